This design comes from an exercise in tuning for small area on the open sky130 flow, not from production work. Function was checked by simulation only, so behaviour that the tests miss may differ from the original. The runs stand in the order in which they began. Some may have run side by side, so a run need not build on the results above it, and the first need not be the original design. Some runs may be left out. An edit can pass the tests and still lose a function that they never use. No driver is modelled on the clock port, so clocking that relies on it looks cheaper here than on a real chip. Power is estimated from default activity; no workload was simulated.

[design.v]
module sd_adc (
    input  bit        clk,
    input  bit        rst,
    input  bit        adc_lvds_pin,
    output bit        adc_fb_pin,
    output bit [15:0] adc_output,
    output bit        adc_valid
);
    bit [7:0]  cnt;
    bit        ena, vld, fb;
    bit [16:0] cacc;
    bit [14:0] racc;
    bit [16:0] xs;
    bit [15:0] yr, zr;
    bit        y16, z16;
    bit [15:0] tr, s3, s2, hr;
    bit        cs, c2, c3, sat_hi, sat_lo;
    bit [2:0]  nb;
    bit        zo;
    wire c255 = (cnt == 8'd255);
    wire c0   = (cnt == 8'd0);
    wire a    = fb & ~(c0 & ~ena);
    wire shift_in = (cnt[7:4] == 4'd0);                  
    wire k16      = (cnt == 8'd16);
    wire wr       = (cnt >= 8'd3)  && (cnt <= 8'd18);    
    wire fix      = (cnt >= 8'd20) && (cnt <= 8'd35);    
    wire ymask    = (nb <= 3'd1);
    wire zmask    = (nb <= 3'd2);
    wire zk = zmask ? 1'b0 : (shift_in ? zr[0] : (k16 ? z16 : 1'b0));
    wire xk = xs[0];
    wire sk = xk ^ zk ^ cs;
    wire cs_n = (xk & zk) | (xk & cs) | (zk & cs);
    wire yj  = ~ymask && (cnt >= 8'd3) && (cnt <= 8'd18) && zr[13];
    wire yj2 = ~ymask && (cnt >= 8'd3) && (cnt <= 8'd16) && zr[15];
    wire t    = yj ^ yj2 ^ c2;
    wire c2_n = (yj & yj2) | (yj & c2) | (yj2 & c2);
    wire ns   = ~sk;
    wire fo   = t ^ ns ^ c3;
    wire c3_n = (t & ns) | (t & c3) | (ns & c3);
    wire tin = wr ? fo : (fix ? (sat_hi | (~sat_lo & tr[0])) : tr[0]);
    always_ff @(posedge clk) begin
        fb  <= adc_lvds_pin;
        ena <= c255;
        vld <= ena;
        cnt <= rst ? 8'd0 : cnt + 8'd1;
        if (rst) begin
            cacc <= '0;
            racc <= '0;
        end else if (c255) begin
            cacc <= {2'b00, racc} + {8'd0, a, 8'd0};
            racc <= '0;
        end else begin
            cacc <= cacc + {9'd0, a ? ~cnt : 8'd0};
            racc <= racc + {7'd0, a ? cnt + 8'd1 : 8'd0};
        end
        if (rst)       nb <= 3'd0;
        else if (c255 && nb != 3'd7) nb <= nb + 3'd1;
        zo <= (nb <= 3'd4);
        xs <= (xs >> 1) | (c255 ? cacc : 17'd0);
        yr <= {shift_in ? xs[0] : yr[0], yr[15:1]};
        zr <= {shift_in ? yr[0] : zr[0], zr[15:1]};
        cs <= c255 ? 1'b0 : cs_n;
        c2 <= (cnt == 8'd2) ? 1'b0 : c2_n;
        c3 <= (cnt == 8'd2) ? 1'b1 : c3_n;
        if (k16) begin
            y16    <= xs[0];
            z16    <= y16;
            sat_hi <= (~ymask & y16) | (xs[0] & ~zmask & z16);
        end
        if (cnt == 8'd19) begin
            sat_hi <= sat_hi | (fo & ~tr[15]);
            sat_lo <= ~sat_hi & fo & tr[15];
        end
        tr <= {tin, tr[15:1]};
        s3 <= {wr ? tr[0] : s3[0], s3[15:1]};
        s2 <= {wr ? s3[0] : s2[0], s2[15:1]};
        hr <= {wr ? s2[0] : hr[0], hr[15:1]};
    end
    assign adc_fb_pin = fb;
    assign adc_valid  = vld;
    assign adc_output = {hr[1:0], hr[15:2]} & {16{~zo}};
endmodule
[run.sh]
#!/bin/bash
# synth_recipe.tcl (not shown) runs the flow's synth.tcl, then flattens the netlist and writes it again
# the make line also repeats each setting of config.mk as NAME=value (left out here)
make -C /OpenROAD-flow-scripts/flow DESIGN_CONFIG=/design/flow/config.mk WORK_HOME=/design/flow/orfs CLKGATE_MAP_FILE= SYNTH_SCRIPT=/design/flow/synth_recipe.tcl finish
[config.mk]
export PLATFORM = sky130hd
export DESIGN_NAME = sd_adc
export DESIGN_NICKNAME = sd_adc
export VERILOG_FILES = /design/flow/design.v
export SDC_FILE = /design/flow/constraint.sdc
export NUM_CORES = 4
export LEC_CHECK = 0
export CAP_MARGIN = 20
export CORE_MARGIN = 2
export CORE_UTILIZATION = 40
export SLEW_MARGIN = 20
[constraint.sdc]
create_clock -name core_clock -period 5.0 [get_ports {clk}]
set_input_delay 1.0000 -clock core_clock [delete_from_list [all_inputs] [get_ports {clk}]]
set_output_delay 1.0000 -clock core_clock [all_outputs]
set_load 0.01 [all_outputs]
==> summary.txt, run 1 <==
* Outcome: no timing/DRC/antenna violations
* Initial antenna violation count at 0
* Synthesis-to-layout area growth at 16.2%
* WL/cell at 13.7 um
* Finished Cell Area at 6760 um^2
* Row count at 44
* Antenna-violating nets left at 0
* Final setup vio count at 0
* Largest net degree at the start of global routing at 29
* Leakage at 2.81 nW
* Post-Syn Area at 5820 um^2
* Post-DP Area at 6180 um^2
* Post-synth ARST share at 0%
* Die X-Extent at 125 um
* CP Capture Type: register
* Total Routing Usage GR at 14.5%
* Routability cong. at 0.833
* Power share of the clock group at 44.6%
* Port buffer count at 20
* Total congestion overflow at 0
* Core area at 14400 um^2
* Count leader, synth: dfxtp_1
* Cts bufs inserted at 17
* Detailed-route via count at 3812
* Total power draw at 2.86 mW
* Router iterations before antenna repair at 4
* RSZ-0062 raised after global routing: false
* Worst Path Required at 5.35 ns
* Clock Latency Late Sink at 0.42 ns
* Die Span Y at 125 um
* Vias in the first global route at 3733
* # fillers at 1306
* Net Count, Synth at 580
* Setup Buffers After CTS at 0
* Measured slew at the worst slew-check pin at 0.728 ns
* Psw at 0.696 mW
* # diodes at 0
* Max cap viols at 0
* Routed WL at 10400 um
* CP startpoint kind: register
* Switching part of the total at 24.3%
* Clock transition at path regs at 0.07 ns
* CTS sink cnt at 167
* Post-Route Setup TNS at 0 ns
* Hold_buf cts at 0
* IO Count at 21
* Synth top area cells: dfxtp_1 (56%), ha_1 (5.4%), nor2_1 (3.4%), a21o_1 (2.8%), nand2_1 (2.1%)
* Final Slew Violations at 0
* Detail Placement HPWL at 7070 um
* Crit Path Class: register to register
* Maximum clock path buffer count at 2
* Synth area leader: dfxtp_1
* Gate power share at 6.0%
* Synth Register Bits at 167
* Post-route clock period utilization at 77.8%
* Mean Syn Cell Area at 10.6 um^2
* Post-Synthesis Cells at 547
* Remaining DRCs at 0
* Number of gates resized after CTS at 0
* Initial drt markers at 161
* CP max FO at 16
* Max_slew headroom at 51.0%
* CTS tree: yes
* Ratio of cells with drive above 1 in the final layout at 7.57%
* Synth Flop Type: dfxtp_1
* Clock H-tree levels at 4
* Hold crit path type: register to register
* Worst Skew at 0.00623 ns
* Flop pwr share at 49.4%
* P per Cell Area at 423 nW/um^2
* Final Hold Fails at 0
* Sequential share of the synthesized area at 58.1%
* Initial Util at 40.5%
* Synth top area share at 56.0%
* Post-layout net count at 601
* Worst vdd ir at 0.000243 V
* Ys Warns at 1
* Vias per std cell at 4.98
* Synth cell types at 53
* Clock tree root driver cell: clkbuf_16
* Commonest cells post-synth: dfxtp_1 (163), nor2_1 (52), nand2_1 (33), ha_1 (25), a21oi_1 (23)
* Fmax at 257 MHz
* Internal power at 2.17 mW
* EDFF count, synth at 4
* Die ar. at 15500 um^2
* Crit path time final at 3.89 ns
* First-pass GRT wire length at 18100 um
* Crit path DAT at 4.24 ns
-- power by group through the flow --
stage | Combinational (mW) | Sequential [mW] | Clock, mW
floorplan | 0.143 | 1.43 | 0
global placement | 0.169 | 1.44 | 0
detailed placement | 0.172 | 1.44 | 0
CTS | 0.173 | 1.41 | 1.31
global route | 0.198 | 1.42 | 1.36
finish | 0.173 | 1.41 | 1.28
-- worst paths after layout --
kind	from	to	slack [ns]	cells past startpoint
setup reg to reg	cnt[5]$_SDFF_PP0_	cacc[14]$_SDFF_PP0_	1.11	11
hold reg to reg	s3[12]$_DFF_P_	s3[11]$_DFF_P_	0.32	0
setup / recovery	cnt[5]$_SDFF_PP0_	cacc[14]$_SDFF_PP0_	1.11	11
hold / removal	s3[12]$_DFF_P_	s3[11]$_DFF_P_	0.32	0
-- layer usage --
metal  wire [um]  share of wire (%)  vias up  GRT usage [%]
met4         148                1.4        0           5.22
met2        4750                 45       69           22.3
li1            -                  -     1946              -
met1        5100                 49     1784           18.9
met3         453                4.3       13           5.24
met5           0                  0        -              0
-- cell usage in the layout (no fill, tap or decap), types with 9 or more instances in the layout --
cell type | Yosys | routed
or3_1 | 9 | 9
nor2b_1 | 18 | 18
o21ai_0 | 17 | 17
xor2_1 | 10 | 10
a21o_1 | 22 | 22
ha_1 | 25 | 25
nand4_1 | 11 | 11
nand3_1 | 21 | 21
nand2_1 | 33 | 33
nor2_1 | 52 | 52
a21oi_1 | 23 | 23
clkbuf_16 | 0 | 17
inv_1 | 18 | 18
clkdlybuf4s50_1 | 0 | 20
dfxtp_1 | 163 | 163
xnor2_1 | 12 | 12
-- critical path, cell delays in order, from the launching register on --
cell and delay [ns]:
dfxtp_1 0.37, nor3_1 0.39, nand2b_1 0.22, o31ai_4 0.63
nor2_1 0.15, ha_1 0.25, fa_1 0.42, a21oi_1 0.21
o21ai_1 0.14, o22ai_1 0.48, mux2_2 0.40, a21oi_1 0.14
-- logic make-up after synthesis --
group	synth area share, %
AO/OA/AOI/OAI	12.4
XOR/XNOR	3.31
adder cells (fa/ha/maj)	7.09
buffers and inverters	2.90
flip-flops	58.1
multiplexers	0.967
AND/OR/NAND/NOR	15.3
-- sequential cells by signal, summed over array words and instances (netlist names), 3 cells and up --
name  count
zr       16
racc     15
cacc     17
s2       16
cnt       8
tr       16
xs       17
yr       16
s3       16
hr       16
nb        3
-- final cells by class --
cell class              count  area, um^2  area share, %
flip-flops and latches    167        3380           50.0
multi-input cells         340        2270           33.6
clock buffers              17         425           6.29
well taps                 184         230           3.40
repair buffers             23         223           3.29
clock inverters            15         160           2.37
inverters                  19        71.3           1.05
-- through the flow --
| step | hold slack [ns] | setup slack (ns) | utilization [%] | std cells |
|---|---|---|---|---|
| 2_1_floorplan | 0.310 | 1.70 | - | 547 |
| 3_3_place_gp | 0.310 | 1.34 | 43.0 | 733 |
| 3_5_place_dp | 0.312 | 1.16 | 43.0 | 733 |
| 4_1_cts | 0.324 | 1.16 | 47.1 | 765 |
| 5_1_grt | 0.329 | 0.654 | 47.1 | 765 |
| 6_report | 0.322 | 1.11 | 47.1 | 765 |
==> inputs of run 2 (changes only) <==
--- a/config.mk
+++ b/config.mk
@@ -10,2 +10,3 @@
 export CORE_UTILIZATION = 40
+export CTS_BUF_LIST = sky130_fd_sc_hd__clkbuf_2 sky130_fd_sc_hd__clkbuf_4 sky130_fd_sc_hd__clkbuf_8
 export SLEW_MARGIN = 20
==> summary.txt, run 2 <==
* CTS sink cnt at 167
* Antenna-violating nets left at 0
* Worst vdd ir at 0.000187 V
* Cts bufs inserted at 17
* Outcome: no timing/DRC/antenna violations
* Post-layout net count at 601
* First-pass GRT wire length at 17800 um
* # fillers at 1323
* Net Count, Synth at 580
* Clock H-tree levels at 4
* Initial antenna violation count at 0
* WL/cell at 13.5 um
* Ratio of cells with drive above 1 in the final layout at 7.57%
* Vias in the first global route at 3712
* Vias per std cell at 4.94
* Worst hold start: s3[12]$_DFF_P_
* Crit path DAT at 4.25 ns
* Mean Syn Cell Area at 10.6 um^2
* CTS tree: yes
* Die X-Extent at 125 um
* Synth cell types at 53
* Clock tree root driver cell: clkbuf_8
* Synth Register Bits at 167
* Reg2Reg Depth at 11
* IO Count at 21
* Setup Buffers After CTS at 0
* Most frequent cells in the layout: dfxtp_1 (163), nor2_1 (52), nand2_1 (33)
* Crit Path Class: register to register
* Remaining DRCs at 0
* Power share of the clock group at 37.1%
* CP startpoint kind: register
* Maximum clock path buffer count at 2
* Largest net degree at the start of global routing at 29
* Leakage at 2.73 nW
* Commonest cells post-synth: dfxtp_1 (163), nor2_1 (52), nand2_1 (33), ha_1 (25), a21oi_1 (23)
* Biggest registers after layout: cacc: 17 flops, xs: 17 flops
* Reg-to-reg slack, setup at 1.12 ns
* Post-Syn Area at 5820 um^2
* CP max FO at 16
* Post-Route Setup TNS at 0 ns
* Synthesis-to-layout area growth at 12.9%
* Fmax at 258 MHz
* RSZ-0062 raised after global routing: false
* Port buffer count at 20
* Psw at 0.648 mW
* Most common cell after layout, fill and taps aside: dfxtp_1
* Hold depth at 0
* Router iterations before antenna repair at 6
* Routed WL at 10300 um
* Total congestion overflow at 0
* Synth top area cells: dfxtp_1 (56%), ha_1 (5.4%), nor2_1 (3.4%), a21o_1 (2.8%), nand2_1 (2.1%)
* R2R Path Start: cnt[5]$_SDFF_PP0_
* Detail Placement HPWL at 7070 um
* Row count at 44
* Hold crit path type: register to register
* Core area at 14400 um^2
* Hold path endpoint: s3[11]$_DFF_P_
* Final Slew Violations at 0
* Ys Warns at 1
* Worst Path Required at 5.38 ns
* Switching part of the total at 25.7%
* Total Routing Usage GR at 14.3%
* CP Capture Type: register
* P per Cell Area at 384 nW/um^2
* Gate power share at 6.9%
* Measured slew at the worst slew-check pin at 0.715 ns
* Max_slew headroom at 51.9%
* Max cap viols at 0
* Clock Latency Late Sink at 0.45 ns
* Post-Synthesis Cells at 547
* Crit path time final at 3.88 ns
* EDFF count, synth at 4
* Sequential share of the synthesized area at 58.1%
* Count leader, synth: dfxtp_1
* Flop pwr share at 56.0%
* Post-route clock period utilization at 77.5%
* Synth Flop Type: dfxtp_1
* Synth area leader: dfxtp_1
* Die ar. at 15500 um^2
* Routability cong. at 0.833
* Clock transition at path regs at 0.09 ns
* Die Span Y at 125 um
* Worst Skew at 0.0105 ns
* Initial drt markers at 146
* R2r endpoint: cacc[14]$_SDFF_PP0_
* Number of gates resized after CTS at 0
* Final Hold Fails at 0
* Final setup vio count at 0
* Internal power at 1.87 mW
* # diodes at 0
* Final hold slack at 0.328 ns
* Post-synth ARST share at 0%
* Hold_buf cts at 0
* Synth top area share at 56.0%
* Initial Util at 40.5%
* Detailed-route via count at 3782
run 2: layout make-up:
cell class,instances,area (um^2),share of cell area [%]
clock buffers,17,234,3.56
multi-input cells,340,2270,34.6
well taps,184,230,3.50
flip-flops and latches,167,3380,51.5
clock inverters,15,160,2.44
inverters,19,71.3,1.09
repair buffers,23,223,3.39
run 2: worst max-delay path: stages (launching register included):
cell      delay, ns
dfxtp_1        0.38
nor3_1         0.39
nand2b_1       0.22
o31ai_4        0.62
nor2_1         0.15
ha_1           0.25
fa_1           0.42
a21oi_1        0.21
o21ai_1        0.14
o22ai_1        0.47
mux2_2         0.40
a21oi_1        0.14
run 2: kinds of logic (layout without fill, tap and decap cells):
logic type | after synthesis | in the layout | synth area share [%]
muxes | 5 | 5 | 0.967
adders and majority gates | 30 | 30 | 7.09
and+or+nand+nor | 178 | 178 | 15.3
buffers and inverters | 40 | 74 | 2.90
xor gates and xnor gates | 22 | 22 | 3.31
DFF | 167 | 167 | 58.1
AOI/OAI and AO/OA | 105 | 105 | 12.4
run 2: worst max path at each step:
stage,to,start,slack (ns)
5_1_grt,cacc[14]$_SDFF_PP0_,cnt[7]$_SDFF_PP0_,0.65
4_1_cts,cacc[14]$_SDFF_PP0_,cnt[7]$_SDFF_PP0_,1.15
6_report,cacc[14]$_SDFF_PP0_,cnt[5]$_SDFF_PP0_,1.12
3_5_place_dp,cacc[14]$_SDFF_PP0_,cnt[7]$_SDFF_PP0_,1.16
3_3_place_gp,cacc[14]$_SDFF_PP0_,cnt[5]$_SDFF_PP0_,1.34
2_1_floorplan,cacc[14]$_SDFF_PP0_,cnt[5]$_SDFF_PP0_,1.70
run 2: power by group through the flow:
stage | combinational [mW] | clock, mW | sequential [mW]
5_1_grt | 0.198 | 1.02 | 1.42
4_1_cts | 0.173 | 0.971 | 1.41
2_1_floorplan | 0.143 | 0 | 1.43
3_3_place_gp | 0.169 | 0 | 1.44
3_5_place_dp | 0.172 | 0 | 1.44
6_report | 0.173 | 0.936 | 1.41
run 2: per-stage QoR:
| step | cell area [um^2] | util [%] | setup slack, ns | std cells | power, mW |
|---|---|---|---|---|---|
| final | 6570 | 45.7 | 1.12 | 765 | 2.52 |
| after global routing | 6570 | 45.7 | 0.647 | 765 | 2.64 |
| after CTS | 6570 | 45.7 | 1.15 | 765 | 2.56 |
| after detailed placement | 6180 | 43.0 | 1.16 | 733 | 1.62 |
| after global placement | 6180 | 43.0 | 1.34 | 733 | 1.61 |
| after floorplan | 5820 | - | 1.70 | 547 | 1.57 |
run 2: routing by layer:
layer | up-vias | global-route usage, % | wire [um]
met1 | 1763 | 18.7 | 5020
li1 | 1943 | - | -
met3 | 16 | 4.85 | 444
met4 | 0 | 5.02 | 144
met5 | - | 0 | 0
met2 | 60 | 22.1 | 4730
==> inputs of run 3 (changes only) <==
==> design.v (replaced) <==
module sd_adc (
    input  bit        clk,
    input  bit        rst,
    input  bit        adc_lvds_pin,
    output bit        adc_fb_pin,
    output bit [15:0] adc_output,
    output bit        adc_valid
);
    bit [7:0]  cnt;
    bit        ena, vld, fb;
    bit [16:0] cacc;
    bit [14:0] racc;
    bit [16:0] xs;
    bit [15:0] yr, zr;
    bit        y16, z16;
    bit [15:0] tr, s3, s2, hn;
    bit        cs, c2, c3, sat_hi, sat_lo;
    bit        nb0;
    bit        zo;
    wire c255 = (cnt == 8'd255);
    wire c0   = (cnt == 8'd0);
    wire a    = fb & ~(c0 & ~ena);
    wire ar   = a & ~rst;
    wire shift_in = (cnt[7:4] == 4'd0);                  
    wire k16      = (cnt == 8'd16);
    wire wr       = (cnt >= 8'd3)  && (cnt <= 8'd18);    
    wire zk = nb0 ? 1'b0 : (shift_in ? zr[0] : (k16 ? z16 : 1'b0));
    wire xk = xs[0];
    wire sk = xk ^ zk ^ cs;
    wire cs_n = (xk & zk) | (xk & cs) | (zk & cs);
    wire yj  = ~nb0 && (cnt != 8'd19) && zr[13];
    wire yj2 = ~nb0 && (cnt <= 8'd16) && zr[15];
    wire t    = yj ^ yj2 ^ c2;
    wire c2_n = (yj & yj2) | (yj & c2) | (yj2 & c2);
    wire ns   = ~sk;
    wire fo   = t ^ ns ^ c3;
    wire c3_n = (t & ns) | (t & c3) | (ns & c3);
    wire tin = wr ? fo : (sat_hi | (~sat_lo & tr[0]));
    bit [16:0] cbase, cacc_n;
    bit [17:0] cc;
    bit [7:0]  cop, rop;
    bit [14:0] racc_n;
    bit [15:0] rc;
    always_comb begin
        cbase = (c255 | rst) ? {2'b00, racc} : cacc;
        cop   = ar ? ~cnt : 8'd0;
        cc[0] = 1'b0;
        for (int i = 0; i < 8; i++) begin
            cacc_n[i] = cbase[i] ^ cop[i] ^ cc[i];
            cc[i+1]   = (cbase[i] & cop[i]) | (cbase[i] & cc[i]) | (cop[i] & cc[i]);
        end
        cc[8] = cc[8] | (ar & c255);
        for (int i = 8; i < 17; i++) begin
            cacc_n[i] = cbase[i] ^ cc[i];
            cc[i+1]   = cbase[i] & cc[i];
        end
        rop   = a ? cnt : 8'd0;
        rc[0] = a;
        for (int i = 0; i < 8; i++) begin
            racc_n[i] = racc[i] ^ rop[i] ^ rc[i];
            rc[i+1]   = (racc[i] & rop[i]) | (racc[i] & rc[i]) | (rop[i] & rc[i]);
        end
        for (int i = 8; i < 15; i++) begin
            racc_n[i] = racc[i] ^ rc[i];
            rc[i+1]   = racc[i] & rc[i];
        end
    end
    always_ff @(posedge clk) begin
        fb  <= adc_lvds_pin;
        ena <= c255;
        vld <= ena;
        cnt <= rst ? 8'd0 : cnt + 8'd1;
        cacc <= cacc_n;
        racc <= (rst | c255) ? 15'd0 : racc_n;
        nb0 <= rst | (nb0 & ~c255);
        zo  <= nb0;
        xs <= (xs >> 1) | (c255 ? cacc : 17'd0);
        yr <= {shift_in ? xs[0] & ~nb0 : yr[0], yr[15:1]};
        zr <= {shift_in ? yr[0] & ~nb0 : zr[0], zr[15:1]};
        cs <= c255 ? 1'b0 : cs_n;
        c2 <= (cnt == 8'd2) ? 1'b0 : c2_n;
        c3 <= (cnt == 8'd2) ? 1'b1 : c3_n;
        if (k16) begin
            y16    <= xs[0] & ~nb0;
            z16    <= y16 & ~nb0;
            sat_hi <= ~nb0 & (y16 | (xs[0] & z16));
            sat_lo <= 1'b0;
        end
        if (cnt == 8'd19) begin
            sat_hi <= sat_hi | (fo & ~tr[15]);
            sat_lo <= ~sat_hi & fo & tr[15];
        end
        tr <= {tin, tr[15:1]};
        s3 <= {wr ? tr[0] & ~nb0 : s3[0], s3[15:1]};
        s2 <= {wr ? s3[0] & ~nb0 : s2[0], s2[15:1]};
        hn <= {wr ? ~(s2[0] & ~nb0) : hn[0], hn[15:1]};
    end
    assign adc_fb_pin = fb;
    assign adc_valid  = vld;
    assign adc_output = ~({hn[1:0], hn[15:2]} | {16{zo}});
endmodule
==> summary.txt, run 3 <==
* Vias in the first global route at 2805
* Most common cell on crit path: ha_4
* Maximum clock path buffer count at 2
* Hold crit path type: register to register
* Worst path cell trace: buf_6 > a41oi_4 > mux2_4 > ha_4 > inv_2 > fa_2 > fa_2 > inv_2 > fa_2 > fa_2 > fa_2 > fa_2 > fa_2 > a21o_1 > ha_2 > ha_4 > ha_4 > ha_4 > ha_4 > ha_4 > ha_4 > ha_4 > xnor2_1
* Most frequent cells in the layout: dfxtp_1 (157), nor2_1 (35), buf_4 (33)
* Post-Syn Area at 5150 um^2
* # diodes at 0
* Detail Placement HPWL at 5290 um
* Post-synth ARST share at 0%
* Post-route clock period utilization at 103%
* Sequential share of the synthesized area at 64.9%
* Synth top area share at 62.6%
* Ys Warns at 1
* Post-layout net count at 478
* Max incr delay on CP at 0.36 ns
* Worst vdd ir at 0.000178 V
* EDFF count, synth at 4
* Worst Skew at 0.00770 ns
* Initial Util at 40.8%
* Clock tree root driver cell: clkbuf_8
* Detailed-route via count at 2735
* Most common cell after layout, fill and taps aside: dfxtp_1
* Clock transition at path regs at 0.09 ns
* Met1 Routed Length at 3770 um
* Synth area leader: dfxtp_1
* Remaining DRCs at 0
* Synth Register Bits at 165
* Max_slew headroom at 68.9%
* Routed WL at 7840 um
* Outcome: finished with violations
* Fmax at 194 MHz
* Max cap viols at 0
* Synthesis-to-layout area growth at 24.0%
* RSZ-0062 raised after global routing: true
* Synth Flop Type: dfxtp_1
* Top layer in use: met4
* Vias per std cell at 4.38
* Area taken by flip-flops and latches at 3350 um^2
* Antenna-violating nets left at 0
* Layout Check Fails: negative setup slack
* Count leader, synth: dfxtp_1
* Crit path DAT at 5.50 ns
* Crit Path Class: input port to register
* Clock H-tree levels at 4
* IO Count at 21
* Multi-input logic area at 1900 um^2
* Router iterations before antenna repair at 4
* Post-DP Area at 5910 um^2
* Die Span Y at 117 um
* Cts bufs inserted at 17
* Biggest registers after layout: cacc: 17 flops, xs: 17 flops
* Final Slew Violations at 0
* Clock Latency Late Sink at 0.46 ns
* Core area at 12600 um^2
* Crit path time final at 5.14 ns
* Final setup vio count at 3
* Commonest cells post-synth: dfxtp_1 (161), nor2_1 (35), and2_1 (21), ha_1 (19), a21o_1 (18)
* Final Hold Fails at 0
* CP Capture Type: register
* WL/cell at 12.6 um
* CP max FO at 2
* CP startpoint kind: input port
* Leakage at 2.75 nW
* Worst setup margin at -0.143 ns
* Initial antenna violation count at 0
* DR WL met2 at 3530 um
* CTS tree: yes
* Mean Syn Cell Area at 13.5 um^2
* Post-Synthesis Cells at 381
* Port buffer count at 20
* CTS sink cnt at 165
* First-pass GRT wire length at 13400 um
* P per Cell Area at 392 nW/um^2
* Largest net degree at the start of global routing at 26
* Die X-Extent at 117 um
* Synth cell types at 41
* CP max stage cell: fa_2
* Net Count, Synth at 420
* Total congestion overflow at 0
* Row count at 41
* Die ar. at 13800 um^2
* Worst Path Required at 5.36 ns
* Final hold slack at 0.331 ns
* Total Routing Usage GR at 12.7%
* Routability cong. at 0.767
* Finished Cell Area at 6390 um^2
* Initial drt markers at 148
* Synth top area cells: dfxtp_1 (63%), fa_1 (6.6%), mux2_4 (4.7%), ha_1 (4.6%), a21o_1 (2.6%)
* Routed wl met3 at 374 um
* Measured slew at the worst slew-check pin at 0.466 ns
* # fillers at 1101
* Ratio of cells with drive above 1 in the final layout at 29.2%
run 3: where the power goes:
part	switching, mW	internal, mW
clock network	0.518	0.432
registers	0.0396	1.39
logic	0.0564	0.0657
total	0.615	1.89
run 3: metal layers:
metal / track usage, % / vias to the layer above
li1: - / 1359
met1: 15.9 / 1312
met2: 18.6 / 46
met3: 5.67 / 18
met4: 6.10 / 0
met5: 0 / -
run 3: path summary, 6_finish.rpt:
path	cells past startpoint	endpoint	slack [ns]	startpoint
max	23	cacc[16]$_DFF_P_	-0.14	rst
min	0	s2[0]$_DFF_P_	0.33	s2[1]$_DFF_P_
max reg2reg	23	cacc[16]$_DFF_P_	-0.09	cnt[7]$_SDFF_PP0_
min reg2reg	0	s2[0]$_DFF_P_	0.33	s2[1]$_DFF_P_
run 3: logic make-up after synthesis:
logic type	Yosys count	synth area share [%]
flops	165	64.9
simple gates	89	9.13
compound gates	32	4.91
mux	20	5.46
fa+ha+maj	36	11.2
xor+xnor	9	1.53
buf+inv	30	2.87
run 3: area by class of cell:
cell class              instances  area share [%]
well taps                     172            3.37
inverters                      15           0.881
repair buffers                 54            7.21
clock buffers                  18            3.88
clock inverters                14            2.43
multi-input cells             186            29.8
flip-flops and latches        165            52.5
run 3: through the flow:
stage	setup TNS, ns	util, %	power (mW)	instances	setup WS (ns)
after detailed placement	-4.68	46.8	1.58	587	-1.03
after global placement	-4.25	46.8	1.57	587	-0.968
after global routing	-0.786	50.6	2.62	624	-0.240
final	-0.264	50.6	2.51	624	-0.143
after floorplan	-1.71	-	1.53	381	-0.530
after CTS	-0.248	50.4	2.54	622	-0.126
run 3: repair_timing:
action                     in CTS  in global routing
gates resized for setup        12                  7
setup endpoints to repair       7                  5
pin swaps                       1                  2
hold buffers                    0                  0
buffers inserted                3                  2
run 3: worst max-delay path, delay by kind of cell:
kind / cells / cell delay, ns
fa+ha+maj: 16 / 3.49
mux: 1 / 0.34
buf+inv: 3 / 0.19
xor+xnor: 1 / 0.11
compound gates: 2 / 0.36
==> inputs of run 4 (changes only) <==
==> flow/run.sh (new file) <==
#!/bin/bash
# Own layout flow: the standard ORFS flow (standard.sh), with
#  - CTS without dummy loads and with small clock buffers,
#  - port buffers of the smallest buffer cell,
#  - power recovery (downsizing on paths with slack) after global routing.
# The full output of the flow goes to standard.log in the work folder; ORFS
# keeps each step's own log under orfs/logs.
set -euo pipefail
export CTS_ARGS='-sink_clustering_enable -repair_clock_nets -dont_use_dummy_load -buf_list "sky130_fd_sc_hd__clkbuf_2 sky130_fd_sc_hd__clkbuf_4 sky130_fd_sc_hd__clkbuf_8"'
export BUFFER_PORTS_ARGS='-buffer_cell sky130_fd_sc_hd__buf_1'
export RECOVER_POWER=100
bash standard.sh > standard.log 2>&1
==> standard.sh (new file) <==
#!/bin/bash
# synth_recipe.tcl (not shown) runs the flow's synth.tcl, then flattens the netlist and writes it again
# the make line also repeats each setting of config.mk as NAME=value (left out here)
make -C /OpenROAD-flow-scripts/flow DESIGN_CONFIG=/design/flow/config.mk WORK_HOME=/design/flow/orfs CLKGATE_MAP_FILE= SYNTH_SCRIPT=/design/flow/synth_recipe.tcl "${@:-finish}"
removed: run.sh
==> summary.txt, run 4 <==
* Outcome: finished with violations
* Layout Check Fails: negative setup slack
* Max_slew headroom at 68.5%
* Initial antenna violation count at 0
* Synth top area share at 62.6%
* Detailed-route via count at 2691
* RSZ-0062 raised after global routing: true
* Routability cong. at 0.817
* IO Count at 21
* Initial drt markers at 89
* Measured slew at the worst slew-check pin at 0.472 ns
* CP max FO at 2
* Router iterations before antenna repair at 4
* Area taken by flip-flops and latches at 3350 um^2
* Total Routing Usage GR at 11.9%
* Crit path DAT at 5.51 ns
* Final Hold Fails at 0
* CP delay by family, top: adder cells
* R2R Path Start: cnt[1]$_SDFF_PP0_
* Cts bufs inserted at 17
* Final hold slack at 0.309 ns
* Synth top area cells: dfxtp_1 (63%), fa_1 (6.6%), mux2_4 (4.7%), ha_1 (4.6%), a21o_1 (2.6%)
* Synth Flop Type: dfxtp_1
* Commonest cells post-synth: dfxtp_1 (161), nor2_1 (35), and2_1 (21), ha_1 (19), a21o_1 (18)
* EDFF count, synth at 4
* Max incr delay on CP at 0.35 ns
* Most common cell after layout, fill and taps aside: dfxtp_1
* Die X-Extent at 117 um
* Port buffer count at 20
* Crit Path Class: input port to register
* Biggest registers after layout: cacc: 17 flops, xs: 17 flops
* # diodes at 0
* CTS sink cnt at 165
* Worst setup margin at -0.197 ns
* Hold_buf cts at 0
* Sequential share of the synthesized area at 64.9%
* Vias in the first global route at 2737
* Antenna-violating nets left at 0
* Clock H-tree levels at 4
* Die Span Y at 117 um
* Clock tree root driver cell: clkbuf_8
* Total power draw at 2.22 mW
* Detail Placement HPWL at 5200 um
* CP max stage cell: fa_2
* Row count at 41
* Post-Route Setup TNS at -0.445 ns
* CP startpoint kind: input port
* Crit path time final at 5.20 ns
* Final setup vio count at 4
* WL/cell at 12.4 um
* Synth Register Bits at 165
* Net Count, Synth at 420
* Routed WL at 7510 um
* Post-layout net count at 474
* # fillers at 1154
* Number of standard cells in the final layout excluding fillers at 605
* Post-Synthesis Cells at 381
* Vias per std cell at 4.45
* Clock Latency Late Sink at 0.43 ns
* Initial Util at 40.8%
* P per Cell Area at 366 nW/um^2
* Synth cell types at 41
* Die ar. at 13800 um^2
* Post-Syn Area at 5150 um^2
* Count leader, synth: dfxtp_1
* Total congestion overflow at 0
* Max cap viols at 0
* Critical Path Source: rst
* First-pass GRT wire length at 12900 um
* Largest net degree at the start of global routing at 26
* Mean Syn Cell Area at 13.5 um^2
* Hold crit path type: register to register
* Worst vdd ir at 0.000161 V
* Multi-input logic area at 1900 um^2
* Ratio of cells with drive above 1 in the final layout at 25.4%
* Clock transition at path regs at 0.09 ns
* Most frequent cells in the layout: dfxtp_1 (158), nor2_1 (34), buf_4 (28)
* Worst path cell trace: buf_8 > a41oi_4 > mux2_4 > ha_4 > inv_2 > fa_2 > fa_2 > inv_2 > fa_2 > fa_2 > fa_2 > fa_2 > fa_2 > a21o_1 > ha_2 > ha_4 > ha_4 > ha_4 > ha_4 > ha_4 > ha_4 > ha_4 > xnor2_2
* Synthesis-to-layout area growth at 17.8%
* Most common cell on crit path: ha_4
* Ys Warns at 1
* Post-route clock period utilization at 104%
* CP Capture Type: register
* Synth area leader: dfxtp_1
* Worst hold start: yr[5]$_DFF_P_
* Remaining DRCs at 0
* Fmax at 192 MHz
* CTS tree: yes
* Worst Skew at 0.0266 ns
* Post-synth ARST share at 0%
* Core area at 12600 um^2
* DP Cell Count at 585
* Maximum clock path buffer count at 2
* Critical path buffer and inverter count at 3
* Final Slew Violations at 0
* Worst Path Required at 5.32 ns
* Leakage at 2.61 nW
## run 4: cell count changes in the layout (fill, tap and decap cells not counted), moves of 3 or more
cell,change
buf_4,-5
inv_6,-8
inv_8,-3
clkdlybuf4s50_1,-19
buf_1,+19
## run 4: path summary, 6_finish.rpt
path	to	slack (ns)	cells past startpoint
max reg2reg	cacc[16]$_DFF_P_	-0.12	23
max	cacc[16]$_DFF_P_	-0.20	23
min reg2reg	yr[4]$_DFF_P_	0.31	0
min	yr[4]$_DFF_P_	0.31	0
## run 4: repair_timing
item | 4_1_cts | 5_1_grt
endpoints found under the setup margin | 4 | 5
resized for setup | 9 | 5
pin swaps | 2 | 2
buffers inserted | 2 | 1
## run 4: kinds of logic after synthesis
logic type | count (synthesis) | synth area share [%]
compound gates | 32 | 4.91
flops | 165 | 64.9
fa+ha+maj | 36 | 11.2
simple gates | 89 | 9.13
mux | 20 | 5.46
xor+xnor | 9 | 1.53
buf+inv | 30 | 2.87
## run 4: layer usage
layer	part of all wire, %	global-route usage [%]	routed length [um]
met2	47	18.6	3520
met1	47	14.9	3510
met4	2.0	4.82	148
met3	4.3	4.55	324
met5	0	0	0
## run 4: layout make-up
type | count | area share, %
timing repair buffer | 50 | 5.13
multi-input combinational | 186 | 31.3
inverter | 15 | 0.928
clock buffer | 17 | 3.86
tap | 172 | 3.55
sequential | 165 | 55.2
## run 4: report_power, final
part / switching [mW] / internal, mW
logic: 0.0547 / 0.0602
clock network: 0.372 / 0.299
registers: 0.0378 / 1.40
total: 0.464 / 1.75
## run 4: per-stage QoR
step / instance area [um^2] / util, % / setup WS, ns
floorplan: 5370 / - / -0.530
global placement: 5770 / 45.7 / -0.600
detailed placement: 5770 / 45.7 / -0.665
CTS: 6050 / 47.9 / -0.164
global route: 6070 / 48.1 / -0.309
finish: 6070 / 48.1 / -0.197
==> inputs of run 5 (changes only) <==
--- a/design.v
+++ b/design.v
@@ -12,2 +12,3 @@
     bit [14:0] racc;
+    bit        c4, rc4;
     bit [16:0] xs;
@@ -21,4 +22,4 @@
     wire c0   = (cnt == 8'd0);
-    wire a    = fb & ~(c0 & ~ena);
-    wire ar   = a & ~rst;
+    wire first = c0 & ~ena;
+    wire a    = fb & ~first;
     wire shift_in = (cnt[7:4] == 4'd0);                  
@@ -38,30 +39,26 @@
     wire tin = wr ? fo : (sat_hi | (~sat_lo & tr[0]));
-    bit [16:0] cbase, cacc_n;
-    bit [17:0] cc;
+    bit [3:0]  cl, rl, cm, rm;
+    bit        cl_c, rl_c, cm_c, rm_c;
+    bit [16:0] cacc_n;
+    bit [15:0] racc_n;
     bit [7:0]  cop, rop;
-    bit [14:0] racc_n;
-    bit [15:0] rc;
+    function automatic bit [4:0] add4(input bit [3:0] x, input bit [3:0] y, input bit ci);
+        bit [4:0] c;
+        bit [3:0] r;
+        c[0] = ci;
+        for (int i = 0; i < 4; i++) begin
+            r[i]   = x[i] ^ y[i] ^ c[i];
+            c[i+1] = (x[i] & y[i]) | (x[i] & c[i]) | (y[i] & c[i]);
+        end
+        add4 = {c[4], r};
+    endfunction
     always_comb begin
-        cbase = (c255 | rst) ? {2'b00, racc} : cacc;
-        cop   = ar ? ~cnt : 8'd0;
-        cc[0] = 1'b0;
-        for (int i = 0; i < 8; i++) begin
-            cacc_n[i] = cbase[i] ^ cop[i] ^ cc[i];
-            cc[i+1]   = (cbase[i] & cop[i]) | (cbase[i] & cc[i]) | (cop[i] & cc[i]);
-        end
-        cc[8] = cc[8] | (ar & c255);
-        for (int i = 8; i < 17; i++) begin
-            cacc_n[i] = cbase[i] ^ cc[i];
-            cc[i+1]   = cbase[i] & cc[i];
-        end
-        rop   = a ? cnt : 8'd0;
-        rc[0] = a;
-        for (int i = 0; i < 8; i++) begin
-            racc_n[i] = racc[i] ^ rop[i] ^ rc[i];
-            rc[i+1]   = (racc[i] & rop[i]) | (racc[i] & rc[i]) | (rop[i] & rc[i]);
-        end
-        for (int i = 8; i < 15; i++) begin
-            racc_n[i] = racc[i] ^ rc[i];
-            rc[i+1]   = racc[i] & rc[i];
-        end
+        cop = a ? ~cnt : 8'd0;
+        rop = a ? cnt : 8'd0;
+        {cl_c, cl} = add4(cacc[3:0], cop[3:0], 1'b0);
+        {cm_c, cm} = add4(cacc[7:4], cop[7:4], c4);
+        cacc_n = {cacc[16:8] + {8'd0, cm_c}, cm, cl};
+        {rl_c, rl} = add4(racc[3:0], rop[3:0], a);
+        {rm_c, rm} = add4(racc[7:4], rop[7:4], rc4);
+        racc_n = {{1'b0, racc[14:8]} + {7'd0, rm_c}, rm, rl};
     end
@@ -72,7 +69,14 @@
         cnt <= rst ? 8'd0 : cnt + 8'd1;
-        cacc <= cacc_n;
-        racc <= (rst | c255) ? 15'd0 : racc_n;
+        if (c255 | first) begin
+            cacc <= {1'b0, racc_n};
+            c4   <= rl_c;
+        end else begin
+            cacc <= cacc_n;
+            c4   <= cl_c;
+        end
+        racc <= (rst | c255) ? 15'd0 : racc_n[14:0];
+        rc4  <= ~(rst | c255) & rl_c;
         nb0 <= rst | (nb0 & ~c255);
         zo  <= nb0;
-        xs <= (xs >> 1) | (c255 ? cacc : 17'd0);
+        xs <= (xs >> 1) | (c255 ? cacc_n : 17'd0);
         yr <= {shift_in ? xs[0] & ~nb0 : yr[0], yr[15:1]};
==> run.sh (new file) <==
#!/bin/bash
# synth_recipe.tcl (not shown) runs the flow's synth.tcl, then flattens the netlist and writes it again
# the make line also repeats each setting of config.mk as NAME=value (left out here)
make -C /OpenROAD-flow-scripts/flow DESIGN_CONFIG=/design/flow/config.mk WORK_HOME=/design/flow/orfs CLKGATE_MAP_FILE= SYNTH_SCRIPT=/design/flow/synth_recipe.tcl finish
removed: flow/run.sh
removed: standard.sh
==> summary.txt, run 5 <==
* Clock transition at path regs at 0.09 ns
* Commonest cells post-synth: dfxtp_1 (163), nor2_1 (48), inv_1 (28), fa_1 (17)
* Fmax at 269 MHz
* Reg2Reg Depth at 13
* # diodes at 0
* Final Slew Violations at 0
* Remaining DRCs at 0
* Biggest registers after layout: cacc: 17 flops, xs: 17 flops
* Vias in the first global route at 2794
* Sequential share of the synthesized area at 64.4%
* Synth Flop Type: dfxtp_1
* CP startpoint kind: register
* Maximum clock path buffer count at 2
* Die ar. at 14100 um^2
* EDFF count, synth at 4
* Crit path time final at 3.72 ns
* Number of gates resized after CTS at 0
* Worst vdd ir at 0.000268 V
* Final Hold Fails at 0
* Hold path endpoint: yr[7]$_DFF_P_
* Crit Path Class: register to register
* Synth area leader: dfxtp_1
* IO Count at 21
* Core area at 12700 um^2
* Finished Cell Area at 6020 um^2
* First-pass GRT wire length at 13700 um
* Final core utilization at 47.3%
* Ratio of cells with drive above 1 in the final layout at 12.6%
* Ys Warns at 1
* Detailed-route via count at 2768
* Post-Synthesis Cells at 414
* Post-DP Area at 5590 um^2
* Max_slew headroom at 60.7%
* Worst Path Required at 5.32 ns
* CTS tree: yes
* Post-Syn Area at 5260 um^2
* Total Routing Usage GR at 12.5%
* Hold crit path type: register to register
* Max cap viols at 0
* Synthesis-to-layout area growth at 14.6%
* Synth Register Bits at 167
* Final setup vio count at 0
* Initial antenna violation count at 0
* Critical Path Source: cnt[0]$_SDFF_PP0_
* CP delay by family, top: adder cells
* Die X-Extent at 119 um
* RSZ-0062 raised after global routing: false
* Critical path buffer and inverter count at 2
* Synth top area cells: dfxtp_1 (62%), fa_1 (6.5%), nor2_1 (3.4%), mux2i_1 (2.5%), edfxtp_1 (2.3%)
* Detail Placement HPWL at 5330 um
* Post-route clock period utilization at 74.4%
* P per Cell Area at 441 nW/um^2
* Row count at 41
* Most common cell after layout, fill and taps aside: dfxtp_1
* Post-layout net count at 470
* Vias per std cell at 4.42
* Routed WL at 7850 um
* Leakage at 2.49 nW
* Worst setup margin at 1.28 ns
* Crit path DAT at 4.04 ns
* Initial drt markers at 136
* Worst slack, placed at 1.26 ns
* CP Capture Type: register
* Worst hold start: yr[8]$_DFF_P_
* Post-Route Setup TNS at 0 ns
* Cts bufs inserted at 17
* Clock tree root driver cell: clkbuf_8
* Worst Skew at 0.0110 ns
* Router iterations before antenna repair at 4
* Mean Syn Cell Area at 12.7 um^2
* Hold_buf cts at 0
* CP max stage cell: dfxtp_1
* Routability cong. at 0.785
* Reg-to-reg slack, setup at 1.28 ns
* Worst path cell trace: inv_1 > ha_1 > a41o_1 > or2_2 > fa_1 > fa_1 > fa_1 > inv_1 > ha_1 > ha_1 > nand3_1 > xor2_1 > mux2i_1
* Number of standard cells in the final layout excluding fillers at 626
* Measured slew at the worst slew-check pin at 0.588 ns
* Setup Buffers After CTS at 0
* Total congestion overflow at 0
* Total power draw at 2.66 mW
* Hold depth at 0
* Antenna-violating nets left at 0
* Max incr delay on CP at 0.47 ns
* R2r endpoint: cacc[12]$_DFF_P_
* Initial Util at 41.3%
* Most frequent cells in the layout: dfxtp_1 (163), nor2_1 (48), inv_1 (28)
* Outcome: no timing/DRC/antenna violations
* WL/cell at 12.5 um
* Port buffer count at 20
* Clock H-tree levels at 4
* Synth top area share at 62.1%
* CP max FO at 11
* Largest net degree at the start of global routing at 19
* Count leader, synth: dfxtp_1
* CTS sink cnt at 167
* Post-synth ARST share at 0%
* Clock Latency Late Sink at 0.44 ns
* Net Count, Synth at 443
* Die Span Y at 119 um
* Final hold slack at 0.328 ns
* Synth cell types at 48
* R2R Path Start: cnt[0]$_SDFF_PP0_
* DP Cell Count at 594
run 5: changes by cell type after synthesis, moves of 10 or more:
cell,delta
ha_1,-10
and2_1,-11
o21bai_1,+10
mux2i_1,+10
a21o_1,-12
mux2_4,-13
inv_1,+13
nor2_1,+13
run 5: layout make-up:
cell class	count	area [um^2]
clock inverters	14	190
inverters	29	109
flip-flops and latches	167	3380
multi-input cells	206	1680
well taps	172	215
clock buffers	18	248
repair buffers	20	200
fillers	1186	6700
run 5: power by group:
group	total (mW)	leakage [nW]	switching (mW)	internal, mW
Combinational	0.184	0.915	0.0973	0.0863
Clock	1.01	0.215	0.493	0.521
Sequential	1.46	1.36	0.0387	1.42
run 5: layer usage:
metal	vias up	global-route usage (%)	part of all wire, %
li1	1386	-	-
met1	1331	16.5	49
met2	44	18.7	46
met3	7	4.49	3.8
met4	0	5.21	1.1
met5	-	0	0
run 5: worst max path at each step:
| stage | end | slack (ns) | cells after the start |
|---|---|---|---|
| global route | xs[16]$_SDFF_PN0_ | 1.03 | 13 |
| finish | cacc[12]$_DFF_P_ | 1.28 | 13 |
| CTS | xs[16]$_SDFF_PN0_ | 1.28 | 13 |
| detailed placement | cacc[12]$_DFF_P_ | 1.26 | 13 |
| global placement | cacc[12]$_DFF_P_ | 1.40 | 13 |
| floorplan | cacc[12]$_DFF_P_ | 1.56 | 14 |
run 5: kinds of logic (layout without fill, tap and decap cells):
logic type	Yosys count	after routing	share of synthesized area [%]
flip-flops	167	167	64.4
AND/OR/NAND/NOR	109	109	11.5
buffers and inverters	41	81	3.69
AO/OA/AOI/OAI	30	30	4.07
adder cells (fa/ha/maj)	26	26	8.62
multiplexers	22	22	4.62
XOR/XNOR	19	19	3.17
==> inputs of run 6 (changes only) <==
==> flow/run.sh (new file) <==
#!/bin/bash
# Own layout flow: the standard ORFS flow (standard.sh), with
#  - CTS without dummy loads and with small clock buffers,
#  - port buffers of the smallest buffer cell,
#  - power recovery (downsizing on paths with slack) after global routing.
# The full output of the flow goes to standard.log in the work folder; ORFS
# keeps each step's own log under orfs/logs.
set -euo pipefail
export CTS_ARGS='-sink_clustering_enable -repair_clock_nets -dont_use_dummy_load -buf_list "sky130_fd_sc_hd__clkbuf_2 sky130_fd_sc_hd__clkbuf_4 sky130_fd_sc_hd__clkbuf_8"'
export BUFFER_PORTS_ARGS='-buffer_cell sky130_fd_sc_hd__buf_1'
export RECOVER_POWER=100
bash standard.sh > standard.log 2>&1
==> standard.sh (new file) <==
#!/bin/bash
# synth_recipe.tcl (not shown) runs the flow's synth.tcl, then flattens the netlist and writes it again
# the make line also repeats each setting of config.mk as NAME=value (left out here)
make -C /OpenROAD-flow-scripts/flow DESIGN_CONFIG=/design/flow/config.mk WORK_HOME=/design/flow/orfs CLKGATE_MAP_FILE= SYNTH_SCRIPT=/design/flow/synth_recipe.tcl "${@:-finish}"
removed: run.sh
==> summary.txt, run 6 <==
* Outcome: no timing/DRC/antenna violations
* Most common cell after layout, fill and taps aside: dfxtp_1
* Post-Route Setup TNS at 0 ns
* Commonest cells post-synth: dfxtp_1 (163), nor2_1 (48), inv_1 (28), fa_1 (17)
* Post-synth ARST share at 0%
* CP max FO at 11
* Hold crit path type: register to register
* Number of gates resized after CTS at 0
* # diodes at 0
* Max_slew headroom at 26.9%
* CP max stage cell: nor4_1
* Biggest registers after layout: cacc: 17 flops, xs: 17 flops
* EDFF count, synth at 4
* Multi-input logic area at 1630 um^2
* Crit path DAT at 4.21 ns
* Final core utilization at 44.4%
* Vias per std cell at 4.38
* Final Slew Violations at 0
* Max cap viols at 0
* Maximum clock path buffer count at 2
* Clock tree root driver cell: clkbuf_8
* Final hold slack at 0.310 ns
* Most common cell on crit path: fa_1
* Synth cell types at 48
* CP delay by family, top: adder cells
* Total power draw at 2.32 mW
* Total Routing Usage GR at 12.5%
* Ratio of cells with drive above 1 in the final layout at 7.29%
* Antenna-violating nets left at 0
* Sequential share of the synthesized area at 64.4%
* Synth Flop Type: dfxtp_1
* Most frequent cells in the layout: dfxtp_1 (163), nor2_1 (48), inv_1 (28)
* Post-layout net count at 470
* Row count at 41
* DP Cell Count at 594
* Clock H-tree levels at 4
* WL/cell at 12.6 um
* Net Count, Synth at 443
* Core area at 12700 um^2
* Routability cong. at 0.777
* Hold_buf cts at 0
* Worst slack, placed at 1.26 ns
* Die Span Y at 119 um
* Area taken by flip-flops and latches at 3380 um^2
* Remaining DRCs at 0
* Largest net degree at the start of global routing at 19
* Post-route clock period utilization at 77.7%
* Clock Latency Late Sink at 0.44 ns
* Router iterations before antenna repair at 4
* Final Hold Fails at 0
* P per Cell Area at 411 nW/um^2
* Mean Syn Cell Area at 12.7 um^2
* Synth top area cells: dfxtp_1 (62%), fa_1 (6.5%), nor2_1 (3.4%), mux2i_1 (2.5%), edfxtp_1 (2.3%)
* Synth Register Bits at 167
* Routed WL at 7700 um
* CP Capture Type: register
* Max incr delay on CP at 0.94 ns
* Post-Syn Area at 5260 um^2
* First-pass GRT wire length at 13500 um
* Worst Path Required at 5.32 ns
* Crit Path Class: register to register
* CP startpoint kind: register
* Number of standard cells in the final layout excluding fillers at 611
* Post-DP Area at 5460 um^2
* CTS sink cnt at 167
* Ys Warns at 1
* Post-Synthesis Cells at 414
* Synthesis-to-layout area growth at 7.43%
* Clock transition at path regs at 0.09 ns
* Detailed-route via count at 2679
* Worst vdd ir at 0.000184 V
* Worst setup margin at 1.11 ns
* Worst Skew at 0.0312 ns
* # fillers at 1232
* Setup Buffers After CTS at 0
* Finished Cell Area at 5650 um^2
* Die ar. at 14100 um^2
* Measured slew at the worst slew-check pin at 1.09 ns
* Initial antenna violation count at 0
* Fmax at 257 MHz
* Die X-Extent at 119 um
* Crit path time final at 3.89 ns
* Total congestion overflow at 0
* Detail Placement HPWL at 5300 um
* RSZ-0062 raised after global routing: false
* IO Count at 21
* Worst path cell trace: nor4_1 > a41o_1 > nor2_1 > ha_1 > o21bai_1 > fa_1 > fa_1 > fa_1 > mux2_2
* Count leader, synth: dfxtp_1
* Cts bufs inserted at 17
* Leakage at 2.33 nW
* Initial drt markers at 142
* Final setup vio count at 0
* Critical path buffer and inverter count at 0
* Vias in the first global route at 2769
* Synth area leader: dfxtp_1
* CTS tree: yes
* Synth top area share at 62.1%
* Port buffer count at 20
* Initial Util at 41.3%
-- run 6: changes by cell type in the layout (fill, tap and decap cells not counted), moves of 3 or more --
cell | before | now
buf_1 | 0 | 19
mux2_1 | 0 | 3
inv_6 | 3 | 0
clkdlybuf4s50_1 | 20 | 0
clkinv_4 | 3 | 0
bufinv_16 | 3 | 0
-- run 6: logic make-up (layout without fill, tap and decap cells) --
family	count (synthesis)	after routing	synth area share, %
buffers and inverters	41	66	3.69
DFF	167	167	64.4
xor gates and xnor gates	19	19	3.17
AOI/OAI and AO/OA	30	30	4.07
and+or+nand+nor	109	109	11.5
muxes	22	22	4.62
adders and majority gates	26	26	8.62
-- run 6: final cells by class --
cell class,instances,share of cell area (%)
clock buffer,17,4.14
inverter,29,1.93
multi-input combinational,206,28.9
sequential,167,59.9
tap,172,3.81
timing repair buffer,20,1.33
-- run 6: metal layers --
layer	track usage (%)	share of wire (%)	vias to the layer above
li1	-	-	1373
met3	4.73	3.8	12
met1	16.4	51	1252
met5	0	0	-
met4	5.13	1.4	0
met2	18.5	44	42
-- run 6: power breakdown --
part / switching [mW] / internal, mW
sequential: 0.0377 / 1.42
combinational: 0.0962 / 0.0822
clock: 0.383 / 0.300
total: 0.517 / 1.80
-- run 6: worst paths after layout --
path | depth (start not counted) | slack, ns | startpoint | to
worst max-delay path | 9 | 1.11 | cnt[5]$_SDFF_PP0_ | cacc[3]$_DFF_P_
worst min register to register | 0 | 0.31 | zr[7]$_DFF_P_ | zr[6]$_DFF_P_
worst max register to register | 9 | 1.11 | cnt[5]$_SDFF_PP0_ | cacc[3]$_DFF_P_
worst min-delay path | 0 | 0.31 | zr[7]$_DFF_P_ | zr[6]$_DFF_P_
==> inputs of run 7 (changes only) <==
--- a/design.v
+++ b/design.v
@@ -54,2 +54,13 @@
     endfunction
+    function automatic bit [9:0] inc9(input bit [8:0] x, input bit ci);
+        bit [9:0] c;
+        bit [8:0] r;
+        c[0] = ci;
+        for (int i = 0; i < 9; i++) begin
+            r[i]   = x[i] ^ c[i];
+            c[i+1] = x[i] & c[i];
+        end
+        inc9 = {c[9], r};
+    endfunction
+    bit [9:0] ci9, ri9;
     always_comb begin
@@ -59,6 +70,8 @@
         {cm_c, cm} = add4(cacc[7:4], cop[7:4], c4);
-        cacc_n = {cacc[16:8] + {8'd0, cm_c}, cm, cl};
+        ci9 = inc9(cacc[16:8], cm_c);
+        cacc_n = {ci9[8:0], cm, cl};
         {rl_c, rl} = add4(racc[3:0], rop[3:0], a);
         {rm_c, rm} = add4(racc[7:4], rop[7:4], rc4);
-        racc_n = {{1'b0, racc[14:8]} + {7'd0, rm_c}, rm, rl};
+        ri9 = inc9({2'b00, racc[14:8]}, rm_c);
+        racc_n = {ri9[7:0], rm, rl};
     end
==> summary.txt, run 7 <==
* Outcome: no timing/DRC/antenna violations
* Synth top area share at 62.7%
* Post-Syn Area at 5210 um^2
* Total power draw at 2.32 mW
* Count leader, synth: dfxtp_1
* Post-Route Setup TNS at 0 ns
* IO Count at 21
* First-pass GRT wire length at 13500 um
* Synth Area in Compound Gates at 4.81%
* WL/cell at 12.7 um
* Post-route clock period utilization at 83.5%
* Routed WL at 7560 um
* Post-Synthesis Cells at 396
* CP startpoint kind: register
* Largest net degree at the start of global routing at 21
* CP max stage cell: dfxtp_1
* Routed wl met3 at 281 um
* Detail Placement HPWL at 5000 um
* Total Routing Usage GR at 12.4%
* Remaining DRCs at 0
* Row count at 41
* Crit path time final at 4.17 ns
* Synth Register Bits at 167
* Mean Syn Cell Area at 13.2 um^2
* Top layer in use: met4
* Most frequent cells in the layout: dfxtp_1 (163), nor2_1 (34), inv_1 (28)
* Die Span Y at 118 um
* Synth cell types at 45
* EDFF count, synth at 4
* # diodes at 0
* DR WL met2 at 3450 um
* Final setup vio count at 0
* Switching part of the total at 22.3%
* P per Cell Area at 413 nW/um^2
* Maximum clock path buffer count at 2
* Gate power share at 7.3%
* Initial drt markers at 162
* Finished Cell Area at 5620 um^2
* CTS tree: yes
* Clock H-tree levels at 4
* Vias in the first global route at 2778
* Crit path DAT at 4.49 ns
* Final Hold Fails at 0
* Crit Path Class: register to register
* Internal power at 1.80 mW
* Post-layout net count at 465
* CP Capture Type: register
* Core area at 12700 um^2
* Synth Flop Type: dfxtp_1
* Clock tree root driver cell: clkbuf_8
* Fmax at 240 MHz
* # fillers at 1208
* Clock Latency Late Sink at 0.43 ns
* Xor/xnor share of the synthesized area at 1.01%
* Final Slew Violations at 0
* Max_slew headroom at 31.7%
* Leakage at 2.43 nW
* Clock transition at path regs at 0.08 ns
* Die ar. at 13900 um^2
* Most common cell after layout, fill and taps aside: dfxtp_1
* Antenna-violating nets left at 0
* Setup Buffers After CTS at 0
* Routability cong. at 0.780
* CTS sink cnt at 167
* Synth top area cells: dfxtp_1 (63%), fa_1 (6.5%), ha_1 (4.8%), nor2_1 (2.5%), edfxtp_1 (2.3%)
* Max incr delay on CP at 0.52 ns
* Worst vdd ir at 0.000222 V
* Most common cell on crit path: ha_1
* Biggest registers after layout: cacc: 17 flops, xs: 17 flops
* Flop pwr share at 63.0%
* Power share of the clock group at 29.7%
* Post-synth ARST share at 0%
* Hold crit path type: register to register
* Cts bufs inserted at 17
* Initial Util at 41.1%
* Total congestion overflow at 0
* Synth area leader: dfxtp_1
* Area share of fa/ha/maj cells after synthesis at 11.3%
* Worst Skew at 0.0258 ns
* RSZ-0062 raised after global routing: false
* Port buffer count at 20
* Critical path buffer and inverter count at 1
* Area taken by flip-flops and latches at 3380 um^2
* Post-synthesis mux area share at 4.32%
* Synthesis-to-layout area growth at 7.88%
* Post-DP Area at 5430 um^2
* Die X-Extent at 118 um
* Vias per std cell at 4.51
* Met1 Routed Length at 3710 um
* Commonest cells post-synth: dfxtp_1 (163), nor2_1 (34), inv_1 (27), ha_1 (20), fa_1 (17)
* CP delay by family, top: adder cells
* Hold_buf cts at 0
* Net Count, Synth at 436
* Initial antenna violation count at 0
* Router iterations before antenna repair at 4
* Multi-input logic area at 1610 um^2
* Ratio of cells with drive above 1 in the final layout at 8.04%
* Combinational family with the most area after synthesis: adder cells
* Detailed-route via count at 2684
* Worst path cell trace: nor2_1 > a41o_1 > or2_2 > fa_1 > fa_1 > fa_1 > inv_1 > ha_1 > ha_1 > ha_1 > ha_1 > ha_1 > ha_1 > ha_1 > ha_1 > mux2_2
* Number of gates resized after CTS at 0
* Simple-gate share of the synthesized area at 10.2%
* Max cap viols at 0
* CP max FO at 11
* Worst Path Required at 5.32 ns
* Ys Warns at 1
* Measured slew at the worst slew-check pin at 1.01 ns
* Sequential share of the synthesized area at 65.0%
* Psw at 0.518 mW
==> run 7: cell type report <==
type                            instances  share of cell area (%)
Tap cell                              172                    3.83
Sequential cell                       167                    60.2
Timing Repair Buffer                   20                    1.34
Multi-Input combinational cell        191                    28.6
Clock buffer                           17                    4.16
Inverter                               28                    1.87
==> run 7: power by group through the flow <==
stage	sequential, mW	combinational, mW	clock, mW
final	1.46	0.168	0.688
after global routing	1.47	0.196	0.770
after CTS	1.46	0.174	0.711
after detailed placement	1.49	0.172	0
after global placement	1.49	0.169	0
after floorplan	1.48	0.138	0
==> run 7: kinds of logic (layout without fill, tap and decap cells) <==
family          count (synthesis)  in the layout
flops                         167            167
simple gates                   93             93
buf+inv                        38             65
fa+ha+maj                      37             37
compound gates                 35             35
mux                            20             20
xor+xnor                        6              6
==> run 7: worst register-to-register path, delay by kind of cell (launching register included) <==
kind / cells / cell delay, ns
AOI/OAI and AO/OA: 1 / 0.38
adders and majority gates: 11 / 2.36
buffers and inverters: 1 / 0.06
DFF: 1 / 0.52
muxes: 1 / 0.26
and+or+nand+nor: 2 / 0.50
==> run 7: final timing paths <==
path | startpoint | end | slack, ns | cells past startpoint
max | cnt[2]$_SDFF_PP0_ | cacc[15]$_DFF_P_ | 0.83 | 16
min reg2reg | s2[5]$_DFF_P_ | s2[4]$_DFF_P_ | 0.31 | 0
max reg2reg | cnt[2]$_SDFF_PP0_ | cacc[15]$_DFF_P_ | 0.83 | 16
min | s2[5]$_DFF_P_ | s2[4]$_DFF_P_ | 0.31 | 0
==> run 7: per-stage QoR <==
step                worst slack, ns  std cells  hold WS [ns]  utilization, %
finish                        0.825        595         0.305            44.3
global route                  0.567        595         0.323            44.3
CTS                           0.720        595         0.310            44.7
detailed placement            0.709        578         0.312            42.8
global placement              0.797        578         0.312            42.8
floorplan                     0.912        396         0.310               -
==> run 7: metal layers <==
metal	vias to the layer above	track usage [%]
li1	1339	-
met1	1295	16.1
met2	41	18.7
met3	9	4.26
met4	0	5.50
met5	-	0
==> inputs of run 8 (changes only) <==
==> flow/run.sh (replaced) <==
#!/bin/bash
# Own layout flow: the standard ORFS flow (standard.sh), with
#  - CTS without dummy loads, with buf_6 as the clock buffer (same drive
#    as clkbuf_8 at less area),
#  - port buffers of the smallest buffer cell,
#  - power recovery (downsizing on paths with slack) after global routing.
# The full output of the flow goes to standard.log in the work folder; ORFS
# keeps each step's own log under orfs/logs.
set -euo pipefail
export CTS_ARGS='-sink_clustering_enable -repair_clock_nets -dont_use_dummy_load -buf_list sky130_fd_sc_hd__buf_6'
export BUFFER_PORTS_ARGS='-buffer_cell sky130_fd_sc_hd__buf_1'
export RECOVER_POWER=100
bash standard.sh > standard.log 2>&1
--- a/config.mk
+++ b/config.mk
@@ -10,3 +10,2 @@
 export CORE_UTILIZATION = 40
-export CTS_BUF_LIST = sky130_fd_sc_hd__clkbuf_2 sky130_fd_sc_hd__clkbuf_4 sky130_fd_sc_hd__clkbuf_8
 export SLEW_MARGIN = 20
==> summary.txt, run 8 <==
* Worst vdd ir at 0.000215 V
* Die ar. at 13900 um^2
* Biggest registers after layout: cacc: 17 flops, xs: 17 flops
* Port buffer count at 20
* Synth top area cells: dfxtp_1 (63%), fa_1 (6.5%), ha_1 (4.8%), nor2_1 (2.5%), edfxtp_1 (2.3%)
* Synth Flop Type: dfxtp_1
* Routability cong. at 0.780
* Post-Syn Area at 5210 um^2
* CP max stage cell: dfxtp_1
* Post-layout net count at 465
* Clock tree root driver cell: buf_6
* Core area at 12700 um^2
* IO Count at 21
* Worst Skew at 0.0268 ns
* Hold crit path type: register to register
* # diodes at 0
* Total congestion overflow at 0
* Synthesis-to-layout area growth at 7.06%
* CTS sink cnt at 167
* Most frequent cells in the layout: dfxtp_1 (163), nor2_1 (34), inv_1 (28)
* Clock transition at path regs at 0.09 ns
* Final Hold Fails at 0
* Detailed-route via count at 2654
* Post-route clock period utilization at 83.5%
* CTS tree: yes
* CP Capture Type: register
* CP max FO at 11
* Synth area leader: dfxtp_1
* Synth cell types at 45
* Initial drt markers at 125
* Max cap viols at 0
* WL/cell at 12.7 um
* Mean Syn Cell Area at 13.2 um^2
* Maximum clock path buffer count at 2
* Number of gates resized after CTS at 0
* P per Cell Area at 409 nW/um^2
* Router iterations before antenna repair at 4
* Cts bufs inserted at 17
* Die X-Extent at 118 um
* Net Count, Synth at 436
* Setup Buffers After CTS at 0
* Max incr delay on CP at 0.51 ns
* Remaining DRCs at 0
* CP delay by family, top: adder cells
* Ys Warns at 1
* Antenna-violating nets left at 0
* Post-Synthesis Cells at 396
* Largest net degree at the start of global routing at 21
* DR WL met2 at 3480 um
* Critical path buffer and inverter count at 1
* Synth top area share at 62.7%
* RSZ-0062 raised after global routing: false
* Final setup vio count at 0
* Crit path time final at 4.17 ns
* Vias per std cell at 4.46
* CP startpoint kind: register
* Most common cell on crit path: ha_1
* Leakage at 2.41 nW
* Vias in the first global route at 2773
* Final hold slack at 0.303 ns
* Initial Util at 41.1%
* Count leader, synth: dfxtp_1
* Clock H-tree levels at 4
* Hold_buf cts at 0
* Most common cell after layout, fill and taps aside: dfxtp_1
* Commonest cells post-synth: dfxtp_1 (163), nor2_1 (34), inv_1 (27), ha_1 (20), fa_1 (17)
* Post-synth ARST share at 0%
* First-pass GRT wire length at 13500 um
* Synth Register Bits at 167
* Initial antenna violation count at 0
* Worst path cell trace: nor2_1 > a41o_1 > or2_2 > fa_1 > fa_1 > fa_1 > inv_1 > ha_1 > ha_1 > ha_1 > ha_1 > ha_1 > ha_1 > ha_1 > ha_1 > mux2_2
* Post-Route Setup TNS at 0 ns
* Die Span Y at 118 um
* Total Routing Usage GR at 12.3%
* Row count at 41
* # fillers at 1217
* Crit path DAT at 4.46 ns
* Sequential share of the synthesized area at 65.0%
* Worst Path Required at 5.28 ns
* Routed WL at 7540 um
* Routed wl met3 at 294 um
* Clock Latency Late Sink at 0.41 ns
* Max_slew headroom at 31.5%
* Ratio of cells with drive above 1 in the final layout at 8.04%
* Met1 Routed Length at 3690 um
* Top layer in use: met4
* Measured slew at the worst slew-check pin at 1.01 ns
* Crit Path Class: register to register
* Outcome: no timing/DRC/antenna violations
* Final Slew Violations at 0
* Fmax at 240 MHz
* Detail Placement HPWL at 5000 um
* EDFF count, synth at 4
[run 8: cell count changes in the layout (fill, tap and decap cells not counted)]
cell	delta
clkbuf_8	-17
buf_6	+17
[run 8: cell families after synthesis]
| family | after synthesis | synth area share (%) |
|---|---|---|
| buf+inv | 38 | 3.36 |
| mux | 20 | 4.32 |
| compound gates | 35 | 4.81 |
| flops | 167 | 65.0 |
| simple gates | 93 | 10.2 |
| xor+xnor | 6 | 1.01 |
| fa+ha+maj | 37 | 11.3 |
[run 8: through the flow]
step	util [%]	area (um^2)	setup slack (ns)	instances	total power [mW]
after floorplan	-	5210	0.912	396	1.62
after global placement	42.8	5430	0.797	578	1.66
after detailed placement	42.8	5430	0.709	578	1.66
after CTS	44.3	5620	0.724	595	2.31
after global routing	44.0	5580	0.552	595	2.41
final	44.0	5580	0.825	595	2.28
[run 8: where the power goes]
| group | switching (mW) | internal, mW | total [mW] |
|---|---|---|---|
| Clock | 0.389 | 0.258 | 0.647 |
| Sequential | 0.0376 | 1.43 | 1.46 |
| Combinational | 0.0914 | 0.0767 | 0.168 |
[run 8: cell type report]
type | count | area (um^2) | area share (%)
sequential | 167 | 3380 | 60.7
timing repair buffer | 20 | 75.1 | 1.35
multi-input combinational | 191 | 1610 | 28.8
clock buffer | 17 | 191 | 3.43
tap | 172 | 215 | 3.86
inverter | 28 | 105 | 1.89
[run 8: path summary, 6_finish.rpt]
kind	cells after the start	to	slack (ns)	start
max reg2reg	16	cacc[15]$_DFF_P_	0.83	cnt[3]$_SDFF_PP0_
min	0	s2[4]$_DFF_P_	0.30	s2[5]$_DFF_P_
min reg2reg	0	s2[4]$_DFF_P_	0.30	s2[5]$_DFF_P_
max	16	cacc[15]$_DFF_P_	0.83	cnt[3]$_SDFF_PP0_
[run 8: metal layers]
metal	vias to the layer above	track usage, %
li1	1339	-
met1	1267	16.3
met2	42	18.6
met3	6	4.26
met4	0	4.59
met5	-	0
==> inputs of run 9 (changes only) <==
--- a/flow/run.sh
+++ b/flow/run.sh
@@ -9,3 +9,3 @@
 set -euo pipefail
-export CTS_ARGS='-sink_clustering_enable -repair_clock_nets -dont_use_dummy_load -buf_list sky130_fd_sc_hd__buf_6'
+export CTS_ARGS='-sink_clustering_enable -repair_clock_nets -dont_use_dummy_load -buf_list sky130_fd_sc_hd__buf_4'
 export BUFFER_PORTS_ARGS='-buffer_cell sky130_fd_sc_hd__buf_1'
==> summary.txt, run 9 <==
* Maximum clock path buffer count at 2
* Crit Path Class: register to register
* Vias in the first global route at 2756
* Synth cell types at 45
* CP Capture Type: register
* Leakage at 2.39 nW
* Crit path DAT at 4.50 ns
* Count leader, synth: dfxtp_1
* First-pass GRT wire length at 13500 um
* Switching part of the total at 22.9%
* Routed WL at 7530 um
* Worst vdd ir at 0.000194 V
* Hold_buf cts at 0
* Final Hold Fails at 0
* Synth Flop Type: dfxtp_1
* Antenna-violating nets left at 0
* Final core utilization at 43.5%
* Die Span Y at 118 um
* Worst Skew at 0.0353 ns
* CTS sink cnt at 167
* Crit path time final at 4.18 ns
* Initial Util at 41.1%
* Hold crit path type: register to register
* Commonest cells post-synth: dfxtp_1 (163), nor2_1 (34), inv_1 (27), ha_1 (20), fa_1 (17)
* Detail Placement HPWL at 5000 um
* Clock transition at path regs at 0.12 ns
* Synth area leader: dfxtp_1
* Clock tree root driver cell: buf_4
* Die X-Extent at 118 um
* Worst setup margin at 0.819 ns
* Ratio of cells with drive above 1 in the final layout at 8.04%
* Most common cell after layout, fill and taps aside: dfxtp_1
* Port buffer count at 20
* # fillers at 1225
* Mean Syn Cell Area at 13.2 um^2
* Xor/xnor share of the synthesized area at 1.01%
* Number of gates resized after CTS at 0
* Reg-to-reg slack, setup at 0.82 ns
* CP startpoint kind: register
* Remaining DRCs at 0
* Detailed-route via count at 2645
* Internal power at 1.67 mW
* Flop pwr share at 67.4%
* Post-synth ARST share at 0%
* Max_slew headroom at 31.6%
* Post-Syn Area at 5210 um^2
* Synth top area share at 62.7%
* Post-Synthesis Cells at 396
* Total power draw at 2.17 mW
* Final setup vio count at 0
* Fmax at 239 MHz
* Worst Path Required at 5.32 ns
* Simple-gate share of the synthesized area at 10.2%
* Total congestion overflow at 0
* Most frequent cells in the layout: dfxtp_1 (163), nor2_1 (34), inv_1 (28)
* R2r endpoint: cacc[15]$_DFF_P_
* Worst slack, placed at 0.709 ns
* Synth top area cells: dfxtp_1 (63%), fa_1 (6.5%), ha_1 (4.8%), nor2_1 (2.5%), edfxtp_1 (2.3%)
* Finished Cell Area at 5510 um^2
* End point of the critical path: cacc[15]$_DFF_P_
* Outcome: no timing/DRC/antenna violations
* Post-DP Area at 5430 um^2
* Die ar. at 13900 um^2
* Post-synthesis mux area share at 4.32%
* Cts bufs inserted at 17
* Initial antenna violation count at 0
* Reg2Reg Depth at 16
* Initial drt markers at 143
* Clock Latency Late Sink at 0.45 ns
* # diodes at 0
* Sequential share of the synthesized area at 65.0%
* Critical Path Source: cnt[3]$_SDFF_PP0_
* Routability cong. at 0.780
* IO Count at 21
* Combinational family with the most area after synthesis: adder cells
* EDFF count, synth at 4
* Net Count, Synth at 436
* Post-Route Setup TNS at 0 ns
* Synth Register Bits at 167
* Synthesis-to-layout area growth at 5.84%
* P per Cell Area at 393 nW/um^2
* RSZ-0062 raised after global routing: false
* Biggest registers after layout: cacc: 17 flops, xs: 17 flops
* Post-route clock period utilization at 83.6%
* Final Slew Violations at 0
* R2R Path Start: cnt[3]$_SDFF_PP0_
* Measured slew at the worst slew-check pin at 1.01 ns
* WL/cell at 12.7 um
* Area share of fa/ha/maj cells after synthesis at 11.3%
* Post-layout net count at 465
* Setup Buffers After CTS at 0
* Clock H-tree levels at 4
* Psw at 0.495 mW
* Largest net degree at the start of global routing at 21
* CP max FO at 11
* Total Routing Usage GR at 12.2%
* CTS tree: yes
* Row count at 41
* Gate power share at 7.8%
* Core area at 12700 um^2
* Vias per std cell at 4.45
* Power share of the clock group at 24.8%
* Ys Warns at 1
* Router iterations before antenna repair at 4
* Synth Area in Compound Gates at 4.81%
* Max cap viols at 0
==> run 9: worst min path at each step <==
stage              startpoint  slack, ns        endpoint  depth (start not counted)
2_1_floorplan   s2[1]$_DFF_P_       0.31   s2[0]$_DFF_P_                          0
3_3_place_gp    s2[6]$_DFF_P_       0.31   s2[5]$_DFF_P_                          0
3_5_place_dp   yr[13]$_DFF_P_       0.31  yr[12]$_DFF_P_                          0
4_1_cts         s2[5]$_DFF_P_       0.31   s2[4]$_DFF_P_                          0
5_1_grt         s2[5]$_DFF_P_       0.31   s2[4]$_DFF_P_                          0
6_report        s2[5]$_DFF_P_       0.30   s2[4]$_DFF_P_                          0
==> run 9: cells by family after synthesis <==
family                   count (synthesis)
flip-flops                             167
AO/OA/AOI/OAI                           35
buffers and inverters                   38
multiplexers                            20
adder cells (fa/ha/maj)                 37
AND/OR/NAND/NOR                         93
XOR/XNOR                                 6
==> run 9: per-stage QoR <==
stage,cells,hold WS (ns)
finish,595,0.299
global route,595,0.314
CTS,595,0.306
detailed placement,578,0.312
global placement,578,0.312
floorplan,396,0.310
==> run 9: final cells by class <==
class | count | area, um^2 | area share, %
Multi-Input combinational cell | 191 | 1610 | 29.1
Sequential cell | 167 | 3380 | 61.4
Inverter | 28 | 105 | 1.91
Tap cell | 172 | 215 | 3.90
Timing Repair Buffer | 20 | 75.1 | 1.36
Clock buffer | 17 | 128 | 2.32
==> run 9: power groups by stage <==
stage               Combinational, mW  Clock (mW)  Sequential [mW]
floorplan                       0.138           0             1.48
global placement                0.169           0             1.49
detailed placement              0.172           0             1.49
CTS                             0.175       0.563             1.46
global route                    0.196       0.621             1.47
finish                          0.168       0.538             1.46
==> run 9: worst max-delay path, stage by stage (launching register included) <==
cell	delay, ns
dfxtp_1	0.51
nor2_1	0.18
a41o_1	0.39
or2_2	0.33
fa_1	0.41
fa_1	0.38
fa_1	0.36
inv_1	0.06
ha_1	0.14
ha_1	0.14
ha_1	0.13
ha_1	0.13
ha_1	0.14
ha_1	0.14
ha_1	0.14
ha_1	0.23
mux2_2	0.26
==> run 9: routing by layer <==
metal | share of wire, % | GRT usage [%] | up-vias
met2 | 46 | 18.6 | 41
met5 | 0 | 0 | -
met3 | 3.5 | 4.26 | 5
met1 | 50 | 16.3 | 1264
met4 | 1.0 | 3.92 | 0
li1 | - | - | 1335
==> inputs of run 10 (changes only) <==
--- a/flow/run.sh
+++ b/flow/run.sh
@@ -2,4 +2,5 @@
 # Own layout flow: the standard ORFS flow (standard.sh), with
-#  - CTS without dummy loads, with buf_6 as the clock buffer (same drive
-#    as clkbuf_8 at less area),
+#  - CTS without dummy loads, built of buf_4; a POST_CTS hook
+#    (upsize_clk.tcl) turns the clock buffers whose sinks see more than
+#    115 ps of slew into buf_6,
 #  - port buffers of the smallest buffer cell,
@@ -10,2 +11,3 @@
 export CTS_ARGS='-sink_clustering_enable -repair_clock_nets -dont_use_dummy_load -buf_list sky130_fd_sc_hd__buf_4'
+export POST_CTS_TCL="$PWD/flow/upsize_clk.tcl"
 export BUFFER_PORTS_ARGS='-buffer_cell sky130_fd_sc_hd__buf_1'
==> flow/upsize_clk.tcl (new file) <==
# POST_CTS hook: the clock tree is built of buf_4; each clock buffer whose
# sinks see a slew above 115 ps (placement parasitics) becomes a buf_6,
# then the placement is legalized again.
estimate_parasitics -placement
set n 0
foreach inst [get_cells clkbuf*] {
  set worst 0
  set out [get_pins -of_objects $inst -filter "direction==output"]
  foreach p [get_pins -of_objects [get_nets -of_objects $out] -filter "direction==input"] {
    foreach k {slew_max_rise slew_max_fall} {
      set s [get_property $p $k]
      if {$s > $worst} { set worst $s }
    }
  }
  if {$worst > 0.115} {
    replace_cell $inst sky130_fd_sc_hd__buf_6
    incr n
  }
}
puts "upsize_clk: $n clock buffers upsized to buf_6"
detailed_placement
check_placement -verbose
==> summary.txt, run 10 <==
* Synth top area cells: dfxtp_1 (63%), fa_1 (6.5%), ha_1 (4.8%), nor2_1 (2.5%), edfxtp_1 (2.3%)
* Synthesis-to-layout area growth at 6.20%
* Die ar. at 13900 um^2
* Worst slack, placed at 0.709 ns
* Mean Syn Cell Area at 13.2 um^2
* Post-Route Setup TNS at 0 ns
* Hold depth at 0
* Sequential share of the synthesized area at 65.0%
* Crit path time final at 4.18 ns
* CP Capture Type: register
* Switching part of the total at 22.7%
* R2R Path Start: cnt[3]$_SDFF_PP0_
* Total congestion overflow at 0
* Synth top area share at 62.7%
* Initial antenna violation count at 0
* Area taken by flip-flops and latches at 3380 um^2
* Most common cell after layout, fill and taps aside: dfxtp_1
* Post-Syn Area at 5210 um^2
* Most common cell on crit path: ha_1
* Clock Latency Late Sink at 0.37 ns
* Routed WL at 7520 um
* Final Slew Violations at 0
* R2r endpoint: cacc[15]$_DFF_P_
* Post-Synthesis Cells at 396
* # fillers at 1225
* Gate power share at 7.7%
* Detail Placement HPWL at 5000 um
* Count leader, synth: dfxtp_1
* Final Hold Fails at 0
* Multi-input logic area at 1610 um^2
* Reg-to-reg slack, setup at 0.82 ns
* Die X-Extent at 118 um
* Fmax at 239 MHz
* Router iterations before antenna repair at 4
* Post-route clock period utilization at 83.6%
* CTS sink cnt at 167
* Crit Path Class: register to register
* Max_slew headroom at 31.6%
* Power share of the clock group at 25.9%
* Internal power at 1.70 mW
* Max cap viols at 0
* Initial drt markers at 145
* Vias in the first global route at 2767
* Vias per std cell at 4.44
* Worst Path Required at 5.26 ns
* Remaining DRCs at 0
* # diodes at 0
* Reg2Reg Depth at 16
* Port buffer count at 20
* Core area at 12700 um^2
* Post-synth ARST share at 0%
* Synth Register Bits at 167
* Worst Skew at 0.0291 ns
* Routability cong. at 0.780
* Hold path endpoint: yr[8]$_DFF_P_
* Critical path buffer and inverter count at 1
* Total power draw at 2.20 mW
* Crit path DAT at 4.44 ns
* Largest net degree at the start of global routing at 21
* Outcome: no timing/DRC/antenna violations
* Final setup vio count at 0
* Psw at 0.498 mW
* Ratio of cells with drive above 1 in the final layout at 8.04%
* Flop pwr share at 66.5%
* Final core utilization at 43.6%
* Row count at 41
* Worst hold start: yr[9]$_DFF_P_
* Clock transition at path regs at 0.09 ns
* Detailed-route via count at 2642
* Synth area leader: dfxtp_1
* P per Cell Area at 397 nW/um^2
* Total Routing Usage GR at 12.2%
* CP delay by family, top: adder cells
* Most frequent cells in the layout: dfxtp_1 (163), nor2_1 (34), inv_1 (28)
* Initial Util at 41.1%
* Die Span Y at 118 um
* Worst vdd ir at 0.000194 V
* CP max stage cell: dfxtp_1
* CTS tree: yes
* Ys Warns at 1
* WL/cell at 12.6 um
* Final hold slack at 0.316 ns
* Net Count, Synth at 436
* IO Count at 21
* Biggest registers after layout: cacc: 17 flops, xs: 17 flops
* Post-layout net count at 465
* CP max FO at 11
* Worst setup margin at 0.820 ns
* Hold crit path type: register to register
* EDFF count, synth at 4
* Synth Flop Type: dfxtp_1
* Synth cell types at 45
* First-pass GRT wire length at 13500 um
* Leakage at 2.40 nW
* Worst path cell trace: nor2_1 > a41o_1 > or2_2 > fa_1 > fa_1 > fa_1 > inv_1 > ha_1 > ha_1 > ha_1 > ha_1 > ha_1 > ha_1 > ha_1 > ha_1 > mux2_2
* Commonest cells post-synth: dfxtp_1 (163), nor2_1 (34), inv_1 (27), ha_1 (20), fa_1 (17)
* Max incr delay on CP at 0.51 ns
* Measured slew at the worst slew-check pin at 1.01 ns
* Critical Path Source: cnt[3]$_SDFF_PP0_
* CP startpoint kind: register
* Antenna-violating nets left at 0
* RSZ-0062 raised after global routing: false
==> run 10: cell count changes in the layout (fill, tap and decap cells not counted) <==
cell	before	now
buf_4	17	12
buf_6	0	5
==> run 10: power groups by stage <==
stage          Sequential, mW  Combinational, mW  Clock [mW]
6_report                 1.46              0.168       0.568
5_1_grt                  1.47              0.196       0.654
3_3_place_gp             1.49              0.169           0
3_5_place_dp             1.49              0.172           0
2_1_floorplan            1.48              0.138           0
==> run 10: routing by layer <==
metal / GRT usage [%] / part of all wire [%] / vias to the layer above
li1: - / - / 1335
met1: 16.2 / 50 / 1265
met2: 18.7 / 46 / 40
met3: 4.26 / 3.6 / 2
met4: 3.92 / 0.47 / 0
met5: 0 / 0 / -
==> run 10: layout make-up <==
class | count | share of cell area (%)
sequential | 167 | 61.2
multi-input combinational | 191 | 29.0
tap | 172 | 3.89
clock buffer | 17 | 2.65
inverter | 28 | 1.90
timing repair buffer | 20 | 1.36
==> run 10: stage by stage <==
step | instance area [um^2] | cells
final | 5530 | 595
after global placement | 5430 | 578
after detailed placement | 5430 | 578
after global routing | 5530 | 595
after floorplan | 5210 | 396
==> run 10: worst max path at each step <==
stage	slack (ns)	endpoint	cells after the start
finish	0.82	cacc[15]$_DFF_P_	16
global route	0.55	cacc[15]$_DFF_P_	17
detailed placement	0.71	cacc[15]$_DFF_P_	18
global placement	0.80	cacc[15]$_DFF_P_	17
floorplan	0.91	cacc[15]$_DFF_P_	18
==> run 10: kinds of logic after synthesis <==
family	share of synthesized area (%)
AND/OR/NAND/NOR	10.2
adder cells (fa/ha/maj)	11.3
multiplexers	4.32
AO/OA/AOI/OAI	4.81
flip-flops	65.0
XOR/XNOR	1.01
buffers and inverters	3.36
==> inputs of run 11 (changes only) <==
--- a/config.mk
+++ b/config.mk
@@ -9,3 +9,4 @@
 export CORE_MARGIN = 2
-export CORE_UTILIZATION = 40
+export CORE_UTILIZATION = 65
+export PLACE_DENSITY = 0.75
 export SLEW_MARGIN = 20
==> summary.txt, run 11 <==
* Total congestion overflow at 0
* CP max FO at 11
* DP Cell Count at 508
* IO Count at 21
* Switching part of the total at 22.6%
* Vias in the first global route at 2684
* Total Routing Usage GR at 19.0%
* Leakage at 2.40 nW
* Final core utilization at 70.3%
* R2r endpoint: cacc[15]$_DFF_P_
* Psw at 0.493 mW
* Synth cell types at 45
* CP startpoint kind: register
* Vias per std cell at 5.04
* Mean Syn Cell Area at 13.2 um^2
* Crit Path Class: register to register
* Post-layout net count at 465
* Multi-input logic area at 1610 um^2
* Max_slew headroom at 32.5%
* Post-route clock period utilization at 84.3%
* Fmax at 237 MHz
* CP Capture Type: register
* Reg2Reg Depth at 16
* Total power draw at 2.18 mW
* Detail Placement HPWL at 5060 um
* Synth Register Bits at 167
* Detailed-route via count at 2646
* Post-DP Area at 5340 um^2
* Synthesis-to-layout area growth at 4.37%
* Initial Util at 67.4%
* # fillers at 559
* Ys Warns at 1
* Measured slew at the worst slew-check pin at 0.998 ns
* Synth top area share at 62.7%
* Final setup vio count at 0
* Remaining DRCs at 0
* Hold crit path type: register to register
* Internal power at 1.69 mW
* Finished Cell Area at 5440 um^2
* Biggest registers after layout: cacc: 17 flops, xs: 17 flops
* Most common cell after layout, fill and taps aside: dfxtp_1
* R2R Path Start: cnt[3]$_SDFF_PP0_
* Synth top area cells: dfxtp_1 (63%), fa_1 (6.5%), ha_1 (4.8%), nor2_1 (2.5%), edfxtp_1 (2.3%)
* Worst setup margin at 0.786 ns
* Ratio of cells with drive above 1 in the final layout at 7.80%
* Worst Path Required at 5.25 ns
* Initial antenna violation count at 0
* End point of the critical path: cacc[15]$_DFF_P_
* Post-Route Setup TNS at 0 ns
* RSZ-0062 raised after global routing: false
* Gate power share at 7.7%
* Initial drt markers at 122
* Synth area leader: dfxtp_1
* Routability cong. at 0.808
* Flop pwr share at 67.1%
* Power share of the clock group at 25.2%
* Synth Flop Type: dfxtp_1
* Reg-to-reg slack, setup at 0.79 ns
* Sequential share of the synthesized area at 65.0%
* Die X-Extent at 93.5 um
* First-pass GRT wire length at 12400 um
* Most frequent cells in the layout: dfxtp_1 (163), nor2_1 (34), inv_1 (28)
* Crit path DAT at 4.46 ns
* CTS sink cnt at 167
* EDFF count, synth at 4
* Post-synth ARST share at 0%
* Largest net degree at the start of global routing at 21
* WL/cell at 14.0 um
* Die ar. at 8740 um^2
* CTS tree: yes
* Final hold slack at 0.312 ns
* Commonest cells post-synth: dfxtp_1 (163), nor2_1 (34), inv_1 (27), ha_1 (20), fa_1 (17)
* Worst slack, placed at 0.700 ns
* Count leader, synth: dfxtp_1
* Router iterations before antenna repair at 4
* Port buffer count at 20
* Clock transition at path regs at 0.10 ns
* Net Count, Synth at 436
* Post-Syn Area at 5210 um^2
* Routed WL at 7360 um
* Final Slew Violations at 0
* Row count at 32
* Number of standard cells in the final layout excluding fillers at 525
* Die Span Y at 93.5 um
* Critical Path Source: cnt[3]$_SDFF_PP0_
* Worst vdd ir at 0.000258 V
* Antenna-violating nets left at 0
* Crit path time final at 4.21 ns
* Outcome: no timing/DRC/antenna violations
* P per Cell Area at 401 nW/um^2
* Final Hold Fails at 0
* Post-Synthesis Cells at 396
* Clock Latency Late Sink at 0.37 ns
* Worst Skew at 0.0265 ns
* # diodes at 0
* Area taken by flip-flops and latches at 3380 um^2
* Core area at 7730 um^2
* Max cap viols at 0
run 11: cell counts after synthesis:
Identical to the previous run, type by type.
run 11: layout make-up:
| class | instances | share of cell area [%] |
|---|---|---|
| flip-flops and latches | 167 | 62.2 |
| inverters | 28 | 1.93 |
| repair buffers | 20 | 1.38 |
| well taps | 102 | 2.35 |
| multi-input cells | 191 | 29.5 |
| clock buffers | 17 | 2.56 |
run 11: routing by layer:
layer / vias to the layer above / part of all wire [%] / GRT usage (%)
li1: 1340 / - / -
met1: 1245 / 46 / 23.8
met2: 49 / 48 / 30.4
met3: 12 / 3.4 / 5.16
met4: 0 / 1.9 / 9.31
met5: - / 0 / 0
run 11: worst max-delay path, cell delays in order (launching register included):
cell	delay [ns]
dfxtp_1	0.52
nor2_1	0.18
a41o_1	0.39
or2_2	0.33
fa_1	0.41
fa_1	0.39
fa_1	0.37
inv_1	0.06
ha_1	0.14
ha_1	0.14
ha_1	0.13
ha_1	0.13
ha_1	0.14
ha_1	0.13
ha_1	0.13
ha_1	0.23
mux2_2	0.26
run 11: cell families (layout without fill, tap and decap cells):
group / after synthesis / after routing / synth area share, %
buffers and inverters: 38 / 65 / 3.36
flip-flops: 167 / 167 / 65.0
adder cells (fa/ha/maj): 37 / 37 / 11.3
XOR/XNOR: 6 / 6 / 1.01
AO/OA/AOI/OAI: 35 / 35 / 4.81
multiplexers: 20 / 20 / 4.32
AND/OR/NAND/NOR: 93 / 93 / 10.2
run 11: how the worst min path moves through the flow:
stage	startpoint	end	slack (ns)	cells after the start
after floorplan	s2[1]$_DFF_P_	s2[0]$_DFF_P_	0.31	0
after global placement	zr[10]$_DFF_P_	zr[9]$_DFF_P_	0.31	0
after detailed placement	s2[6]$_DFF_P_	s2[5]$_DFF_P_	0.31	0
after global routing	yr[11]$_DFF_P_	yr[10]$_DFF_P_	0.31	0
final	yr[8]$_DFF_P_	yr[7]$_DFF_P_	0.31	0
run 11: power groups by stage:
stage	Clock, mW	Sequential [mW]	Combinational (mW)
2_1_floorplan	0	1.48	0.138
3_3_place_gp	0	1.49	0.164
3_5_place_dp	0	1.49	0.170
5_1_grt	0.620	1.47	0.193
6_report	0.550	1.46	0.167
==> inputs of run 12 (changes only) <==
--- a/design.v
+++ b/design.v
@@ -31,3 +31,3 @@
     wire cs_n = (xk & zk) | (xk & cs) | (zk & cs);
-    wire yj  = ~nb0 && (cnt != 8'd19) && zr[13];
+    wire yj  = ~nb0 && wr && zr[13];
     wire yj2 = ~nb0 && (cnt <= 8'd16) && zr[15];
@@ -96,3 +96,3 @@
         zr <= {shift_in ? yr[0] & ~nb0 : zr[0], zr[15:1]};
-        cs <= c255 ? 1'b0 : cs_n;
+        cs <= cs_n;
         c2 <= (cnt == 8'd2) ? 1'b0 : c2_n;
--- a/config.mk
+++ b/config.mk
@@ -9,4 +9,3 @@
 export CORE_MARGIN = 2
-export CORE_UTILIZATION = 65
-export PLACE_DENSITY = 0.75
+export CORE_UTILIZATION = 40
 export SLEW_MARGIN = 20
==> summary.txt, run 12 <==
* Outcome: no timing/DRC/antenna violations
* Synth top area share at 62.8%
* Crit path time final at 4.43 ns
* Die Span Y at 118 um
* Post-layout net count at 465
* Critical path buffer and inverter count at 3
* CP Capture Type: register
* First-pass GRT wire length at 13100 um
* Final Hold Fails at 0
* Ys Warns at 1
* Crit. path cell count at 19
* Post-Syn Area at 5200 um^2
* Largest net degree at the start of global routing at 21
* Biggest registers after layout: cacc: 17 flops, xs: 17 flops
* Routability cong. at 0.738
* Crit Path Class: register to register
* Total Routing Usage GR at 12.4%
* Post-Synthesis Cells at 397
* CTS tree: yes
* Initial drt markers at 136
* Clock transition at path regs at 0.10 ns
* CP delay by family, top: adder cells
* Synth Register Bits at 167
* Core area at 12700 um^2
* Clock Latency Late Sink at 0.39 ns
* Leakage at 2.41 nW
* Worst vdd ir at 0.000153 V
* Most common cell after layout, fill and taps aside: dfxtp_1
* Post-synth ARST share at 0%
* Max incr delay on CP at 0.45 ns
* Reg-to-reg slack, setup at 0.57 ns
* Synth top area cells: dfxtp_1 (63%), fa_1 (6.5%), ha_1 (4.8%), mux2_2 (2.4%), edfxtp_1 (2.3%)
* Routed WL at 7430 um
* Worst path cell trace: inv_1 > ha_1 > or4b_1 > o21ai_0 > clkbuf_1 > or2_2 > fa_1 > fa_1 > fa_1 > inv_1 > ha_1 > ha_1 > ha_1 > ha_1 > ha_1 > ha_1 > ha_1 > ha_1 > mux2_2
* IO Count at 21
* Count leader, synth: dfxtp_1
* Remaining DRCs at 0
* EDFF count, synth at 4
* Critical Path Source: cnt[0]$_SDFF_PP0_
* Vias per std cell at 4.41
* Sequential share of the synthesized area at 65.1%
* # fillers at 1215
* Ratio of cells with drive above 1 in the final layout at 8.98%
* Final hold slack at 0.305 ns
* CP max stage cell: dfxtp_1
* Max_slew headroom at 41.4%
* RSZ-0062 raised after global routing: false
* Worst Path Required at 5.28 ns
* P per Cell Area at 398 nW/um^2
* Synthesis-to-layout area growth at 6.33%
* Net Count, Synth at 437
* Reg2Reg Depth at 19
* Initial Util at 41.0%
* Most frequent cells in the layout: dfxtp_1 (163), nor2_1 (32), inv_1 (24)
* Multi-input logic area at 1620 um^2
* Detailed-route via count at 2625
* WL/cell at 12.5 um
* R2R Path Start: cnt[0]$_SDFF_PP0_
* Worst Skew at 0.0432 ns
* Measured slew at the worst slew-check pin at 0.879 ns
* Vias in the first global route at 2678
* CTS sink cnt at 167
* Crit path DAT at 4.72 ns
* Mean Syn Cell Area at 13.1 um^2
* Final setup vio count at 0
* Post-Route Setup TNS at 0 ns
* Max cap viols at 0
* Synth area leader: dfxtp_1
* Row count at 41
* Most common cell on crit path: ha_1
* CP startpoint kind: register
* Total congestion overflow at 0
* Commonest cells post-synth: dfxtp_1 (163), nor2_1 (31), inv_1 (24), ha_1 (20), fa_1 (17)
* CP max FO at 11
* Hold crit path type: register to register
* # diodes at 0
* Fmax at 226 MHz
* Detail Placement HPWL at 5050 um
* R2r endpoint: cacc[15]$_DFF_P_
* Area taken by flip-flops and latches at 3380 um^2
* Final Slew Violations at 0
* Post-route clock period utilization at 88.7%
* Antenna-violating nets left at 0
* Router iterations before antenna repair at 4
* Die ar. at 13900 um^2
* Port buffer count at 20
* End point of the critical path: cacc[15]$_DFF_P_
* Synth Flop Type: dfxtp_1
* Initial antenna violation count at 0
* Synth cell types at 44
* Die X-Extent at 118 um
-- run 12: cell families after synthesis --
family,count (synthesis),share of synthesized area [%]
flops,167,65.1
simple gates,97,10.2
fa+ha+maj,37,11.4
buf+inv,36,3.32
compound gates,33,4.38
mux,21,4.60
xor+xnor,6,1.01
-- run 12: through the flow --
step	setup slack [ns]	util, %	instance area [um^2]	power (mW)	cells
2_1_floorplan	0.870	-	5200	1.64	397
3_3_place_gp	0.699	42.7	5410	1.68	578
3_5_place_dp	0.558	42.7	5410	1.69	578
5_1_grt	0.315	43.6	5530	2.33	595
6_report	0.565	43.6	5530	2.20	595
-- run 12: worst min-delay path by stage --
stage | from | endpoint | slack, ns | cells after the start
2_1_floorplan | s2[1]$_DFF_P_ | s2[0]$_DFF_P_ | 0.31 | 0
3_3_place_gp | yr[6]$_DFF_P_ | yr[5]$_DFF_P_ | 0.31 | 0
3_5_place_dp | s3[15]$_DFF_P_ | s3[14]$_DFF_P_ | 0.31 | 0
5_1_grt | zr[14]$_DFF_P_ | zr[13]$_DFF_P_ | 0.32 | 0
6_report | yr[10]$_DFF_P_ | yr[9]$_DFF_P_ | 0.30 | 0
-- run 12: final cells by class --
class / count / area share (%)
sequential: 167 / 61.2
multi-input combinational: 194 / 29.4
tap: 172 / 3.89
clock buffer: 17 / 2.45
inverter: 24 / 1.63
timing repair buffer: 21 / 1.43
-- run 12: power by group --
group          switching, mW  internal [mW]
logic                 0.0986         0.0861
registers             0.0379           1.42
clock network          0.369          0.183
total                  0.505           1.69
-- run 12: metal layers --
metal / up-vias / routed length, um / track usage, %
li1: 1332 / - / -
met1: 1246 / 3660 / 15.4
met2: 37 / 3370 / 18.7
met3: 10 / 301 / 4.55
met4: 0 / 104 / 6.78
met5: - / 0 / 0
-- run 12: worst reg2reg max path: cells and delay by family (launching register included) --
family | cells | cell delay, ns
flip-flops | 1 | 0.45
AND/OR/NAND/NOR | 2 | 0.53
adder cells (fa/ha/maj) | 12 | 2.60
AO/OA/AOI/OAI | 1 | 0.07
multiplexers | 1 | 0.26
buffers and inverters | 3 | 0.44
==> inputs of run 13 (changes only) <==
--- a/design.v
+++ b/design.v
@@ -32,3 +32,3 @@
     wire yj  = ~nb0 && wr && zr[13];
-    wire yj2 = ~nb0 && (cnt <= 8'd16) && zr[15];
+    wire yj2 = ~nb0 && (shift_in || k16) && zr[15];     
     wire t    = yj ^ yj2 ^ c2;
==> summary.txt, run 13 <==
* Router iterations before antenna repair at 4
* Synth Flop Type: dfxtp_1
* Max incr delay on CP at 0.43 ns
* Post-Synthesis Cells at 394
* Outcome: no timing/DRC/antenna violations
* Final setup vio count at 0
* Synth Register Bits at 167
* Reg-to-reg slack, setup at 0.40 ns
* GRT Max-Usage Layer: met2
* Worst Path Required at 5.26 ns
* Met1 capacity usage during global routing at 15.9%
* Synth top area share at 63.3%
* Flop pwr share at 66.2%
* Count leader, synth: dfxtp_1
* Hold path endpoint: s2[9]$_DFF_P_
* R2r endpoint: cacc[15]$_DFF_P_
* CTS sink cnt at 167
* Leakage at 2.36 nW
* Total Routing Usage GR at 12.3%
* Worst vdd ir at 0.000195 V
* Power share of the clock group at 26.3%
* Post-route clock period utilization at 92.0%
* Total power draw at 2.21 mW
* Psw at 0.505 mW
* Antenna-violating nets left at 0
* Hold crit path type: register to register
* Met3 Track Usage GR at 3.97%
* Internal power at 1.70 mW
* Die Span Y at 118 um
* Commonest cells post-synth: dfxtp_1 (163), nor2_1 (34), and2_1 (20), ha_1 (20), inv_1 (18)
* Most frequent cells in the layout: dfxtp_1 (163), nor2_1 (34), ha_1 (20)
* Row count at 41
* Detail Placement HPWL at 4970 um
* Vias in the first global route at 2693
* Met2 GRT Util at 18.1%
* Final Slew Violations at 0
* Biggest registers after layout: cacc: 17 flops, xs: 17 flops
* Measured slew at the worst slew-check pin at 1.18 ns
* Reg2Reg Depth at 19
* CTS tree: yes
* Hold depth at 0
* Mean Syn Cell Area at 13.1 um^2
* Most common cell on crit path: ha_1
* Clock transition at path regs at 0.09 ns
* Crit path time final at 4.60 ns
* Sequential share of the synthesized area at 65.6%
* EDFF count, synth at 4
* Remaining DRCs at 0
* Total congestion overflow at 0
* Routed WL at 7480 um
* Clock Latency Late Sink at 0.40 ns
* CP max stage cell: dfxtp_1
* Max cap viols at 0
* Synthesis-to-layout area growth at 6.87%
* # diodes at 0
* Vias per std cell at 4.42
* CP max FO at 6
* Net Count, Synth at 434
* Synth area leader: dfxtp_1
* CP startpoint kind: register
* First-pass GRT wire length at 13100 um
* Combinational family with the most area after synthesis: adder cells
* Initial drt markers at 96
* Xor/xnor share of the synthesized area at 1.02%
* Die X-Extent at 118 um
* DP Cell Count at 574
* Core area at 12600 um^2
* P per Cell Area at 400 nW/um^2
* Port buffer count at 20
* Crit path DAT at 4.87 ns
* WL/cell at 12.7 um
* Simple-gate share of the synthesized area at 9.36%
* Post-synth ARST share at 0%
* Gate power share at 7.5%
* Switching part of the total at 22.9%
* Most common cell after layout, fill and taps aside: dfxtp_1
* Initial Util at 40.9%
* Die ar. at 13800 um^2
* Final Hold Fails at 0
* Worst hold start: s2[10]$_DFF_P_
* Worst path cell trace: inv_1 > ha_1 > or4b_4 > o21ai_0 > or2_2 > fa_1 > fa_1 > fa_1 > fa_1 > inv_1 > ha_1 > ha_1 > ha_1 > ha_1 > ha_1 > ha_1 > ha_1 > ha_1 > mux2_2
* Post-layout net count at 461
* Initial antenna violation count at 0
* Worst Skew at 0.0354 ns
* Largest net degree at the start of global routing at 21
* Crit Path Class: register to register
* Ys Warns at 1
* Ratio of cells with drive above 1 in the final layout at 9.55%
* Synth Area in Compound Gates at 6.04%
* Post-synthesis mux area share at 3.69%
* Synth cell types at 44
* Number of standard cells in the final layout excluding fillers at 591
* Fmax at 217 MHz
* RSZ-0062 raised after global routing: false
* Routability cong. at 0.802
* CP Capture Type: register
* Detailed-route via count at 2612
* Post-Route Setup TNS at 0 ns
* Area share of fa/ha/maj cells after synthesis at 11.5%
* Max_slew headroom at 20.3%
* Synth top area cells: dfxtp_1 (63%), fa_1 (6.6%), ha_1 (4.9%), mux2_2 (2.6%), nor2_1 (2.5%)
* IO Count at 21
* R2R Path Start: cnt[0]$_SDFF_PP0_
* Post-Syn Area at 5160 um^2
## run 13: cell count changes after synthesis, moves of 2 or more
cell	previous run	this run
and2_1	15	20
clkbuf_1	4	6
buf_2	5	3
inv_1	24	18
mux2i_1	7	1
nor3_1	7	5
nand3_1	6	4
nor2_1	31	34
nand2_1	7	2
o21ai_0	4	15
buf_4	0	2
## run 13: power by group through the flow
stage,sequential (mW),clock (mW),combinational [mW]
floorplan,1.48,0,0.136
global placement,1.49,0,0.166
detailed placement,1.49,0,0.169
global route,1.47,0.665,0.198
finish,1.46,0.581,0.165
## run 13: cell type report
| cell class | count | area, um^2 |
|---|---|---|
| Sequential cell | 167 | 3380 |
| Tap cell | 172 | 215 |
| Inverter | 18 | 67.6 |
| Timing Repair Buffer | 21 | 78.8 |
| Fill cell | 1212 | 7110 |
| Multi-Input combinational cell | 196 | 1620 |
| Clock buffer | 17 | 150 |
## run 13: per-layer routing
metal	wire [um]	up-vias
li1	-	1331
met1	3740	1244
met2	3350	22
met3	232	15
met4	160	0
met5	0	-
## run 13: logic make-up (layout without fill, tap and decap cells)
logic type / Yosys count / in the layout
buffers and inverters: 31 / 56
adder cells (fa/ha/maj): 37 / 37
flip-flops: 167 / 167
AO/OA/AOI/OAI: 47 / 47
multiplexers: 16 / 16
AND/OR/NAND/NOR: 90 / 90
XOR/XNOR: 6 / 6
## run 13: how the worst max path moves through the flow
stage	from	end	slack [ns]	depth (start not counted)
3_3_place_gp	cnt[0]$_SDFF_PP0_	cacc[15]$_DFF_P_	0.54	19
6_report	cnt[0]$_SDFF_PP0_	cacc[15]$_DFF_P_	0.40	19
2_1_floorplan	cnt[0]$_SDFF_PP0_	cacc[15]$_DFF_P_	0.53	20
5_1_grt	cnt[0]$_SDFF_PP0_	cacc[15]$_DFF_P_	0.07	19
3_5_place_dp	cnt[0]$_SDFF_PP0_	cacc[15]$_DFF_P_	0.43	19
## run 13: worst max-delay path, delay by kind of cell (launching register included)
kind	cells	cell delay (ns)
adders and majority gates	13	2.96
buffers and inverters	2	0.17
muxes	1	0.26
and+or+nand+nor	2	0.54
AOI/OAI and AO/OA	1	0.09
DFF	1	0.43
## run 13: metrics by stage
stage	hold WS, ns	util (%)	cell area (um^2)	setup WS (ns)
5_1_grt	0.318	43.7	5510	0.0693
2_1_floorplan	0.310	-	5160	0.528
3_5_place_dp	0.312	42.6	5380	0.433
6_report	0.308	43.7	5510	0.399
3_3_place_gp	0.313	42.6	5380	0.536

## port drivers added, routing unchanged
In the flow no input, the clock included, has a driving cell. The finished layouts below were timed again as built, in two steps. Step 1, drivers: a clkbuf_16 drives clk and a buf_2 each remaining input, both assumed. Step 2, shift: input delay + t, output delay - t, t = (earliest + latest rising clock arrival at the registers) / 2. This alone moves slack from input paths to output paths. Slacks: ideal ports / drivers / drivers and shift; pairs: ideal ports / drivers.
| run | shift t [ns] | slack for setup (ns) | cell pins on the clock port's net |
|---|---|---|---|
| run 1 | 0.458 | 1.109 / 1.109 / 1.109 | 1 |
| run 2 | 0.476 | 1.125 / 1.125 / 1.125 | 1 |
| run 3 | 0.488 | -0.143 / -0.146 / -0.634 | 1 |
| run 4 | 0.451 | -0.197 / -0.205 / -0.655 | 1 |
| run 5 | 0.465 | 1.282 / 1.282 / 1.282 | 1 |
| run 6 | 0.458 | 1.113 / 1.113 / 1.113 | 1 |
| run 7 | 0.456 | 0.825 / 0.825 / 0.825 | 1 |
| run 8 | 0.425 | 0.825 / 0.825 / 0.825 | 1 |
| run 9 | 0.455 | 0.819 / 0.819 / 0.819 | 1 |
| run 10 | 0.391 | 0.820 / 0.820 / 0.820 | 1 |
| run 11 | 0.392 | 0.786 / 0.786 / 0.786 | 1 |
| run 12 | 0.401 | 0.565 / 0.565 / 0.565 | 1 |
| run 13 | 0.417 | 0.399 / 0.399 / 0.399 | 1 |
The setup slack of run 3, which loses most, moves by -0.003 ns with the drivers and by -0.491 ns with both steps.
